This design comes from an exercise in tuning for small area on the open sky130 flow, not from production work. RTL that was checked went through simulation tests only; none was proved equivalent to the original. Runs are listed by start time; runs that overlapped did not see each other's results, and the first one shown may already differ from the original design. Some runs may be left out. An edit can pass the tests and still lose a function that they never use. Only the layout flow was run in runs 3 and 4; the RTL was not checked for function there. In runs 6 to 8 the design's own scripts or RTL, not TritonCTS, make the clock network. The flow treats the clock pin as an ideal source. Dropping or thinning the clock tree relies on that and would not hold on a real chip. Power figures rest on the tool's default switching activity, not on a simulated workload.

File: design/flow/config.mk
export PLATFORM = sky130hd
export DESIGN_NAME = top_module
export DESIGN_NICKNAME = top_module
export VERILOG_FILES = /design/flow/design.v
export SDC_FILE = /design/flow/constraint.sdc
export NUM_CORES = 4
export LEC_CHECK = 0
export CAP_MARGIN = 20
export CORE_MARGIN = 2
export CORE_UTILIZATION = 40
export SLEW_MARGIN = 20
File: design/flow/constraint.sdc
create_clock -name core_clock -period 10.0 [get_ports {CLK100MHZ}]
set_input_delay 2.0000 -clock core_clock [delete_from_list [all_inputs] [get_ports {CLK100MHZ}]]
set_output_delay 2.0000 -clock core_clock [all_outputs]
set_load 0.01 [all_outputs]
File: design/flow/design.v
`timescale 1ns / 1ps
module wave_generator(
    output reg [9:0] out_wave
    , input wire reset
    , input wire clk
    );
    parameter max_tap = 10'd1023;
	parameter count_of_1sec = 10000000; 
	parameter count_limit_of_tapup = count_of_1sec/max_tap;
	reg [27:0]counter_tapup; 
    always @ (posedge clk) begin
		if(reset == 0) begin
			out_wave <= 0;
			counter_tapup <= 28'b0;
		end else begin
			if(out_wave == max_tap) begin
			end else begin
				if(counter_tapup == count_limit_of_tapup) begin
					counter_tapup <= 28'b0;
					out_wave <= out_wave + 10'b1;
				end else begin
					counter_tapup <= counter_tapup + 28'b1;
				end
			end
		end
	end
endmodule
`timescale 1ns / 1ps
module delta_sigma_modulation(
    input wire [9:0] input_sig
    , input wire reset
    , input wire clk
	, output reg out_sig
    );
    parameter max_tap = 11'd1023;
	parameter tap_threash = 511; 
	parameter clk_div = 100; 
	parameter STATE_UPDATE_Y_CURRENT = 2'd0;
	parameter STATE_UPDATE_PDM_OUT = 2'd1;
	parameter STATE_UPDATE_OUT_SIG = 2'd2;
	parameter STATE_UPDATE_OTHER = 2'd3;
	reg [27:0]counter_tapup; 
	reg signed [11:0] y_current;
	reg signed [11:0] y_previous;
	reg signed [11:0] pdm_out_current;
	reg signed [11:0] pdm_out_previous;
	reg [1:0] state;
	reg signed [11:0] input_sig_buf;
	always @ (posedge clk) begin
		if(reset == 0) begin
			input_sig_buf <= 0;
		end else begin
			input_sig_buf <= input_sig[9:0];
		end
	end
    always @ (posedge clk) begin
		if(reset == 0) begin
			out_sig <= 0;
			counter_tapup <= 28'b0;
			y_current <= 12'b0;
			y_previous <= 12'b0;
			pdm_out_current <= 12'b0;
			pdm_out_previous <= 12'b0;
			state <= STATE_UPDATE_Y_CURRENT;
		end else begin
			if(counter_tapup == clk_div) begin
				if(state == STATE_UPDATE_Y_CURRENT) begin
					y_current <= input_sig_buf  - pdm_out_previous + y_previous ;
					state <= STATE_UPDATE_PDM_OUT;
				end else if(state == STATE_UPDATE_PDM_OUT) begin
					if(y_current > tap_threash) begin
						pdm_out_current <= max_tap;
					end else begin
						pdm_out_current <= 12'b0;
					end
					state <= STATE_UPDATE_OUT_SIG;
				end else if(state == STATE_UPDATE_OUT_SIG) begin
					if(pdm_out_current == max_tap) begin
						out_sig <= 1'b1;
					end else begin
						out_sig <= 1'b0;
					end
					state <= STATE_UPDATE_OTHER;
				end else if(state == STATE_UPDATE_OTHER) begin
					y_previous <= y_current;
					pdm_out_previous <= pdm_out_current;
					counter_tapup <= 28'b0;
					state <= STATE_UPDATE_Y_CURRENT;
				end
			end else begin
				counter_tapup <= counter_tapup + 28'b1;
			end
		end
	end
endmodule
`timescale 1ns / 1ps
module top_module(
    input wire ck_rst
    , input wire CLK100MHZ
	, output wire out_sig
    );
	wire [9:0] wave_signal;
	wave_generator wave_generator(.out_wave(wave_signal)
								, .reset(ck_rst)
								, .clk(CLK100MHZ));
	delta_sigma_modulation delta_sigma_modulation(.input_sig(wave_signal)
												, .reset(ck_rst)
												, .clk(CLK100MHZ)
												, .out_sig(out_sig));		
endmodule
File: design/flow/run.sh
#!/bin/bash
# synth_recipe.tcl (not shown) runs the flow's synth.tcl, then flattens the netlist and writes it again
# the make line also repeats each setting of config.mk as NAME=value (left out here)
make -C /OpenROAD-flow-scripts/flow DESIGN_CONFIG=/design/flow/config.mk WORK_HOME=/design/flow/orfs CLKGATE_MAP_FILE= SYNTH_SCRIPT=/design/flow/synth_recipe.tcl finish
==> results of run 1 <==
## tightest hold or removal path, delay by kind of cell (launching register included)
kind | cells | cell delay, ps
flip-flops | 1 | 310
AO/OA/AOI/OAI | 1 | 50
AND/OR/NAND/NOR | 1 | 50
## layout by cell type (no fill, tap or decap), types with 3 or more instances in the layout
master / n
a211oi_1: 3
a21o_1: 4
a21oi_1: 19
and2_1: 16
and3_1: 9
and4_1: 5
buf_4: 5
clkbuf_1: 3
clkbuf_16: 9
dfxtp_1: 105
fa_1: 10
ha_1: 23
inv_1: 54
mux2_2: 5
mux2i_1: 18
nand2_1: 43
nand2b_1: 4
nand3_1: 34
nand3b_1: 5
nand4_1: 17
nor2_1: 86
nor3_1: 23
nor4_1: 18
nor4_2: 3
nor4b_1: 3
o211ai_1: 6
o21ai_0: 8
o311ai_0: 3
or3_1: 3
or4_1: 4
xnor2_1: 31
xor2_1: 23
## cell usage after synthesis (16+ instances only)
library cell  number
a21oi_1           19
nand2_1           43
dfxtp_1          105
and2_1            16
nor2_1            86
inv_1             54
nor3_1            23
nand4_1           17
ha_1              23
xor2_1            23
nand3_1           34
xnor2_1           31
mux2i_1           18
nor4_1            18
## power groups by stage
stage / registers [mW] / logic (mW) / clock network, mW
after floorplan: 0.431 / 0.0125 / 0
final: 0.422 / 0.0163 / 0.347
after CTS: 0.422 / 0.0166 / 0.359
after detailed placement: 0.432 / 0.0165 / 0
after global placement: 0.432 / 0.0161 / 0
after global routing: 0.422 / 0.0191 / 0.376
## cell type report
type,instances,area (sq um)
flip-flops and latches,105,2100
fillers,1290,7390
clock inverters,3,40.0
multi-input cells,455,3080
inverters,55,206
clock buffers,13,250
repair buffers,8,62.6
well taps,176,220
## stage by stage
step / util [%] / cells
2_1_floorplan: - / 639
3_3_place_gp: 42.4 / 798
3_5_place_dp: 42.5 / 799
4_1_cts: 44.6 / 815
5_1_grt: 44.6 / 815
6_report: 44.6 / 815
## layer usage
metal  vias to the layer above  wire, um  share of wire, %  GRT usage [%]
met5                         -         0                 0              0
met4                         0        83              0.77           4.31
met3                         8       353               3.3           4.65
met2                        47      5260                49           26.7
met1                      2001      5120                47           20.0
li1                       2177         -                 -              -
## flip-flops by register name, indices dropped and copies added, names as in the netlist
name	flops
delta_sigma_modulation.out_sig	1
delta_sigma_modulation.state	2
delta_sigma_modulation.counter_tapup	28
delta_sigma_modulation.y_current	12
delta_sigma_modulation.pdm_out_current	1
delta_sigma_modulation.y_previous	12
delta_sigma_modulation.input_sig_buf	10
delta_sigma_modulation.pdm_out_previous	1
wave_generator.counter_tapup	28
wave_generator.out_wave	10
## worst paths after layout
kind / slack, ps / to / cells after the start
setup / recovery: 6130 / delta_sigma_modulation.y_current[6] / 6
hold / removal: 450 / delta_sigma_modulation.y_current[5] / 2
setup reg to reg: 7080 / delta_sigma_modulation.y_current[8] / 9
hold reg to reg: 450 / delta_sigma_modulation.y_current[5] / 2
## kinds of logic after synthesis
family,after synthesis
AND/OR/NAND/NOR,287
flip-flops,105
buffers and inverters,79
AO/OA/AOI/OAI,58
XOR/XNOR,54
adder cells (fa/ha/maj),33
multiplexers,23
==> impl_results.md, run 1 <==
- WP buf/inv: 4
- Chip height: ~120 um
- Area Growth Syn to Fin: 8.35%
- CP most frequent cell: buf_4
- Clk pwr share: 44.2%
- Cts hold-fix bufs: 0
- Via count: 4233
- Post-CTS Setup Repair Bufs: 0
- Cts bufs inserted: 9
- CTS root buf: clkbuf_16
- Post-route ant nets: 0
- Crit-path max FO: between 40 and 50
- Avg Vias per Cell: 5.19
- Distinct cells, synth: 55
- CTS tree: built
- Detailed router's first-iteration violation count: around 200
- Slew margin rel.: 44.6%
- Share of layout cells above drive strength 1: about 5.6%
- Reg2reg start: delta_sigma_modulation.pdm_out_previous[8]
- Slew @ Worst Pin: ~800 ps
- Ys async rst share: 0%
- Net Sw Frac: 20.4%
- Power Total: around 0.79 mW
- Number of flops mapped to enable cells by yosys: 0
- Max_cap viols: 0
- PortBufs: 2
- Post-synthesis compound-gate area fraction: between 6 and 7%
- Setup TNS: 0 ps
- Detailed Route WL: between 10 and 15 mm
- Setup skew after layout: 7.26 ps
- Synthesized area: about 0.0055 sq mm
- Clk slew on worst S/H paths: around 70 ps
- First-pass GRT wire length: roughly 19 mm
- Top cell type's share of synthesized area: a little under two fifths
- Synth Area in XOR/XNOR: about 8.6%
- Critical-path cell list: clkdlybuf4s50_1, buf_4, clkinv_1, buf_4, or4_1, nand3_1
- DRC viols: 0
- Outcome: finished clean
- Die area: 0.0147 sq mm
- CP max-delay cell: or4_1
- Die X: between 100 and 150 um
- Core area: 0.0133 sq mm
- Mean area per synthesized cell: around 8.6 sq um
- Adder-cell share of the synthesized area: 8.87%
- Setup WS pre-CTS: ~5800 ps
- WL per Instance: 13.3 um
- Worst Min Path Start: delta_sigma_modulation.y_current[5]
- Clock Path Buffers: 2
- Yosys warning count: 2
- Resized Gates After CTS: 0
- Total track usage: 15.9%
- Crit path largest cell delay: approximately 550 ps
- Period minus WS final: around 3900 ps
- Setup ws final: 6130 ps
- Final hold slack: around 450 ps
- PD cells: between 100 and 150 mW/mm^2
- Register bit total from synthesis: ~110
- Register share of total power: a little over half
- Comb power frac: 2.1%
- Final Cell Area: ~0.006 sq mm
- Clock latency (worst-skew pair): 350 ps
- CP Capture Type: flop
- Final Max Slew Viols: 0
- Synth top area cells: dfxtp_1 38%, nor2_1 5.9%, ha_1 5.2%
- Htree depth: 3
- Final setup viols: 0
- Leakage: around 2.1 nW
- Clock sink count: ~110
- Critical path class: in2reg
- Largest family of logic cells by synthesized area: simple AND/OR/NAND/NOR gates
- Gp weighted congestion: roughly 0.8
- Cell taking the most area after synthesis: dfxtp_1
- Antenna violations before repair: 0
- Maximum VDD drop: just over 0.09 mV
- Largest delay share family, worst path: buffers and inverters
- Cells after Synth: between 600 and 700
- CP Data Required Time: ~10000 ps
- Max Freq: ~260 MHz
- Main synth FF type: dfxtp_1
- Worst endpoint data arrival time: between 4000 and 5000 ps
- Starting density of the core: between 40% and 50%
- Diode count: 0
- Post-DP HPWL: around 7.5 mm
- Final Cycle Share: between 30 and 40%
- CP startpoint kind: input pin
- Worst min-delay path class: reg2reg
- IO Pins: 3
- Sequential fraction of the synthesis area: a little under two fifths
- Crit path from: ck_rst
- Placed inst area: between 0.005 and 0.006 sq mm
- Nets: 669
- Row cnt: 42
- Vias in the first global route: around 4000
- Mux contribution to synthesized area: 4.30%
- Area share of and/or/nand/nor cells after synthesis: 27.3%
- Gr ovfl total: 0
- Final hold vios: 0
- Largest net degree at the start of global routing: between 40 and 50
- Syn Nets: 674
- Drt pass-1 iters: 4
- RSZ-0062 raised after global routing: no
- Switching power: around 0.16 mW
- Int Power: 0.625 mW
==> run 2: changes to the inputs <==
==> design/flow/design.v (replaced) <==
`timescale 1ns / 1ps
module top_module(
    input wire ck_rst
    , input wire CLK100MHZ
	, output reg out_sig
    );
	reg [6:0] pos;    
	reg [6:0] fcnt;   
	reg [9:0] x;      
	reg [9:0] acc;    
	wire rst = ~ck_rst;
	wire [7:0] pc;
	wire [6:0] ps;
	assign pc[0] = 1'b1;
	genvar i;
	generate for (i = 0; i < 7; i = i + 1) begin : g_pos
		assign ps[i] = pos[i] ^ pc[i];
		assign pc[i+1] = pos[i] & pc[i];
	end endgenerate
	wire ev = pc[7];
	wire [7:0] fc;
	wire [6:0] fs;
	assign fc[0] = ev;
	generate for (i = 0; i < 7; i = i + 1) begin : g_f
		assign fs[i] = fcnt[i] ^ fc[i];
		assign fc[i+1] = fcnt[i] & fc[i];
	end endgenerate
	wire fwrap = fc[7];
	wire sat = &x;
	wire [10:0] xc;
	wire [9:0] xs;
	assign xc[0] = fwrap & ~sat;
	generate for (i = 0; i < 10; i = i + 1) begin : g_x
		assign xs[i] = x[i] ^ xc[i];
		assign xc[i+1] = x[i] & xc[i];
	end endgenerate
	wire [10:0] ac;
	wire [9:0] as;
	wire [9:0] g = x & {10{ev}};
	assign ac[0] = out_sig & ev;
	generate for (i = 0; i < 10; i = i + 1) begin : g_a
		assign as[i] = acc[i] ^ g[i] ^ ac[i];
		assign ac[i+1] = (acc[i] & g[i]) | (acc[i] & ac[i]) | (g[i] & ac[i]);
	end endgenerate
	always @(posedge CLK100MHZ) begin
		pos <= (ps & ~{7{rst}}) | ({7{rst | ev}} & 7'd24) | {6'd0, rst};
		fcnt <= (fs & ~{7{rst}}) | ({7{rst | fwrap}} & 7'd34);
		x <= xs & ~{10{rst}};
		acc <= (as & ~{10{rst}}) | {rst, 9'd0};
		out_sig <= ~rst & (ev ? ac[10] : out_sig);
	end
endmodule
==> run 2 against run 1 <==
Effect of this change:
- final cell count decreased by 77%
- sequential share of layout area up 5.0 points
- fmax shrank 39%
- cell area is 71% lower
- wire length is 81% lower
- setup slack worse by 2500 ps
- worst hold slack got worse by 50 ps
- synthesized cell count down 79%
- largest cell class unchanged
- largest power group is now clock
==> impl_results.md, run 2 <==
- CTS tree: built (unchanged)
- Nets: 172 (was 669)
- Register bit total from synthesis: 35 (was 105)
- Largest regs: acc x10, x x10 (was delta_sigma_modulation.counter_tapup x28, wave_generator.counter_tapup x28)
- Core area: 0.00369 sq mm (was 0.0133 sq mm)
- Setup skew after layout: 9.68 ps (was 7.26 ps)
- Maximum VDD drop: 0.0695 mV (was 0.0905 mV)
- Outcome: finished clean (unchanged)
- Area Growth Syn to Fin: 12.4% (was 8.35%)
- Resized Gates After CTS: 0 (unchanged)
- Die X: 66.2 um (was 121 um)
- Met3 usage in global routing: 4.60% (was 4.65%)
- Cts bufs inserted: 5 (was 9)
- Clk slew on worst S/H paths: 70 ps (about the same)
- Worst endpoint data arrival time: 6510 ps (was 4160 ps)
- Placed inst area: 0.00161 sq mm (was 0.00567 sq mm)
- Top cell type's share of synthesized area: 45.2% (was 38.2%)
- Met1 usage: 14.1% (was 20.0%)
- Hold-critical path depth: 1 (was 2)
- Clock latency (worst-skew pair): 290 ps (was 350 ps)
- WL per Instance: 10.9 um (was 13.3 um)
- Detailed router's first-iteration violation count: 23 (was 202)
- Commonest cells after routing, fill and taps aside: 35 x dfxtp_1, 22 x ha_1, 20 x and2_1, 12 x nand2_1 (was 105 x dfxtp_1, 86 x nor2_1, 54 x inv_1, 43 x nand2_1, 34 x nand3_1)
- Count leader, synth: dfxtp_1 (unchanged)
- RSZ-0062 raised after global routing: no (unchanged)
- Diode count: 0 (unchanged)
- CP Data Required Time: 10180 ps (was 10290 ps)
- Cts hold-fix bufs: 0 (unchanged)
- PortBufs: 2 (unchanged)
- Yosys warning count: 1 (was 2)
- Leakage: 0.719 nW (was 2.15 nW)
- Mean area per synthesized cell: 11.6 sq um (was 8.61 sq um)
- CP Capture Type: flop (unchanged)
- CP startpoint kind: flop (was input pin)
- Post-route ant nets: 0 (unchanged)
- Post-DP HPWL: 1.52 mm (was 7.52 mm)
- Setup WS pre-CTS: 3610 ps (was 5770 ps)
- Post-CTS Setup Repair Bufs: 0 (unchanged)
- Final Max Slew Viols: 0 (unchanged)
- Final hold vios: 0 (unchanged)
- Gr ovfl total: 0 (unchanged)
- Worst reg2reg path depth: 19 (was 9)
- Crit-path max FO: 15 (was 43)
- IO Pins: 3 (unchanged)
- Max Freq: 158 MHz (was 258 MHz)
- Final Cell Area: 0.00174 sq mm (was 0.00596 sq mm)
- Final setup viols: 0 (unchanged)
- Chip height: 66.2 um (was 121 um)
- Setup ws final: 3670 ps (was 6130 ps)
- Placed Cells: 179 (was 799)
- R2r setup slk: 3670 ps (was 7080 ps)
- Vias in the first global route: 974 (was 4073)
- Setup TNS: 0 ps (unchanged)
- Total track usage: 12.4% (was 15.9%)
- Max_cap viols: 0 (unchanged)
- Clock sink count: 35 (was 105)
- Synth top area cells: dfxtp_1 45%, ha_1 18%, fa_1 13% (was dfxtp_1 38%, nor2_1 5.9%, ha_1 5.2%)
- Antenna violations before repair: 0 (unchanged)
- Final hold slack: 404 ps (was 454 ps)
- Slew margin rel.: 44.0% (was 44.6%)
- Final Cycle Share: 63.3% (was 38.7%)
- Detailed Route WL: 2.04 mm (was 10.8 mm)
- Critical path class: reg2reg (was in2reg)
- Synthesized area: 0.00155 sq mm (was 0.00550 sq mm)
- Die area: 0.00439 sq mm (was 0.0147 sq mm)
- Largest net degree at the start of global routing: 36 (was 44)
- GR Util met2: 19.8% (was 26.7%)
- Gp weighted congestion: 0.707 (was 0.797)
- Avg Vias per Cell: 4.50 (was 5.19)
- Finished Layout Cells: 187 (was 815)
- Synth cell count leaders: 35 x dfxtp_1, 22 x ha_1, 20 x and2_1, 12 x nand2_1 (was 105 x dfxtp_1, 86 x nor2_1, 54 x inv_1, 43 x nand2_1, 34 x nand3_1)
- Cell taking the most area after synthesis: dfxtp_1 (unchanged)
- GR peak layer: met2 (unchanged)
- Distinct cells, synth: 15 (was 55)
- Drt pass-1 iters: 3 (was 4)
- Number of flops mapped to enable cells by yosys: 0 (unchanged)
- DRC viols: 0 (unchanged)
- Period minus WS final: 6330 ps (was 3870 ps)
- Cells after Synth: 133 (was 639)
- Commonest non-fill, non-tap cell in the layout: dfxtp_1 (unchanged)
- First-pass GRT wire length: 4.00 mm (was 18.9 mm)
- Syn Nets: 167 (was 674)
- Row cnt: 22 (was 42)
- Via count: 841 (was 4233)
- Htree depth: 2 (was 3)
- Main synth FF type: dfxtp_1 (unchanged)
- Starting density of the core: 42.0% (was 41.2%)
- Worst min-delay path class: reg2reg (unchanged)
- PD cells: 170 mW/mm^2 (was 132 mW/mm^2)
- Ys async rst share: 0% (unchanged)
- CTS root buf: clkbuf_8 (was clkbuf_16)
- Slew @ Worst Pin: 838 ps (was 823 ps)
- Sequential fraction of the synthesis area: 45.2% (was 38.2%)
- Share of layout cells above drive strength 1: 5.04% (was 5.63%)
- Clock Path Buffers: 2 (unchanged)
-- run 2: cell types whose count changed in the layout (fill, tap and decap cells not counted), sizes merged, moves of 22 or more --
cell	before	now
nand2	44	12
xor2	23	1
nand3	34	0
nor3	24	0
nor2	86	0
inv	54	10
xnor2	31	0
dfxtp	105	35
-- run 2: final timing paths --
path,startpoint,end
max reg2reg,pos[0],acc[9]
min reg2reg,pos[0],pos[0]
min,pos[0],pos[0]
max,pos[0],acc[9]
-- run 2: worst max-delay path, cell delays in order (launching register included) --
cell,delay (ps)
dfxtp_1,340
ha_1,150
ha_1,140
ha_1,140
ha_1,140
ha_1,140
ha_1,470
nand2_1,150
fa_1,430
fa_1,440
fa_1,420
fa_1,420
fa_1,420
fa_1,440
fa_1,430
fa_1,440
fa_1,400
inv_1,80
fa_1,400
or2b_1,230
-- run 2: area by class of cell --
class                           instances  area [sq um]
Clock buffer                            6          72.6
Clock inverter                          2          60.1
Fill cell                             354          1950
Inverter                               10          37.5
Multi-Input combinational cell         84           791
Sequential cell                        35           701
Tap cell                               48          60.1
Timing Repair Buffer                    2          20.0
-- run 2: stage by stage --
step | total power, mW | utilization, %
after global routing | 0.307 | 47.2
final | 0.296 | 47.2
after detailed placement | 0.150 | 43.6
after global placement | 0.150 | 43.6
after floorplan | 0.149 | -
after CTS | 0.301 | 47.2
-- run 2: per-layer routing --
| layer | part of all wire [%] | vias up |
|---|---|---|
| met3 | 4.0 | 6 |
| met2 | 45 | 7 |
| li1 | - | 430 |
| met1 | 48 | 398 |
| met5 | 0 | - |
| met4 | 2.7 | 0 |
-- run 2: cells by family (layout without fill, tap and decap cells) --
family / after synthesis / count (layout) / synth area share, %
and+or+nand+nor: 49 / 49 / 18.6
AOI/OAI and AO/OA: 1 / 1 / 0.566
DFF: 35 / 35 / 45.2
muxes: 1 / 1 / 0.646
adders and majority gates: 32 / 32 / 30.7
buffers and inverters: 14 / 20 / 3.72
xor gates and xnor gates: 1 / 1 / 0.566
-- run 2: power breakdown --
group / total (mW) / switching (mW) / internal (mW)
Sequential: 0.142 / 0.000645 / 0.141
Clock: 0.149 / 0.0489 / 0.0996
Combinational: 0.00510 / 0.00241 / 0.00269
==> run 3: changes to the inputs <==
--- a/design/flow/design.v
+++ b/design/flow/design.v
@@ -6,16 +6,15 @@
     );
-	reg [6:0] pos;    
-	reg [6:0] fcnt;   
-	reg [9:0] x;      
-	reg [9:0] acc;    
 	wire rst = ~ck_rst;
-	wire [7:0] pc;
-	wire [6:0] ps;
-	assign pc[0] = 1'b1;
 	genvar i;
-	generate for (i = 0; i < 7; i = i + 1) begin : g_pos
-		assign ps[i] = pos[i] ^ pc[i];
-		assign pc[i+1] = pos[i] & pc[i];
-	end endgenerate
-	wire ev = pc[7];
+	reg [6:0] pt;
+	wire [6:0] s = pt ^ 7'b1010101;
+	wire ev = (s[5:0] == 6'b110010);    
+	wire fb = s[6] ^ s[0] ^ ev;
+	always @(posedge CLK100MHZ) begin
+		if (rst)
+			pt <= 7'b1001010 ^ 7'b1010101;
+		else
+			pt <= {s[5:0], fb} ^ 7'b1010101;
+	end
+	reg [6:0] fcnt;
 	wire [7:0] fc;
@@ -28,2 +27,3 @@
 	wire fwrap = fc[7];
+	reg [9:0] x;
 	wire sat = &x;
@@ -36,2 +36,3 @@
 	end endgenerate
+	reg [9:0] acc;
 	wire [10:0] ac;
@@ -45,3 +46,2 @@
 	always @(posedge CLK100MHZ) begin
-		pos <= (ps & ~{7{rst}}) | ({7{rst | ev}} & 7'd24) | {6'd0, rst};
 		fcnt <= (fs & ~{7{rst}}) | ({7{rst | fwrap}} & 7'd34);
==> run 3 against run 2 <==
Effect of this change:
- fmax rose by 10%
- critical path depth fell by 4
- wire length up 5.0%
- critical path type unchanged
- die area is 0.45% higher
- via count is 3.6% higher
- clock skew decreased by 5.1 ps
- highest routed layer unchanged
- flip-flop and latch count is the same
- cell area shrank 2.3%
- combinational power rose by 32%
==> impl_results.md, run 3 <==
- Row cnt: 22 (unchanged)
- Clock Path Buffers: 2 (unchanged)
- Post-route ant nets: 0 (unchanged)
- PD cells: 146 mW/mm^2 (was 170 mW/mm^2)
- Nets: 170 (was 172)
- Ys async rst share: 0% (unchanged)
- Leakage: 0.675 nW (was 0.719 nW)
- Starting density of the core: 42.2% (was 42.0%)
- Critical path class: reg2reg (unchanged)
- CP max-delay cell: nor3b_4 (was ha_1)
- Cells after Synth: 137 (was 133)
- Largest regs: acc x10, x x10 (unchanged)
- Post-DP HPWL: 1.55 mm (was 1.52 mm)
- First-pass GRT wire length: 4.05 mm (was 4.00 mm)
- Sequential fraction of the synthesis area: 45.0% (was 45.2%)
- Syn Nets: 165 (was 167)
- Vias in the first global route: 924 (was 974)
- Setup TNS: 0 ps (unchanged)
- Antenna violations before repair: 0 (unchanged)
- Count leader, synth: dfxtp_1 (unchanged)
- Distinct cells, synth: 25 (was 15)
- WL per Instance: 11.2 um (was 10.9 um)
- Worst min-delay path class: reg2reg (unchanged)
- Crit path largest cell delay: 520 ps (was 470 ps)
- CP Data Required Time: 10160 ps (was 10180 ps)
- Via count: 871 (was 841)
- Slew @ Worst Pin: 576 ps (was 838 ps)
- Final hold vios: 0 (unchanged)
- R2r setup slk: 4260 ps (was 3670 ps)
- Cts hold-fix bufs: 0 (unchanged)
- Synth cell count leaders: 35 x dfxtp_1, 16 x ha_1, 15 x and2_1, 15 x nand2_1, 12 x nor2b_1 (was 35 x dfxtp_1, 22 x ha_1, 20 x and2_1, 12 x nand2_1)
- CP most frequent cell: fa_1 (unchanged)
- Cts bufs inserted: 5 (unchanged)
- PortBufs: 2 (unchanged)
- Diode count: 0 (unchanged)
- Die area: 0.00441 sq mm (was 0.00439 sq mm)
- Setup skew after layout: 4.55 ps (was 9.68 ps)
- Slew margin rel.: 61.5% (was 44.0%)
- Yosys warning count: 1 (unchanged)
- RSZ-0062 raised after global routing: no (unchanged)
- Worst endpoint data arrival time: 5910 ps (was 6510 ps)
- Maximum VDD drop: 0.0855 mV (was 0.0695 mV)
- CTS root buf: clkbuf_8 (unchanged)
- Detailed router's first-iteration violation count: 65 (was 23)
- Max_cap viols: 0 (unchanged)
- Area Growth Syn to Fin: 9.32% (was 12.4%)
- Crit-path max FO: 13 (was 15)
- Cell taking the most area after synthesis: dfxtp_1 (unchanged)
- Core area: 0.00369 sq mm (unchanged)
- Commonest non-fill, non-tap cell in the layout: dfxtp_1 (unchanged)
- CP startpoint kind: flop (unchanged)
- Clk slew on worst S/H paths: 70 ps (about the same)
- Gr ovfl total: 0 (unchanged)
- Number of flops mapped to enable cells by yosys: 0 (unchanged)
- Drt pass-1 iters: 2 (was 3)
- Clock sink count: 35 (unchanged)
- Register bit total from synthesis: 35 (unchanged)
- IO Pins: 3 (unchanged)
- Post-CTS Setup Repair Bufs: 0 (unchanged)
- Gp weighted congestion: 0.687 (was 0.707)
- Synthesized area: 0.00156 sq mm (was 0.00155 sq mm)
- Outcome: finished clean (unchanged)
- Critical-path cell list: nand4b_4, nor3b_4, nand2_1, fa_1, fa_1, fa_1, fa_1, fa_1, fa_1, fa_1, fa_1, fa_1, inv_1, fa_1, nand2b_1 (was ha_1, ha_1, ha_1, ha_1, ha_1, ha_1, nand2_1, fa_1, fa_1, fa_1, fa_1, fa_1, fa_1, fa_1, fa_1, fa_1, inv_1, fa_1, or2b_1)
- Resized Gates After CTS: 0 (unchanged)
- CP Capture Type: flop (unchanged)
- Main synth FF type: dfxtp_1 (unchanged)
- Final Max Slew Viols: 0 (unchanged)
- Max Freq: 174 MHz (was 158 MHz)
- Synth top area cells: dfxtp_1 45%, fa_1 13%, ha_1 13% (was dfxtp_1 45%, ha_1 18%, fa_1 13%)
- Clock latency (worst-skew pair): 280 ps (was 290 ps)
- Period minus WS final: 5740 ps (was 6330 ps)
- Total track usage: 12.8% (was 12.4%)
- Power Total: 0.249 mW (was 0.296 mW)
- Avg Vias per Cell: 4.56 (was 4.50)
- Top cell type's share of synthesized area: 45.0% (was 45.2%)
- Final setup viols: 0 (unchanged)
- Detailed Route WL: 2.14 mm (was 2.04 mm)
- Final Cycle Share: 57.4% (was 63.3%)
- Mean area per synthesized cell: 11.4 sq um (was 11.6 sq um)
- Htree depth: 2 (unchanged)
- Chip height: 66.4 um (was 66.2 um)
- Share of layout cells above drive strength 1: 10.5% (was 5.04%)
- Commonest cells after routing, fill and taps aside: 35 x dfxtp_1, 16 x ha_1, 15 x nand2_1, 15 x and2_1, 12 x nor2b_1 (was 35 x dfxtp_1, 22 x ha_1, 20 x and2_1, 12 x nand2_1)
- DRC viols: 0 (unchanged)
- # fillers: 364 (was 354)
- Largest net degree at the start of global routing: 38 (was 36)
- CTS tree: built (unchanged)
- Die X: 66.4 um (was 66.2 um)
==> run 3: changes by cell type in the layout (fill, tap and decap cells not counted), sizes merged, moves of 2 or more <==
cell	before	now
nor2b	10	12
ha	22	16
or3b	4	2
nor2	0	2
and2	20	16
nand2	12	17
bufinv	2	0
nand4b	0	2
==> run 3: worst paths after layout <==
check,start,to,depth (start not counted)
max,pt[0],acc[9],15
min,pt[4],pt[5],1
max reg2reg,pt[0],acc[9],15
min reg2reg,pt[4],pt[5],1
==> run 3: per-stage QoR <==
stage,hold slack [ps],setup WS (ps),utilization [%],std cells,instance area (sq um)
detailed placement,411,4220,43.8,183,1620
global placement,403,4390,43.8,183,1620
finish,416,4260,46.1,191,1700
global route,445,3900,46.1,191,1700
floorplan,388,4610,-,137,1560
CTS,422,4180,46.1,191,1700
==> run 3: area by class of cell <==
class	instances	area, sq um	share of cell area [%]
multi-input cells	87	791	46.5
flip-flops and latches	35	701	41.2
well taps	48	60.1	3.53
clock inverters	2	12.5	0.735
clock buffers	6	72.6	4.26
inverters	10	37.5	2.21
repair buffers	3	27.5	1.62
==> run 3: cells by family (layout without fill, tap and decap cells) <==
kind of cell | count (synthesis) | after routing | share of synthesized area [%]
adder cells (fa/ha/maj) | 26 | 26 | 25.7
AO/OA/AOI/OAI | 3 | 3 | 1.53
XOR/XNOR | 1 | 1 | 0.563
buffers and inverters | 15 | 21 | 4.18
flip-flops | 35 | 35 | 45.0
multiplexers | 1 | 1 | 0.643
AND/OR/NAND/NOR | 56 | 56 | 22.3
==> run 3: worst max-delay path: cells and delay by family (launching register included) <==
| kind | cells | cell delay (ps) |
|---|---|---|
| fa+ha+maj | 10 | 4180 |
| simple gates | 4 | 960 |
| flops | 1 | 400 |
| buf+inv | 1 | 80 |
==> run 3: routing by layer <==
layer	routed length [um]	GRT usage, %
met1	1050	15.4
met3	77	6.13
met2	953	19.0
met4	56	6.12
met5	0	0
==> run 3: power breakdown <==
part	internal, mW	switching [mW]	total, mW
registers	0.142	0.00317	0.146
logic	0.00361	0.00313	0.00674
clock network	0.0486	0.0480	0.0966
==> run 4: changes to the inputs <==
--- a/design/flow/config.mk
+++ b/design/flow/config.mk
@@ -10,2 +10,5 @@
 export CORE_UTILIZATION = 40
+export CTS_BUF_LIST = sky130_fd_sc_hd__clkbuf_4
+export CTS_CLUSTER_DIAMETER = 300
+export CTS_CLUSTER_SIZE = 50
 export SLEW_MARGIN = 20
==> run 4 against run 3 <==
Effect of this change:
- combinational power is essentially flat
- critical path depth is the same
- synthesized cell count is the same
- first-iteration DRC count shrank 45%
- worst hold slack gained 8.1 ps
- flip-flop and latch count is the same
- largest cell class unchanged
- largest power group unchanged
==> impl_results.md, run 4 <==
- Outcome: finished clean (unchanged)
- Commonest cells after routing, fill and taps aside: 35 x dfxtp_1, 16 x ha_1, 15 x nand2_1, 15 x and2_1, 12 x nor2b_1 (unchanged)
- CP Data Required Time: 10220 ps (was 10160 ps)
- Vias in the first global route: 931 (was 924)
- CTS root buf: clkbuf_4 (was clkbuf_8)
- Share of layout cells above drive strength 1: 11.2% (was 10.5%)
- Period minus WS final: 5760 ps (was 5740 ps)
- PortBufs: 2 (unchanged)
- # fillers: 363 (was 364)
- Syn Nets: 165 (unchanged)
- CP startpoint kind: flop (unchanged)
- CTS tree: built (unchanged)
- Core area: 0.00369 sq mm (unchanged)
- Largest net degree at the start of global routing: 38 (unchanged)
- Post-DP HPWL: 1.55 mm (unchanged)
- Detailed router's first-iteration violation count: 36 (was 65)
- Cells after Synth: 137 (unchanged)
- Worst min-delay path class: reg2reg (unchanged)
- Avg Vias per Cell: 4.58 (was 4.56)
- Slew margin rel.: 61.3% (was 61.5%)
- Die X: 66.4 um (unchanged)
- Clock sink count: 35 (unchanged)
- IO Pins: 3 (unchanged)
- Final hold vios: 0 (unchanged)
- Detailed Route WL: 2.14 mm (about the same)
- Crit-path max FO: 13 (unchanged)
- Worst endpoint data arrival time: 5990 ps (was 5910 ps)
- Area Growth Syn to Fin: 7.56% (was 9.32%)
- Sequential fraction of the synthesis area: 45.0% (unchanged)
- Distinct cells, synth: 25 (unchanged)
- Register bit total from synthesis: 35 (unchanged)
- Antenna violations before repair: 0 (unchanged)
- Gr ovfl total: 0 (unchanged)
- Maximum VDD drop: 0.0764 mV (was 0.0855 mV)
- Leakage: 0.665 nW (was 0.675 nW)
- Setup skew after layout: 9.23 ps (was 4.55 ps)
- Reg2reg start: pt[0] (unchanged)
- CP Capture Type: flop (unchanged)
- Resized Gates After CTS: 0 (unchanged)
- Final Cycle Share: 57.6% (was 57.4%)
- Mean area per synthesized cell: 11.4 sq um (unchanged)
- Multi-input logic area: 791 sq um (unchanged)
- Comb power frac: 2.9% (was 2.7%)
- Die area: 0.00441 sq mm (unchanged)
- PD cells: 137 mW/mm^2 (was 146 mW/mm^2)
- Clock latency (worst-skew pair): 340 ps (was 280 ps)
- Synth top area cells: dfxtp_1 45%, fa_1 13%, ha_1 13% (unchanged)
- Adder-cell share of the synthesized area: 25.7% (unchanged)
- Post-synthesis compound-gate area fraction: 1.53% (unchanged)
- Post-route ant nets: 0 (unchanged)
- Mux contribution to synthesized area: 0.643% (unchanged)
- Setup TNS: 0 ps (unchanged)
- Worst Min Path Start: pt[4] (unchanged)
- Register area: 701 sq um (unchanged)
- Via count: 875 (was 871)
- Crit path from: pt[0] (unchanged)
- Top cell type's share of synthesized area: 45.0% (unchanged)
- Max_cap viols: 0 (unchanged)
- WL per Instance: 11.2 um (about the same)
- Gp weighted congestion: 0.687 (unchanged)
- Final setup viols: 0 (unchanged)
- Row cnt: 22 (unchanged)
- Largest regs: acc x10, x x10 (unchanged)
- Total track usage: 12.8% (unchanged)
- Slew @ Worst Pin: 580 ps (was 576 ps)
- Synth Area in XOR/XNOR: 0.563% (unchanged)
- Util after Layout: 45.4% (was 46.1%)
- Diode count: 0 (unchanged)
- Clk pwr share: 33.5% (was 38.8%)
- Ys async rst share: 0% (unchanged)
- Htree depth: 2 (unchanged)
- First-pass GRT wire length: 4.04 mm (was 4.05 mm)
- Largest family of logic cells by synthesized area: adder cells (unchanged)
- Synth cell count leaders: 35 x dfxtp_1, 16 x ha_1, 15 x and2_1, 15 x nand2_1, 12 x nor2b_1 (unchanged)
- Drt pass-1 iters: 2 (unchanged)
- Cell taking the most area after synthesis: dfxtp_1 (unchanged)
- Max Freq: 174 MHz (about the same)
- Cts bufs inserted: 5 (unchanged)
- Synthesized area: 0.00156 sq mm (unchanged)
- Register share of total power: 63.5% (was 58.5%)
- Commonest non-fill, non-tap cell in the layout: dfxtp_1 (unchanged)
- Yosys warning count: 1 (unchanged)
- Count leader, synth: dfxtp_1 (unchanged)
- DRC viols: 0 (unchanged)
- Nets: 170 (unchanged)
- Int Power: 0.176 mW (was 0.195 mW)
- Switching power: 0.0532 mW (was 0.0543 mW)
- Clk slew on worst S/H paths: 110 ps (was 70 ps)
- Post-CTS Setup Repair Bufs: 0 (unchanged)
- Net Sw Frac: 23.3% (was 21.8%)
- Clock Path Buffers: 2 (unchanged)
- Area share of and/or/nand/nor cells after synthesis: 22.3% (unchanged)
- Number of flops mapped to enable cells by yosys: 0 (unchanged)
- Critical path class: reg2reg (unchanged)
- Final Max Slew Viols: 0 (unchanged)
- Chip height: 66.4 um (unchanged)
- Starting density of the core: 42.2% (unchanged)
- Cts hold-fix bufs: 0 (unchanged)
- Main synth FF type: dfxtp_1 (unchanged)
- RSZ-0062 raised after global routing: no (unchanged)
run 4: worst paths after layout:
kind / endpoint / slack, ps / depth (start not counted)
worst max-delay path: acc[9] / 4240 / 15
worst min-delay path: pt[5] / 420 / 1
worst max register to register: acc[9] / 4240 / 15
worst min register to register: pt[5] / 420 / 1
run 4: metal layers:
layer / up-vias / track usage [%] / wire [um] / share of wire (%)
met4: 0 / 9.18 / 68 / 3.2
met3: 7 / 4.09 / 66 / 3.1
met5: - / 0 / 0 / 0
li1: 441 / - / - / -
met2: 8 / 19.0 / 954 / 45
met1: 419 / 15.4 / 1050 / 49
run 4: power groups by stage:
stage / Sequential (mW) / Combinational, mW / Clock [mW]
3_5_place_dp: 0.149 / 0.00699 / 0
2_1_floorplan: 0.148 / 0.00571 / 0
6_report: 0.145 / 0.00675 / 0.0767
3_3_place_gp: 0.148 / 0.00670 / 0
5_1_grt: 0.146 / 0.00767 / 0.0885
4_1_cts: 0.145 / 0.00689 / 0.0797
run 4: stage by stage:
stage	setup slack [ps]	cells	hold WS, ps	total power, mW	cell area [sq um]
3_5_place_dp	4220	183	411	0.155	1620
3_3_place_gp	4390	183	403	0.155	1620
2_1_floorplan	4610	137	388	0.154	1560
5_1_grt	3880	191	457	0.242	1670
4_1_cts	4170	191	427	0.232	1670
6_report	4240	191	424	0.229	1670
run 4: kinds of logic (layout without fill, tap and decap cells):
family	Yosys count	count (layout)
buffers and inverters	15	21
and+or+nand+nor	56	56
DFF	35	35
AOI/OAI and AO/OA	3	3
xor gates and xnor gates	1	1
adders and majority gates	26	26
muxes	1	1
run 4: critical path, stage by stage (launching register included):
cell and delay, ps:
dfxtp_1 410, nand4b_4 140, nor3b_4 520, nand2_1 150, fa_1 410, fa_1 430, fa_1 420, fa_1 430
fa_1 430, fa_1 420, fa_1 420, fa_1 420, fa_1 400, inv_1 80, fa_1 400, nand2b_1 150
run 4: area by class of cell:
| class | count | share of cell area [%] |
|---|---|---|
| Multi-Input combinational cell | 87 | 47.2 |
| Sequential cell | 35 | 41.9 |
| Tap cell | 48 | 3.59 |
| Clock buffer | 6 | 2.69 |
| Inverter | 10 | 2.24 |
| Timing Repair Buffer | 3 | 1.64 |
| Clock inverter | 2 | 0.747 |
==> run 5: changes to the inputs <==
--- a/design/flow/design.v
+++ b/design/flow/design.v
@@ -9,10 +9,10 @@
 	reg [6:0] pt;
-	wire [6:0] s = pt ^ 7'b1010101;
-	wire ev = (s[5:0] == 6'b110010);    
-	wire fb = s[6] ^ s[0] ^ ev;
+	wire [6:0] s = pt ^ 7'b0101010;
+	wire ev = s[0] & ~s[3] & s[4] & s[5] & s[6];
+	wire fb = s[6] ^ (~s[1] | s[2]);
 	always @(posedge CLK100MHZ) begin
 		if (rst)
-			pt <= 7'b1001010 ^ 7'b1010101;
+			pt <= 7'b1111111;
 		else
-			pt <= {s[5:0], fb} ^ 7'b1010101;
+			pt <= {s[5:0], fb} ^ 7'b0101010;
 	end
@@ -36,10 +36,10 @@
 	end endgenerate
-	reg [9:0] acc;
-	wire [10:0] ac;
-	wire [9:0] as;
-	wire [9:0] g = x & {10{ev}};
-	assign ac[0] = out_sig & ev;
+	reg [9:0] nacc;
+	wire [10:0] nc;               
+	wire [9:0] ns;                
+	wire [9:0] ng = ~(x & {10{ev}});
+	assign nc[0] = ~(out_sig & ev);
 	generate for (i = 0; i < 10; i = i + 1) begin : g_a
-		assign as[i] = acc[i] ^ g[i] ^ ac[i];
-		assign ac[i+1] = (acc[i] & g[i]) | (acc[i] & ac[i]) | (g[i] & ac[i]);
+		assign ns[i] = nacc[i] ^ ng[i] ^ nc[i];
+		assign nc[i+1] = (nacc[i] & ng[i]) | (nacc[i] & nc[i]) | (ng[i] & nc[i]);
 	end endgenerate
@@ -48,4 +48,4 @@
 		x <= xs & ~{10{rst}};
-		acc <= (as & ~{10{rst}}) | {rst, 9'd0};
-		out_sig <= ~rst & (ev ? ac[10] : out_sig);
+		nacc <= (ns | {10{rst}}) & ~{rst, 9'd0};
+		out_sig <= ~rst & (ev ? ~nc[10] : out_sig);
 	end
--- a/design/flow/config.mk
+++ b/design/flow/config.mk
@@ -10,5 +10,2 @@
 export CORE_UTILIZATION = 40
-export CTS_BUF_LIST = sky130_fd_sc_hd__clkbuf_4
-export CTS_CLUSTER_DIAMETER = 300
-export CTS_CLUSTER_SIZE = 50
 export SLEW_MARGIN = 20
==> run 5 against run 4 <==
Effect of this change:
- synthesized cell count decreased by 3.6%
- flip-flop and latch count is the same
- global-route usage shrank 0.29 points
- synthesized area decreased by 4.6%
==> impl_results.md, run 5 <==
- Chip height: 64.9 um (was 66.4 um)
- Total track usage: 12.5% (was 12.8%)
- Syn Nets: 160 (was 165)
- Critical path class: reg2reg (unchanged)
- Sequential fraction of the synthesis area: 47.2% (was 45.0%)
- Share of layout cells above drive strength 1: 6.57% (was 11.2%)
- Comb power frac: 2.1% (was 2.9%)
- Post-CTS Setup Repair Bufs: 0 (unchanged)
- Reg2reg start: pt[6] (was pt[0])
- Final Cycle Share: 47.0% (was 57.6%)
- Yosys warning count: 1 (unchanged)
- Setup skew after layout: 1.61 ps (was 9.23 ps)
- Nets: 164 (was 170)
- Synth top area cells: dfxtp_1 47%, fa_1 13%, ha_1 13% (was dfxtp_1 45%, fa_1 13%, ha_1 13%)
- Multi-input logic area: 721 sq um (was 791 sq um)
- CP most frequent cell: fa_1 (unchanged)
- Post-DP HPWL: 1.47 mm (was 1.55 mm)
- # fillers: 349 (was 363)
- Register area: 701 sq um (unchanged)
- Largest delay share family, worst path: adder cells (unchanged)
- DRC viols: 0 (unchanged)
- Clk slew on worst S/H paths: 70 ps (was 110 ps)
- Number of flops mapped to enable cells by yosys: 0 (unchanged)
- Synth Area in XOR/XNOR: 1.18% (was 0.563%)
- Setup ws final: 5300 ps (was 4240 ps)
- Mux contribution to synthesized area: 0.674% (was 0.643%)
- Top cell type's share of synthesized area: 47.2% (was 45.0%)
- Post-synthesis compound-gate area fraction: 0.590% (was 1.53%)
- Avg Vias per Cell: 4.48 (was 4.58)
- Distinct cells, synth: 17 (was 25)
- First-pass GRT wire length: 3.78 mm (was 4.04 mm)
- Max_cap viols: 0 (unchanged)
- Starting density of the core: 41.2% (was 42.2%)
- CP Capture Type: flop (unchanged)
- Cts hold-fix bufs: 0 (unchanged)
- Outcome: finished clean (unchanged)
- Reg-to-reg critical path endpoint: nacc[9] (was acc[9])
- Gp weighted congestion: 0.727 (was 0.687)
- Clock sink count: 35 (unchanged)
- Htree depth: 2 (unchanged)
- Register share of total power: 58.7% (was 63.5%)
- Commonest non-fill, non-tap cell in the layout: dfxtp_1 (unchanged)
- Max Freq: 213 MHz (was 174 MHz)
- PortBufs: 2 (unchanged)
- Vias in the first global route: 859 (was 931)
- Net Sw Frac: 21.6% (was 23.3%)
- CTS root buf: clkbuf_8 (was clkbuf_4)
- Largest family of logic cells by synthesized area: adder cells (unchanged)
- Util after Layout: 44.9% (was 45.4%)
- Ys async rst share: 0% (unchanged)
- Setup TNS: 0 ps (unchanged)
- Crit path from: pt[6] (was pt[0])
- Cells after Synth: 132 (was 137)
- Maximum VDD drop: 0.0412 mV (was 0.0764 mV)
- CP startpoint kind: flop (unchanged)
- Register bit total from synthesis: 35 (unchanged)
- Clk pwr share: 39.2% (was 33.5%)
- Detailed Route WL: 2.05 mm (was 2.14 mm)
- PD cells: 151 mW/mm^2 (was 137 mW/mm^2)
- CP Data Required Time: 10170 ps (was 10220 ps)
- Area share of and/or/nand/nor cells after synthesis: 19.1% (was 22.3%)
- CP max-delay cell: fa_1 (was nor3b_4)
- Adder-cell share of the synthesized area: 27.0% (was 25.7%)
- Gr ovfl total: 0 (unchanged)
- Setup WS pre-CTS: 5280 ps (was 4220 ps)
- Worst reg2reg path depth: 16 (was 15)
- Count leader, synth: dfxtp_1 (unchanged)
- Worst min-delay path class: reg2reg (unchanged)
- Clock latency (worst-skew pair): 280 ps (was 340 ps)
- Period minus WS final: 4700 ps (was 5760 ps)
- Final setup viols: 0 (unchanged)
- Final hold vios: 0 (unchanged)
- Diode count: 0 (unchanged)
- Die area: 0.00422 sq mm (was 0.00441 sq mm)
- Detailed router's first-iteration violation count: 35 (was 36)
- Via count: 828 (was 875)
- CP Depth: 16 (was 15)
- Mean area per synthesized cell: 11.3 sq um (was 11.4 sq um)
- Critical-path cell list: nand4_1, nor2_2, nand2_1, fa_1, fa_1, inv_1, fa_1, fa_1, fa_1, fa_1, fa_1, fa_1, fa_1, inv_1, fa_1, and2_1 (was nand4b_4, nor3b_4, nand2_1, fa_1, fa_1, fa_1, fa_1, fa_1, fa_1, fa_1, fa_1, fa_1, inv_1, fa_1, nand2b_1)
- Final Max Slew Viols: 0 (unchanged)
- Int Power: 0.191 mW (was 0.176 mW)
- Worst endpoint data arrival time: 4880 ps (was 5990 ps)
- WP buf/inv: 2 (was 1)
- Largest regs: nacc x10, x x10 (was acc x10, x x10)
- Drt pass-1 iters: 2 (unchanged)
- Synth cell count leaders: 35 x dfxtp_1, 23 x and2_1, 20 x nand2_1, 16 x ha_1, 10 x fa_1 (was 35 x dfxtp_1, 16 x ha_1, 15 x and2_1, 15 x nand2_1, 12 x nor2b_1)
- IO Pins: 3 (unchanged)
- Cts bufs inserted: 5 (unchanged)
- Core area: 0.00361 sq mm (was 0.00369 sq mm)
- Synthesized area: 0.00149 sq mm (was 0.00156 sq mm)
- Crit path largest cell delay: 430 ps (was 520 ps)
- Area Growth Syn to Fin: 9.01% (was 7.56%)
- Switching power: 0.0527 mW (was 0.0532 mW)
- CP endpoint: nacc[9] (was acc[9])
- Resized Gates After CTS: 0 (unchanged)
- Commonest cells after routing, fill and taps aside: 35 x dfxtp_1, 23 x and2_1, 20 x nand2_1, 16 x ha_1, 10 x fa_1 (was 35 x dfxtp_1, 16 x ha_1, 15 x nand2_1, 15 x and2_1, 12 x nor2b_1)
- Post-route ant nets: 0 (unchanged)
- Clock Path Buffers: 2 (unchanged)
- Slew @ Worst Pin: 1060 ps (was 580 ps)
- Cell taking the most area after synthesis: dfxtp_1 (unchanged)
- WL per Instance: 11.1 um (was 11.2 um)
- R2r setup slk: 5300 ps (was 4240 ps)
- Die X: 64.9 um (was 66.4 um)
- Largest net degree at the start of global routing: 37 (was 38)
- Crit-path max FO: 13 (unchanged)
- Antenna violations before repair: 0 (unchanged)
- Slew margin rel.: 29.1% (was 61.3%)
- Row cnt: 22 (unchanged)
- Leakage: 0.814 nW (was 0.665 nW)
- RSZ-0062 raised after global routing: no (unchanged)
- CTS tree: built (unchanged)
- Main synth FF type: dfxtp_1 (unchanged)
-- run 5: stage by stage --
step	hold WS (ps)	power [mW]	instances	instance area, sq um
after CTS	395	0.248	185	1620
after global placement	367	0.151	177	1540
after detailed placement	379	0.151	177	1540
after floorplan	358	0.151	132	1490
after global routing	406	0.253	185	1620
final	389	0.244	185	1620
-- run 5: power groups by stage --
stage	Sequential, mW	Clock [mW]	Combinational [mW]
6_report	0.143	0.0957	0.00500
5_1_grt	0.143	0.104	0.00578
2_1_floorplan	0.146	0	0.00449
3_3_place_gp	0.146	0	0.00496
3_5_place_dp	0.146	0	0.00504
4_1_cts	0.143	0.0998	0.00510
-- run 5: worst min-delay path by stage --
stage	cells past startpoint	startpoint	slack, ps	to
finish	1	pt[3]	390	pt[4]
global placement	1	pt[4]	370	pt[5]
CTS	1	pt[4]	400	pt[5]
global route	1	pt[5]	410	pt[6]
detailed placement	1	pt[4]	380	pt[5]
floorplan	1	pt[4]	360	pt[5]
-- run 5: logic make-up (layout without fill, tap and decap cells) --
logic type,Yosys count,in the layout
simple gates,53,53
flops,35,35
mux,1,1
xor+xnor,2,2
compound gates,1,1
fa+ha+maj,26,26
buf+inv,14,19
-- run 5: area by class of cell --
cell class              instances  share of cell area [%]
clock buffers                   5                    4.25
clock inverters                 3                   0.927
inverters                       9                    2.09
multi-input cells              83                    44.5
flip-flops and latches         35                    43.3
well taps                      48                    3.71
repair buffers                  2                    1.24
-- run 5: worst reg2reg max path: cells and delay by family (launching register included) --
family,cells,cell delay (ps)
DFF,1,320
and+or+nand+nor,4,490
adders and majority gates,10,3660
buffers and inverters,2,130
-- run 5: routing by layer --
layer	track usage (%)	vias up	routed length (um)
li1	-	418	-
met1	13.7	393	927
met2	20.1	10	990
met3	2.60	7	47
met4	11.2	0	89
met5	0	-	0
==> run 6: changes to the inputs <==
==> design/flow/flow/run.sh (new file) <==
#!/bin/bash
# The standard ORFS layout (standard.sh), with two changes:
#  - the port buffers are sky130_fd_sc_hd__buf_1 (BUFFER_PORTS_ARGS);
#  - the clock reaches the registers through one clock buffer placed at their
#    centre (flow/cts_hook.tcl, run as ORFS's PRE_CTS_TCL hook), instead of
#    TritonCTS's tree of five buffers and dummy loads.
# The full output of the ORFS make run is in standard_flow.log; ORFS's own
# per-step logs are under orfs/logs/.
set -euo pipefail
cd "$(dirname "$0")/.."
here=$(pwd)
export BUFFER_PORTS_ARGS="-buffer_cell sky130_fd_sc_hd__buf_1"
export PRE_CTS_TCL="$here/flow/cts_hook.tcl"
bash standard.sh > "$here/standard_flow.log" 2>&1
==> design/flow/flow/cts_hook.tcl (new file) <==
set ::clkbuf_cell sky130_fd_sc_hd__clkbuf_8
set ::clkbuf_count 2
if { [info exists ::env(CLKBUF_CELL)] } { set ::clkbuf_cell $::env(CLKBUF_CELL) }
if { [info exists ::env(CLKBUF_COUNT)] } { set ::clkbuf_count $::env(CLKBUF_COUNT) }
rename clock_tree_synthesis triton_clock_tree_synthesis
proc clock_tree_synthesis { args } {
  set db [ord::get_db]
  set block [ord::get_db_block]
  set src [lindex [get_property [lindex [all_clocks] 0] sources] 0]
  set port_net [[$block findBTerm [get_full_name $src]] getNet]
  set master [$db findMaster $::clkbuf_cell]
  set k $::clkbuf_count
  # sink centres, sorted by x
  set pts {}
  foreach it [$port_net getITerms] {
    set bb [[$it getInst] getBBox]
    lappend pts [list [expr { ([$bb xMin] + [$bb xMax]) / 2 }] [expr { ([$bb yMin] + [$bb yMax]) / 2 }] $it]
  }
  set pts [lsort -integer -index 0 $pts]
  set n [llength $pts]
  # initial centres: k equal slices along x
  set cen {}
  for { set g 0 } { $g < $k } { incr g } {
    set lo [expr { $g * $n / $k }]
    set hi [expr { ($g + 1) * $n / $k - 1 }]
    set sx 0.0
    set sy 0.0
    for { set i $lo } { $i <= $hi } { incr i } {
      set sx [expr { $sx + [lindex $pts $i 0] }]
      set sy [expr { $sy + [lindex $pts $i 1] }]
    }
    set m [expr { $hi - $lo + 1 }]
    lappend cen [list [expr { $sx / $m }] [expr { $sy / $m }]]
  }
  # k-means, with each group capped at ceil(n / k) registers so that the
  # buffers share the load evenly
  set cap [expr { ($n + $k - 1) / $k }]
  for { set iter 0 } { $iter < 20 } { incr iter } {
    # assign: all (point, group) pairs by distance, greedily, under the cap
    set pairs {}
    for { set i 0 } { $i < $n } { incr i } {
      for { set g 0 } { $g < $k } { incr g } {
        set dx [expr { [lindex $pts $i 0] - [lindex $cen $g 0] }]
        set dy [expr { [lindex $pts $i 1] - [lindex $cen $g 1] }]
        lappend pairs [list [expr { abs($dx) + abs($dy) }] $i $g]
      }
    }
    set pairs [lsort -real -index 0 $pairs]
    set grp [lrepeat $n -1]
    set cnt [lrepeat $k 0]
    foreach p $pairs {
      lassign $p d i g
      if { [lindex $grp $i] >= 0 || [lindex $cnt $g] >= $cap } { continue }
      lset grp $i $g
      lset cnt $g [expr { [lindex $cnt $g] + 1 }]
    }
    set cen {}
    for { set g 0 } { $g < $k } { incr g } {
      set sx 0.0
      set sy 0.0
      set m 0
      for { set i 0 } { $i < $n } { incr i } {
        if { [lindex $grp $i] == $g } {
          set sx [expr { $sx + [lindex $pts $i 0] }]
          set sy [expr { $sy + [lindex $pts $i 1] }]
          incr m
        }
      }
      lappend cen [list [expr { $sx / $m }] [expr { $sy / $m }]]
    }
  }
  for { set g 0 } { $g < $k } { incr g } {
    set buf [odb::dbInst_create $block $master clkbuf_leaf_$g]
    set net [odb::dbNet_create $block clknet_leaf_$g]
    $net setSigType CLOCK
    set m 0
    for { set i 0 } { $i < $n } { incr i } {
      if { [lindex $grp $i] == $g } {
        set it [lindex $pts $i 2]
        $it disconnect
        $it connect $net
        incr m
      }
    }
    [$buf findITerm A] connect $port_net
    [$buf findITerm X] connect $net
    $buf setOrigin [expr { int([lindex $cen $g 0]) }] [expr { int([lindex $cen $g 1]) }]
    $buf setPlacementStatus PLACED
    puts "clock buffer clkbuf_leaf_$g ($::clkbuf_cell) drives $m clock pins"
  }
}
==> design/flow/standard.sh (new file) <==
#!/bin/bash
# synth_recipe.tcl (not shown) runs the flow's synth.tcl, then flattens the netlist and writes it again
# the make line also repeats each setting of config.mk as NAME=value (left out here)
make -C /OpenROAD-flow-scripts/flow DESIGN_CONFIG=/design/flow/config.mk WORK_HOME=/design/flow/orfs CLKGATE_MAP_FILE= SYNTH_SCRIPT=/design/flow/synth_recipe.tcl "${@:-finish}"
removed: design/flow/run.sh
==> run 6 against run 5 <==
Effect of this change:
- worst hold slack improved by 0.93 ps
- total power fell by 18%
- global-route usage fell by 2.3 points
- critical endpoint unchanged
- first-iteration DRC count fell by 11%
- still clean
- final cell count fell by 2.7%
- clock power fell by 46%
- flip-flop and latch count did not move
- clock skew rose by 9.4 ps
==> impl_results.md, run 6 <==
- Largest delay share family, worst path: adder cells (unchanged)
- CP Depth: 16 (unchanged)
- Final hold vios: 0 (unchanged)
- Leakage: 0.780 nW (was 0.814 nW)
- Clk slew on worst S/H paths: 100 ps (was 70 ps)
- Drt pass-1 iters: 2 (unchanged)
- Diode count: 0 (unchanged)
- Distinct cells, synth: 17 (unchanged)
- Ys async rst share: 0% (unchanged)
- Max Freq: 215 MHz (was 213 MHz)
- CP most frequent cell: fa_1 (unchanged)
- Gr ovfl total: 0 (unchanged)
- Area Growth Syn to Fin: 4.89% (was 9.01%)
- Gp weighted congestion: 0.672 (was 0.727)
- Die X: 64.9 um (unchanged)
- Total track usage: 10.2% (was 12.5%)
- DRC viols: 0 (unchanged)
- Via count: 810 (was 828)
- Share of layout cells above drive strength 1: 3.03% (was 6.57%)
- CP Capture Type: flop (unchanged)
- Main synth FF type: dfxtp_1 (unchanged)
- WP buf/inv: 2 (unchanged)
- Mean area per synthesized cell: 11.3 sq um (unchanged)
- Count leader, synth: dfxtp_1 (unchanged)
- Critical path class: reg2reg (unchanged)
- Number of flops mapped to enable cells by yosys: 0 (unchanged)
- Detailed Route WL: 1.88 mm (was 2.05 mm)
- WL per Instance: 10.4 um (was 11.1 um)
- Synth top area cells: dfxtp_1 47%, fa_1 13%, ha_1 13% (unchanged)
- Resized Gates After CTS: 0 (unchanged)
- Clock latency (worst-skew pair): 160 ps (was 280 ps)
- Register area: 701 sq um (unchanged)
- Hold-critical path depth: 1 (unchanged)
- Cell taking the most area after synthesis: dfxtp_1 (unchanged)
- Synth cell count leaders: 35 x dfxtp_1, 23 x and2_1, 20 x nand2_1, 16 x ha_1, 10 x fa_1 (unchanged)
- IO Pins: 3 (unchanged)
- Detailed router's first-iteration violation count: 31 (was 35)
- Top cell type's share of synthesized area: 47.2% (unchanged)
- Max_cap viols: 0 (unchanged)
- Post-route ant nets: 0 (unchanged)
- First-pass GRT wire length: 3.56 mm (was 3.78 mm)
- Final Cycle Share: 46.6% (was 47.0%)
- Synthesized area: 0.00149 sq mm (unchanged)
- Crit-path max FO: 13 (unchanged)
- Sequential fraction of the synthesis area: 47.2% (unchanged)
- Largest regs: nacc x10, x x10 (unchanged)
- # fillers: 348 (was 349)
- Chip height: 64.9 um (unchanged)
- Post-CTS Setup Repair Bufs: 0 (unchanged)
- Multi-input logic area: 721 sq um (unchanged)
- Maximum VDD drop: 0.0582 mV (was 0.0412 mV)
- PortBufs: 2 (unchanged)
- Syn Nets: 160 (unchanged)
- Final hold slack: 390 ps (was 389 ps)
- Outcome: finished clean (unchanged)
- Worst reg2reg path depth: 16 (unchanged)
- Vias in the first global route: 812 (was 859)
- Cells after Synth: 132 (unchanged)
- Cts hold-fix bufs: 0 (unchanged)
- Row cnt: 22 (unchanged)
- Setup TNS: 0 ps (unchanged)
- Core area: 0.00361 sq mm (unchanged)
- CP Data Required Time: 10060 ps (was 10170 ps)
- Commonest cells after routing, fill and taps aside: 35 x dfxtp_1, 23 x and2_1, 20 x nand2_1, 16 x ha_1, 10 x fa_1 (unchanged)
- Commonest non-fill, non-tap cell in the layout: dfxtp_1 (unchanged)
- Nets: 162 (was 164)
- Setup skew after layout: 11.0 ps (was 1.61 ps)
- Crit path largest cell delay: 430 ps (about the same)
- Worst min-delay path class: reg2reg (unchanged)
- Register bit total from synthesis: 35 (unchanged)
- Final Max Slew Viols: 0 (unchanged)
- Slew margin rel.: 70.6% (was 29.1%)
- Final setup viols: 0 (unchanged)
- CP startpoint kind: flop (unchanged)
- Starting density of the core: 41.2% (unchanged)
- RSZ-0062 raised after global routing: no (unchanged)
- Largest net degree at the start of global routing: 37 (unchanged)
- CP max-delay cell: fa_1 (unchanged)
- Die area: 0.00422 sq mm (unchanged)
- Post-DP HPWL: 1.47 mm (about the same)
- Avg Vias per Cell: 4.50 (was 4.48)
- Slew @ Worst Pin: 441 ps (was 1060 ps)
- Antenna violations before repair: 0 (unchanged)
- Worst endpoint data arrival time: 4710 ps (was 4880 ps)
- PD cells: 128 mW/mm^2 (was 151 mW/mm^2)
- Critical-path cell list: nand4_1, nor2_2, nand2_1, fa_1, fa_1, inv_1, fa_1, fa_1, fa_1, fa_1, fa_1, fa_1, fa_1, inv_1, fa_1, and2_1 (unchanged)
- Period minus WS final: 4660 ps (was 4700 ps)
- Yosys warning count: 1 (unchanged)
-- run 6: cells by family after synthesis --
kind of cell	count (synthesis)	synth area share (%)
adders and majority gates	26	27.0
muxes	1	0.674
buffers and inverters	14	4.30
xor gates and xnor gates	2	1.18
AOI/OAI and AO/OA	1	0.590
DFF	35	47.2
and+or+nand+nor	53	19.1
-- run 6: through the flow --
| step | setup slack [ps] | power, mW | util [%] | area (sq um) | std cells |
|---|---|---|---|---|---|
| after global routing | 5080 | 0.209 | 43.2 | 1560 | 180 |
| final | 5340 | 0.200 | 43.2 | 1560 | 180 |
| after global placement | 5390 | 0.151 | 42.4 | 1530 | 178 |
| after detailed placement | 5310 | 0.151 | 42.4 | 1530 | 178 |
| after CTS | 5320 | 0.191 | 43.2 | 1560 | 180 |
| after floorplan | 5440 | 0.151 | - | 1490 | 132 |
-- run 6: worst register-to-register path, cell delays in order, from the launching register on --
cell	delay, ps
dfxtp_1	330
nand4_1	100
nor2_2	110
nand2_1	110
fa_1	190
fa_1	170
inv_1	50
fa_1	370
fa_1	390
fa_1	420
fa_1	430
fa_1	430
fa_1	430
fa_1	390
inv_1	80
fa_1	400
and2_1	160
-- run 6: path summary, 6_finish.rpt --
kind | startpoint | endpoint | slack [ps]
hold reg to reg | pt[0] | pt[1] | 390
setup reg to reg | pt[6] | nacc[9] | 5340
hold / removal | pt[0] | pt[1] | 390
setup / recovery | pt[6] | nacc[9] | 5340
-- run 6: power by group --
group | internal (mW) | switching (mW) | leakage, nW
Clock | 0.0186 | 0.0332 | 0.0144
Combinational | 0.00165 | 0.00325 | 0.481
Sequential | 0.142 | 0.00124 | 0.285
-- run 6: cell type report --
type / instances / area share, %
multi-input combinational: 83 / 46.3
inverter: 9 / 2.17
sequential: 35 / 45.0
timing repair buffer: 3 / 0.964
tap: 48 / 3.86
buffer: 2 / 1.77
-- run 6: per-layer routing --
layer / global-route usage (%) / vias up / wire length (um)
met5: 0 / - / 0
met4: 0.798 / 0 / 18
met3: 0.694 / 2 / 36
met2: 19.2 / 4 / 951
met1: 13.1 / 392 / 871
li1: - / 412 / -
==> run 7: changes to the inputs <==
==> design/flow/design.v (replaced) <==
`timescale 1ns / 1ps
module top_module(
    input wire ck_rst
    , input wire CLK100MHZ
	, output reg out_sig
    );
	wire rst = ~ck_rst;
	reg [3:0] ph;
	reg phf;
	always @(*) begin
		case (ph[3:1])
			3'b000, 3'b001, 3'b011, 3'b110: phf = 1'b1;
			default: phf = 1'b0;
		endcase
	end
	wire ph9 = (ph == 4'b0101);
	wire ph11 = (ph == 4'b0100);
	wire ph12 = (ph == 4'b1000);
	reg [12:0] ra;
	reg [12:0] rx;
	reg k;                                         
	reg c;                                         
	reg pass;                                      
	reg fresh;                                     
	wire kc = rx[0] & k;
	wire xn = rx[0] ^ k;                           
	wire tick = ph11 & kc & rx[1];                 
	wire rot_c = ph12 & kc;                        
	reg [6:0] fcnt;
	wire [7:0] fc;
	wire [6:0] fs;
	assign fc[0] = rot_c;
	genvar i;
	generate for (i = 0; i < 7; i = i + 1) begin : g_f
		assign fs[i] = fcnt[i] ^ fc[i];
		assign fc[i+1] = fcnt[i] & fc[i];
	end endgenerate
	wire fwrap = fc[7];
	wire sat = &rx[10:1];                          
	wire fa = fresh ? ph9 : ra[0];
	wire fb = fresh ? 1'b0 : xn;
	wire fcin = fresh ? 1'b0 : c;
	wire s = fa ^ fb ^ fcin;
	wire co = (fa & fb) | (fa & fcin) | (fb & fcin);
	always @(posedge CLK100MHZ) begin
		if (rst) begin
			ph <= 4'b0000;
			fcnt <= 7'd34;
			rx[12:10] <= 3'd0;
			pass <= 1'b1;
			fresh <= 1'b1;
			out_sig <= 1'b0;
		end else begin
			ph <= {ph[2:0], phf};
			fcnt <= fwrap ? 7'd34 : fs;
			rx[12:10] <= {(pass & fresh) ? 1'b0 : xn, rx[12:11]};
			pass <= rot_c | (pass & ~ph9);
			fresh <= fresh & ~rot_c;
			if (tick) out_sig <= c;
		end
		ra <= {pass ? s : ra[0], ra[12:1]};
		rx[9:0] <= rx[10:1];
		k <= ph9 | (kc & (~ph12 | (fwrap & ~sat)));
		if (pass) c <= co;
	end
endmodule
==> run 7 against run 6 <==
Effect of this change:
- sequential power up 21%
- fmax up 72%
- combinational power down 36%
- largest power group unchanged
- utilization up 0.63 points
==> impl_results.md, run 7 <==
- Antenna violations before repair: 0 (unchanged)
- Commonest cells after routing, fill and taps aside: 41 x dfxtp_1, 10 x and2_1, 8 x ha_1, 5 x nand2_1 (was 35 x dfxtp_1, 23 x and2_1, 20 x nand2_1, 16 x ha_1, 10 x fa_1)
- Setup TNS: 0 ps (unchanged)
- CP Data Required Time: 10120 ps (was 10060 ps)
- Cells after Synth: 96 (was 132)
- Post-CTS Setup Repair Bufs: 0 (unchanged)
- Register bit total from synthesis: 42 (was 35)
- Cts hold-fix bufs: 0 (unchanged)
- Row cnt: 20 (was 22)
- Area Growth Syn to Fin: 5.83% (was 4.89%)
- Final setup viols: 0 (unchanged)
- Final Cycle Share: 27.1% (was 46.6%)
- Detailed router's first-iteration violation count: 10 (was 31)
- Setup skew after layout: 5.52 ps (was 11.0 ps)
- Count leader, synth: dfxtp_1 (unchanged)
- Setup WS pre-CTS: 7070 ps (was 5310 ps)
- Slew margin rel.: 75.3% (was 70.6%)
- DRC viols: 0 (unchanged)
- Via count: 617 (was 810)
- Critical-path cell list: buf_1, nor2b_1, and2_1 (was nand4_1, nor2_2, nand2_1, fa_1, fa_1, inv_1, fa_1, fa_1, fa_1, fa_1, fa_1, fa_1, fa_1, inv_1, fa_1, and2_1)
- Adder-cell share of the synthesized area: 9.66% (was 27.0%)
- Mean area per synthesized cell: 13.0 sq um (was 11.3 sq um)
- Top cell type's share of synthesized area: 66.0% (was 47.2%)
- Mux contribution to synthesized area: 0% (was 0.674%)
- Ys async rst share: 0% (unchanged)
- Critical path class: in2reg (was reg2reg)
- Max_cap viols: 0 (unchanged)
- Gr ovfl total: 0 (unchanged)
- Synth Area in XOR/XNOR: 0.704% (was 1.18%)
- Sequential fraction of the synthesis area: 68.4% (was 47.2%)
- WL per Instance: 11.7 um (was 10.4 um)
- IO Pins: 3 (unchanged)
- Drt pass-1 iters: 3 (was 2)
- Syn Nets: 107 (was 160)
- Slew @ Worst Pin: 370 ps (was 441 ps)
- Diode count: 0 (unchanged)
- Worst min-delay path class: reg2reg (unchanged)
- Post-synthesis compound-gate area fraction: 3.42% (was 0.590%)
- Main synth FF type: dfxtp_1 (unchanged)
- Maximum VDD drop: 0.102 mV (was 0.0582 mV)
- Gp weighted congestion: 0.696 (was 0.672)
- Clk slew on worst S/H paths: 110 ps (was 100 ps)
- Final hold vios: 0 (unchanged)
- Nets: 112 (was 162)
- Yosys warning count: 1 (unchanged)
- Power Total: 0.233 mW (was 0.200 mW)
- Largest regs: ra x13, rx x13, fcnt x7 (was nacc x10, x x10)
- Cell taking the most area after synthesis: dfxtp_1 (unchanged)
- Commonest non-fill, non-tap cell in the layout: dfxtp_1 (unchanged)
- PD cells: 177 mW/mm^2 (was 128 mW/mm^2)
- Core area: 0.00300 sq mm (was 0.00361 sq mm)
- CP Capture Type: flop (unchanged)
- Total track usage: 9.95% (was 10.2%)
- Post-DP HPWL: 1.15 mm (was 1.47 mm)
- Distinct cells, synth: 26 (was 17)
- Post-route ant nets: 0 (unchanged)
- PortBufs: 2 (unchanged)
- Largest net degree at the start of global routing: 22 (was 37)
- Leakage: 0.541 nW (was 0.780 nW)
- Largest family of logic cells by synthesized area: simple AND/OR/NAND/NOR gates (was adder cells)
- Share of layout cells above drive strength 1: 5.05% (was 3.03%)
- Chip height: 59.8 um (was 64.9 um)
- Crit-path max FO: 11 (was 13)
- Max Freq: 369 MHz (was 215 MHz)
- Synth top area cells: dfxtp_1 66%, ha_1 8.0%, and2_1 5.0% (was dfxtp_1 47%, fa_1 13%, ha_1 13%)
- Detailed Route WL: 1.55 mm (was 1.88 mm)
- Synth cell count leaders: 41 x dfxtp_1, 10 x and2_1, 8 x ha_1, 5 x nand2_1 (was 35 x dfxtp_1, 23 x and2_1, 20 x nand2_1, 16 x ha_1, 10 x fa_1)
- CP max-delay cell: nor2b_1 (was fa_1)
- Area share of and/or/nand/nor cells after synthesis: 16.6% (was 19.1%)
- Resized Gates After CTS: 0 (unchanged)
- Clock latency (worst-skew pair): 170 ps (was 160 ps)
- First-pass GRT wire length: 2.83 mm (was 3.56 mm)
- Avg Vias per Cell: 4.67 (was 4.50)
- Die area: 0.00357 sq mm (was 0.00422 sq mm)
- Vias in the first global route: 632 (was 812)
- Outcome: finished clean (unchanged)
- Period minus WS final: 2710 ps (was 4660 ps)
- Util after Layout: 43.8% (was 43.2%)
- Number of flops mapped to enable cells by yosys: 1 (was 0)
- Crit path largest cell delay: 390 ps (was 430 ps)
- Die X: 59.8 um (was 64.9 um)
- Final Max Slew Viols: 0 (unchanged)
- Setup ws final: 7290 ps (was 5340 ps)
- Synthesized area: 0.00124 sq mm (was 0.00149 sq mm)
- Worst endpoint data arrival time: 2830 ps (was 4710 ps)
- CP startpoint kind: input pin (was flop)
- Starting density of the core: 41.4% (was 41.2%)
- RSZ-0062 raised after global routing: no (unchanged)
[run 7: cell types whose count changed in the layout (fill, tap and decap cells not counted), moves of 2 or more]
cell / change
o21ai_0: +3
nand2_1: -15
dfxtp_1: +6
xor2_1: -2
and2_1: -13
fa_1: -9
ha_1: -8
a21oi_1: +3
nand3b_1: +2
inv_1: -6
[run 7: final timing paths]
check,from,to,slack [ps],depth (start not counted)
worst max register to register,rx[0],fcnt[6],7360,12
worst max-delay path,ck_rst,fcnt[6],7290,3
worst min register to register,ra[9],ra[8],340,0
worst min-delay path,ra[9],ra[8],340,0
[run 7: area by class of cell]
cell class	instances	area, sq um
buffer	2	27.5
fill	304	1690
inverter	3	11.3
multi-input combinational	50	378
sequential	42	851
tap	33	41.3
timing repair buffer	2	7.51
[run 7: where the power goes]
group | switching (mW) | internal (mW) | leakage, nW
Sequential | 0.00181 | 0.172 | 0.345
Combinational | 0.00155 | 0.00160 | 0.182
Clock | 0.0377 | 0.0187 | 0.0144
Total | 0.0411 | 0.192 | 0.541
[run 7: logic make-up after synthesis]
group,after synthesis
flip-flops,42
AND/OR/NAND/NOR,32
adder cells (fa/ha/maj),9
AO/OA/AOI/OAI,8
buffers and inverters,4
XOR/XNOR,1
[run 7: metal layers]
| layer | vias to the layer above | GRT usage (%) | part of all wire [%] |
|---|---|---|---|
| li1 | 324 | - | - |
| met1 | 288 | 14.1 | 51 |
| met2 | 3 | 16.8 | 45 |
| met3 | 2 | 1.30 | 2.8 |
| met4 | 0 | 0.952 | 1.0 |
| met5 | - | 0 | 0 |
[run 7: worst max-delay path: cells and delay by family]
family                 cells  cell delay (ps)
buffers and inverters      1              260
and+or+nand+nor            2              570
[run 7: stage by stage]
| step | std cells | hold slack, ps | instance area [sq um] |
|---|---|---|---|
| 3_5_place_dp | 130 | 313 | 1290 |
| 6_report | 132 | 338 | 1320 |
| 2_1_floorplan | 96 | 310 | 1240 |
| 5_1_grt | 132 | 346 | 1320 |
| 3_3_place_gp | 130 | 314 | 1290 |
| 4_1_cts | 132 | 313 | 1320 |
==> run 8: changes to the inputs <==
--- a/design/flow/design.v
+++ b/design/flow/design.v
@@ -7,3 +7,4 @@
 	wire rst = ~ck_rst;
-	reg [3:0] ph;
+	reg [3:0] pt;
+	wire [3:0] ph = pt ^ 4'b0101;
 	reg phf;
@@ -19,3 +20,4 @@
 	reg [12:0] ra;
-	reg [12:0] rx;
+	reg [12:0] rxs;
+	wire [12:0] rx = rxs ^ 13'h0800;
 	reg k;                                         
@@ -39,5 +41,5 @@
 	wire sat = &rx[10:1];                          
-	wire fa = fresh ? ph9 : ra[0];
-	wire fb = fresh ? 1'b0 : xn;
-	wire fcin = fresh ? 1'b0 : c;
+	wire fa = ~pass | (fresh ? ph9 : ra[0]);
+	wire fb = pass & ~fresh & xn;
+	wire fcin = ~fresh & c;
 	wire s = fa ^ fb ^ fcin;
@@ -46,5 +48,5 @@
 		if (rst) begin
-			ph <= 4'b0000;
+			pt <= 4'b0101;
 			fcnt <= 7'd34;
-			rx[12:10] <= 3'd0;
+			rxs[12:10] <= 3'b010;
 			pass <= 1'b1;
@@ -53,5 +55,5 @@
 		end else begin
-			ph <= {ph[2:0], phf};
+			pt <= {ph[2:0], phf} ^ 4'b0101;
 			fcnt <= fwrap ? 7'd34 : fs;
-			rx[12:10] <= {(pass & fresh) ? 1'b0 : xn, rx[12:11]};
+			rxs[12:10] <= {(pass & fresh) ? 1'b0 : xn, ~rx[12], rx[11]};
 			pass <= rot_c | (pass & ~ph9);
@@ -61,5 +63,5 @@
 		ra <= {pass ? s : ra[0], ra[12:1]};
-		rx[9:0] <= rx[10:1];
+		rxs[9:0] <= rx[10:1];
 		k <= ph9 | (kc & (~ph12 | (fwrap & ~sat)));
-		if (pass) c <= co;
+		c <= co;
 	end
--- a/design/flow/config.mk
+++ b/design/flow/config.mk
@@ -9,3 +9,3 @@
 export CORE_MARGIN = 2
-export CORE_UTILIZATION = 40
+export CORE_UTILIZATION = 30
 export SLEW_MARGIN = 20
==> run 8 against run 7 <==
Effect of this change:
- still clean
- cell area shrank 0.57%
- total power rose by 0.62%
- wire length down 5.6%
- combinational power down 6%
- via count up 4.2%
- final cell count increased by 14%
- register-to-register slack improved by 200 ps
- clock skew up 11 ps
- fmax fell by 0.25%
- largest power group unchanged
- highest routed layer unchanged
==> impl_results.md, run 8 <==
- Critical path class: reg2out (was in2reg)
- Max_cap viols: 0 (unchanged)
- Resized Gates After CTS: 0 (unchanged)
- Final Cycle Share: 27.2% (was 27.1%)
- Crit path from: out_sig (was ck_rst)
- First-pass GRT wire length: 2.69 mm (was 2.83 mm)
- Core area: 0.00394 sq mm (was 0.00300 sq mm)
- Worst Min Path Start: ra[2] (was ra[9])
- Vias in the first global route: 603 (was 632)
- CP Capture Type: output port (was flop)
- Synthesized area: 0.00121 sq mm (was 0.00124 sq mm)
- Starting density of the core: 30.7% (was 41.4%)
- Gp weighted congestion: 0.853 (was 0.696)
- IO Pins: 3 (unchanged)
- Synth cell count leaders: 42 x dfxtp_1, 8 x ha_1, 7 x nor2_1, 6 x inv_1 (was 41 x dfxtp_1, 10 x and2_1, 8 x ha_1, 5 x nand2_1)
- Final hold vios: 0 (unchanged)
- Synth top area cells: dfxtp_1 69%, ha_1 8.3%, and2_1 2.6% (was dfxtp_1 66%, ha_1 8.0%, and2_1 5.0%)
- GR Util met2: 11.3% (was 16.8%)
- Largest net degree at the start of global routing: 22 (unchanged)
- Worst endpoint data arrival time: 720 ps (was 2830 ps)
- Top cell type's share of synthesized area: 69.4% (was 66.0%)
- Cts hold-fix bufs: 0 (unchanged)
- Outcome: finished clean (unchanged)
- Leakage: 0.537 nW (was 0.541 nW)
- Comb power frac: 1.3% (was 1.4%)
- Met1 usage: 11.3% (was 14.1%)
- Register area: 841 sq um (was 851 sq um)
- Yosys warning count: 1 (unchanged)
- Met3 usage in global routing: 1.00% (was 1.30%)
- Period minus WS final: 2720 ps (was 2710 ps)
- Chip height: 67.5 um (was 59.8 um)
- PortBufs: 2 (unchanged)
- Post-CTS Setup Repair Bufs: 0 (unchanged)
- Setup TNS: 0 ps (unchanged)
- Commonest cells after routing, fill and taps aside: 42 x dfxtp_1, 8 x ha_1, 7 x nor2_1, 6 x inv_1 (was 41 x dfxtp_1, 10 x and2_1, 8 x ha_1, 5 x nand2_1)
- Final setup viols: 0 (unchanged)
- R2r setup slk: 7560 ps (was 7360 ps)
- Diode count: 0 (unchanged)
- Clk slew on worst S/H paths: 120 ps (was 110 ps)
- GR peak layer: met1 (was met2)
- Nets: 114 (was 112)
- Max Freq: 368 MHz (was 369 MHz)
- Worst min-delay path class: reg2reg (unchanged)
- Share of layout cells above drive strength 1: 5.94% (was 5.05%)
- Slew margin rel.: 84.4% (was 75.3%)
- Final Max Slew Viols: 0 (unchanged)
- WP buf/inv: 1 (unchanged)
- Main synth FF type: dfxtp_1 (unchanged)
- Post-route ant nets: 0 (unchanged)
- CP Data Required Time: 8000 ps (was 10120 ps)
- Post-DP HPWL: 1.07 mm (was 1.15 mm)
- Register bit total from synthesis: 42 (unchanged)
- RSZ-0062 raised after global routing: no (unchanged)
- Crit path largest cell delay: 370 ps (was 390 ps)
- Sequential fraction of the synthesis area: 69.4% (was 68.4%)
- Power Total: 0.234 mW (was 0.233 mW)
- Die X: 67.5 um (was 59.8 um)
- Register share of total power: 74.4% (about the same)
- Gr ovfl total: 0 (unchanged)
- Syn Nets: 108 (was 107)
- Reg2reg start: pt[1] (was rx[0])
- Clock latency (worst-skew pair): 170 ps (about the same)
- Total track usage: 7.37% (was 9.95%)
- Placed Cells: 149 (was 130)
- Finished Layout Cells: 151 (was 132)
- PD cells: 179 mW/mm^2 (was 177 mW/mm^2)
- Number of flops mapped to enable cells by yosys: 0 (was 1)
- Critical-path cell list: buf_1 (was buf_1, nor2b_1, and2_1)
- Switching power: 0.0421 mW (was 0.0411 mW)
- Avg Vias per Cell: 4.26 (was 4.67)
- Clk pwr share: 24.3% (was 24.2%)
- Setup skew after layout: 16.1 ps (was 5.52 ps)
- # fillers: 383 (was 304)
- Row cnt: 23 (was 20)
- Crit-path max FO: 2 (was 11)
- Slew @ Worst Pin: 234 ps (was 370 ps)
- Largest regs: ra x13, rxs x13, fcnt x7 (was ra x13, rx x13, fcnt x7)
- Ys async rst share: 0% (unchanged)
- Distinct cells, synth: 20 (was 26)
- Commonest non-fill, non-tap cell in the layout: dfxtp_1 (unchanged)
- Count leader, synth: dfxtp_1 (unchanged)
- CP max-delay cell: dfxtp_1 (was nor2b_1)
- Final hold slack: 326 ps (was 338 ps)
- DRC viols: 0 (unchanged)
- Mean area per synthesized cell: 12.5 sq um (was 13.0 sq um)
- Die area: 0.00456 sq mm (was 0.00357 sq mm)
- Detailed Route WL: 1.46 mm (was 1.55 mm)
- Cells after Synth: 97 (was 96)
- CP startpoint kind: flop (was input pin)
- Area Growth Syn to Fin: 8.06% (was 5.83%)
- Maximum VDD drop: 0.121 mV (was 0.102 mV)
- Multi-input logic area: 348 sq um (was 378 sq um)
- WL per Instance: 9.68 um (was 11.7 um)
- Antenna violations before repair: 0 (unchanged)
- Via count: 643 (was 617)
- Int Power: 0.192 mW (about the same)
- Net Sw Frac: 18.0% (was 17.6%)
- Largest delay share family, worst path: flip-flops (was simple AND/OR/NAND/NOR gates)
- Detailed router's first-iteration violation count: 12 (was 10)
- Cell taking the most area after synthesis: dfxtp_1 (unchanged)
- Drt pass-1 iters: 4 (was 3)
==> run 8: logic make-up after synthesis <==
kind of cell             count (synthesis)  synth area share [%]
adder cells (fa/ha/maj)                  9                  9.92
AND/OR/NAND/NOR                         30                  14.1
flip-flops                              42                  69.4
buffers and inverters                    6                  1.86
AO/OA/AOI/OAI                           10                  4.75
==> run 8: stage by stage <==
stage | worst slack [ps] | area [sq um] | utilization [%]
floorplan | 7450 | 1210 | -
finish | 7280 | 1310 | 33.2
detailed placement | 7140 | 1280 | 32.5
global placement | 7170 | 1280 | 32.5
CTS | 7140 | 1310 | 33.2
global route | 7230 | 1310 | 33.2
==> run 8: worst paths after layout <==
check	to	cells after the start
max	out_sig	1
min	ra[1]	0
max reg2reg	fcnt[1]	10
min reg2reg	ra[1]	0
==> run 8: power by group through the flow <==
stage / Combinational [mW] / Sequential (mW) / Clock, mW
2_1_floorplan: 0.00222 / 0.178 / 0
3_3_place_gp: 0.00303 / 0.178 / 0
3_5_place_dp: 0.00301 / 0.178 / 0
4_1_cts: 0.00304 / 0.178 / 0.0439
5_1_grt: 0.00351 / 0.175 / 0.0654
6_report: 0.00297 / 0.174 / 0.0571
==> run 8: per-layer routing <==
metal,up-vias,wire length [um]
met5,-,0
met4,0,21
met3,3,50
met2,3,611
met1,302,779
li1,335,-
==> run 8: area by class of cell <==
cell class | count | share of cell area, %
Sequential cell | 42 | 64.2
Multi-Input combinational cell | 49 | 26.6
Tap cell | 50 | 4.78
Buffer | 2 | 2.10
Inverter | 6 | 1.72
Timing Repair Buffer | 2 | 0.574

what the ideal ports hide:
No port has a modelled driver above. Below, the same layouts with a new extraction and two added sets of constraints. Step 1 assumes that a clkbuf_16 drives the clock port and a buf_2 every other input. Step 2 adds t to the input delays and takes it off the output delays; t is the mean of the earliest and latest rising clock arrival at the registers after step 1. Input paths then give back, and output paths get back, about the clock's delay inside the block. a / b / c = ideal ports / drivers / drivers and shift; a / b = the first two.
run | t, ns | slack for setup (ns) | hold WS [ns]
run 1 | 0.381 | 6.130 / 6.144 / 5.763 | 0.454 / 0.454 / 0.454
run 2 | 0.309 | 3.667 / 3.667 / 3.667 | 0.404 / 0.404 / 0.404
run 3 | 0.305 | 4.256 / 4.256 / 4.256 | 0.416 / 0.416 / 0.416
run 4 | 0.359 | 4.237 / 4.237 / 4.237 | 0.424 / 0.424 / 0.424
run 5 | 0.309 | 5.295 / 5.295 / 5.295 | 0.389 / 0.389 / 0.389
run 6 | 0.189 | 5.344 / 5.344 / 5.344 | 0.390 / 0.390 / 0.390
run 7 | 0.196 | 7.287 / 7.296 / 7.100 | 0.338 / 0.338 / 0.338
run 8 | 0.197 | 7.280 / 7.250 / 7.165 | 0.326 / 0.326 / 0.326
After both steps every run listed still meets setup and hold. The setup slack of run 1, which loses most, moves by +0.014 ns with the drivers and by -0.367 ns with both steps.
